Background: an optimization exercise with open tools, aiming at a short achievable clock period and few clock cycles. Do not read the settings as production practice.
At most, simulation tests tie the RTL to the original design; equivalence was not proved.
The runs stand in the order in which they began. Some may have run side by side, so a run need not build on the results above it, and the first need not be the original design.
The series may have gaps, and a smaller design here may also do less where the tests do not look.
The RTL of runs 2 and 3 was laid out without a check of its function.
No activity file was given, so power comes from the tool's default toggle rates.

## flow/config.mk

```make
export PLATFORM = sky130hd
export DESIGN_NAME = RISC_V
export DESIGN_NICKNAME = RISC_V
export VERILOG_FILES = /design/flow/design.v
export SDC_FILE = /design/flow/constraint.sdc
export NUM_CORES = 4
export LEC_CHECK = 0
export CAP_MARGIN = 20
export CORE_MARGIN = 2
export CORE_UTILIZATION = 40
export SETUP_SLACK_MARGIN = 2.5
export SLEW_MARGIN = 20
```

## flow/design.v

```verilog
module ALU (SrcA, SrcB, ALUControl, ALUResult, zero, gte, lt);
    input [31:0] SrcA, SrcB;
    input [2:0] ALUControl;
    output reg [31:0] ALUResult;
    output  zero, gte, lt;
    always @(SrcA, SrcB, ALUControl) begin
        case (ALUControl)
            3'd0: ALUResult = SrcA+SrcB;
            3'd1: ALUResult = SrcA-SrcB;
            3'd2: ALUResult = SrcA & SrcB;
            3'd3: ALUResult = SrcA | SrcB;
            3'd4: ALUResult = SrcA ^ SrcB;
            3'd5: ALUResult = ($signed(SrcA) < $signed(SrcB)) ? 32'd1 : 32'd0;  
            3'd6: ALUResult= (SrcA < SrcB) ? 32'd1 : 32'd0;  
            default: ALUResult=32'd0;
        endcase
    end
    assign zero = (ALUResult == 0)? 1'b1 :1'b0; 
    assign gte = ($signed(SrcA) >= $signed(SrcB))? 1'b1 :1'b0;
    assign lt = ($signed(SrcA) < $signed(SrcB))? 1'b1 :1'b0;
endmodule
module PC_mux(PCSrc, PC4, PCImm, ALUres, PCNext);
    input [1:0] PCSrc;
    input [31:0] PC4, PCImm, ALUres;
    output reg [31:0] PCNext;
    always @(PCSrc, PC4, PCImm, ALUres) begin
        case (PCSrc)
            2'b00: PCNext = PC4;
            2'b01: PCNext = PCImm;
            2'b10: PCNext = ALUres;
            default: PCNext = 32'd0;
        endcase
    end
endmodule
module PC_register(clk,rst,PCNext,PC);
    input clk,rst;    
    input [31:0] PCNext;
    output reg [31:0] PC;
    always @(posedge clk or posedge rst) begin
        if(rst)
            PC<=32'd0;
        else
            PC <= PCNext;
    end  
endmodule
module Register_file(clk,rst, RegWrite, A1, A2, A3, WD3, RD1, RD2);
    input clk, rst;
    input RegWrite;
    input [4:0] A1;
    input [4:0] A2;
    input [4:0] A3;
    input [31:0] WD3;
    output [31:0] RD1;
    output [31:0] RD2;
    reg [31:0] registers [31:0];
    always @(posedge clk) begin
      if (RegWrite)
	    begin
	        registers[A3] <= WD3;
      end
    end
    assign RD1 = (A1 == 5'd0) ? 32'd0 : registers[A1];
    assign RD2 = (A2 == 5'd0) ? 32'd0 : registers[A2];
endmodule
module Result_mux (ResultSrc, ALUres, ReadData, PC4, ImmExt, Result);
    input [1:0]ResultSrc;
    input [31:0] ALUres, ReadData, PC4, ImmExt;
    output reg [31:0] Result;
    always @(ResultSrc, ALUres, ReadData, PC4, ImmExt) begin
        case (ResultSrc)
            2'b00: Result= ALUres;
            2'b01: Result= ReadData;
            2'b10: Result= PC4;
            2'b11: Result= ImmExt;
            default: Result=32'd0;
        endcase
    end
endmodule
module SrcB_mux(ALUSrc2, RD2, ImmExt, SrcB);
    input ALUSrc2;
    input [31:0] RD2, ImmExt;
    output reg [31:0] SrcB;
    always @(ALUSrc2, RD2, ImmExt) begin
        case (ALUSrc2)
            1'b0: SrcB= RD2;
            1'b1: SrcB= ImmExt;
            default: SrcB=32'd0;
        endcase
    end
endmodule
module adder_PC4(PC, PCPlus4);
    input [31:0] PC;
    output [31:0] PCPlus4;
    wire co;
    assign {co,PCPlus4} = PC + 32'd4;
endmodule
module adder_PCimm(PC, offset, PCTarget);
    input [31:0] PC;
    input [31:0] offset;
    output [31:0] PCTarget;
    wire co;
    assign {co,PCTarget} = PC + offset;
endmodule
module extension_unit (instruction, ImmSrc, ImmExt);
    input [31:0] instruction;
    input [2:0] ImmSrc;
    output [31:0] ImmExt;
    reg [31:0] ImmExt;
    always @(instruction, ImmSrc) begin
        case (ImmSrc)
            3'd0: ImmExt={{20{instruction[31]}},instruction[31:20]};  
            3'd1: ImmExt={{20{instruction[31]}},instruction[31:25],instruction[11:7]};  
            3'd2: ImmExt={{19{instruction[31]}},instruction[31],instruction[7],instruction[30:25],instruction[11:8],1'b0};  
       	    3'd3: ImmExt={{11{instruction[31]}},instruction[31],instruction[19:12],instruction[20],instruction[30:21],1'b0};  
	    3'd4: ImmExt={instruction[31:12],12'd0};  
            default: ImmExt =32'd0; 
        endcase
    end
endmodule
module controller (opcode, func3, func7, zero, bge, lt, 
                    PCSrc, ResultSrc, MemWrite, ALUControl, ALUSrc2, ImmSrc, RegWrite);
    input [6:0] opcode;
    input [2:0] func3;
    input [6:0] func7;
    input zero, bge, lt;
    output reg  MemWrite,RegWrite, ALUSrc2;
    output reg [1:0] PCSrc, ResultSrc;
    output reg [2:0] ALUControl, ImmSrc;
    wire [9:0] function_choose={func7,func3};
    always @(opcode, func3, func7, zero, bge, lt) begin
        {MemWrite, RegWrite} = 2'd0;
        {PCSrc, ResultSrc, ALUSrc2} = 5'd0;
        {ALUControl, ImmSrc} = 6'd0;
        case (opcode)
            	7'd51:begin
		RegWrite=1'b1;
		ALUSrc2=1'b0; 
		ResultSrc=2'b00;
		case (function_choose)
                	0:  ALUControl = 3'b000;    
                	256: ALUControl = 3'b001;   
			6: ALUControl = 3'b011;  
                	7: ALUControl = 3'b010;  
                	2: ALUControl = 3'b101;  
                	3: ALUControl= 3'b110;  
            	endcase 
		end
            	7'd19: begin
			ResultSrc=2'b00;		
			ImmSrc = 3'b000;
		    	RegWrite = 1'b1;
                    	ALUSrc2 = 1'b1;		
			case (func3)
                	3'b000: ALUControl = 3'b000;  
                	3'b100: ALUControl =3'b100;  
                	3'b110: ALUControl = 3'b011;  
                	3'b010: ALUControl = 3'b101;  
                	3'b011: ALUControl = 3'b110;  
            		endcase
		end
            	7'd3:begin
		case(func3)
			3'b010:begin
			ImmSrc = 3'b000;
                	ResultSrc=2'b01;
                	ALUSrc2=1'b1;
                	RegWrite=1'b1;
			end
			endcase
            	end           
            	7'd35:begin
		case(func3)
			3'b010:begin
                		MemWrite=1'b1;
                		ImmSrc=3'b001;
                		ALUSrc2=1'b1;
				ALUControl = 3'b000;
			end
			endcase
            	end           
		7'd99:begin
			ALUSrc2=1'b0;
			ImmSrc = 3'b010; 
			case (func3)
                	3'b000: begin ALUControl = 3'b001; PCSrc = (zero==1)? 2'b01 : 2'b00; end  
                	3'b001: begin ALUControl = 3'b001; PCSrc = (zero==1)? 2'b00 : 2'b01; end  
                	3'b100: PCSrc = (lt==1)?  2'b01: 2'b00;  
                	3'b101: PCSrc = (bge==1)? 2'b01: 2'b00;  
            		endcase
		end
            	7'd55:begin
                	ResultSrc=2'b11;
			ImmSrc= 3'b100;
                	RegWrite= 1'b1;
            	end   
            	7'd111:begin
               		PCSrc=2'b01;
                	ResultSrc=2'b10;
                	ImmSrc=3'b011;
                	RegWrite=1'b1;
            	end   
            	7'd103:begin
			ImmSrc= 3'b000;
			ALUControl = 3'b000;
                	PCSrc=2'b10;
                	ResultSrc=2'b10;
                	RegWrite=1'b1;
               		ALUSrc2=1'b1;
            	end  
        endcase
    end
endmodule
module Datapath(clk, rst, RegWrite, MemWrite, ResultSrc, PCSrc, ALUSrc2, ALUControl,ImmSrc, lt ,bge, zero, opcode, func3, func7,
                imem_addr, imem_rdata, dmem_addr, dmem_wdata, dmem_we, dmem_rdata);
    input clk, rst, RegWrite, MemWrite, ALUSrc2;
    input[1:0] ResultSrc, PCSrc;
    input[2:0] ALUControl, ImmSrc;
    output [6:0] opcode;
    output lt, bge, zero;
    output[2:0] func3;
    output[6:0] func7;
    output [31:0] imem_addr, dmem_addr, dmem_wdata;
    output dmem_we;
    input [31:0] imem_rdata, dmem_rdata;
    wire[31:0] ALUResult, PCPlus4, PCTarget, PCNext, PC, instr, Result, WD, RD1, RD2, ImmExt;
    wire[31:0] SrcB, ReadData;
    wire [4:0] A1, A2, A3;
    assign A1 = instr[19:15];
    assign A2 = instr[24:20];
    assign A3 = instr[11:7];
    assign WD = Result;
    assign opcode = instr[6:0];
    assign func3 = instr[14:12];
    assign func7 = instr[31:25];
    PC_mux PCMUX(PCSrc, PCPlus4, PCTarget, ALUResult, PCNext);
    PC_register PCreg(clk, rst, PCNext, PC);
    adder_PC4 PC4(PC, PCPlus4);
    adder_PCimm PCI(PC, ImmExt, PCTarget);
    SrcB_mux SrcB_data (ALUSrc2, RD2,ImmExt, SrcB);
    ALU ALU_UNIT(RD1, SrcB, ALUControl, ALUResult, zero, bge, lt);
    Result_mux RES_M(ResultSrc, ALUResult, ReadData, PCPlus4, ImmExt, Result);
    extension_unit EXTU(instr, ImmSrc, ImmExt);
    assign imem_addr = PC;
    assign instr = imem_rdata;
    Register_file Reg_F(clk,rst, RegWrite, A1, A2, A3, WD, RD1, RD2);
    assign dmem_addr = ALUResult;
    assign dmem_wdata = RD2;
    assign dmem_we = MemWrite;
    assign ReadData = dmem_rdata;
endmodule
module RISC_V(clk, rst, imem_addr, imem_rdata, dmem_addr, dmem_wdata, dmem_we, dmem_rdata);
    input clk, rst;
    output [31:0] imem_addr;
    input [31:0] imem_rdata;
    output [31:0] dmem_addr, dmem_wdata;
    output dmem_we;
    input [31:0] dmem_rdata;
    wire RegWrite, MemWrite;
    wire[1:0] ResultSrc, PCSrc;
    wire ALUSrc2;
    wire[2:0] ALUControl, ImmSrc;
    wire [6:0] opcode;
    wire lt, bge, zero;
    wire[2:0] func3;
    wire[6:0] func7;
    Datapath dp(clk, rst, RegWrite, MemWrite, ResultSrc, PCSrc, ALUSrc2, ALUControl,ImmSrc, lt ,bge, zero, opcode, func3, func7,
                imem_addr, imem_rdata, dmem_addr, dmem_wdata, dmem_we, dmem_rdata);
    controller cntr(opcode, func3, func7, zero, bge, lt, PCSrc, ResultSrc, MemWrite, ALUControl, ALUSrc2, ImmSrc, RegWrite);
endmodule
```

## flow/run.sh

```bash
#!/bin/bash
# synth_recipe.tcl (not shown) runs the flow's synth.tcl, then flattens the netlist and writes it again
# the make line also repeats each setting of config.mk as NAME=value (left out here)
make -C /OpenROAD-flow-scripts/flow DESIGN_CONFIG=/design/flow/config.mk WORK_HOME=/design/flow/orfs CLKGATE_MAP_FILE= SYNTH_SCRIPT=/design/flow/synth_recipe.tcl finish
```

## flow/constraint.sdc

```tcl
create_clock -name core_clock -period 8.8 [get_ports {clk}]
set_input_delay 1.7600 -clock core_clock [delete_from_list [all_inputs] [get_ports {clk}]]
set_output_delay 1.7600 -clock core_clock [all_outputs]
set_load 0.01 [all_outputs]
```

==> results of run 1 <==
==> synth_stat cells, drive strengths merged (7+ instances only) <==
library cell  instances
o221ai               10
o21bai               19
a21o                 52
edfxtp             1024
a21oi               150
a211o                16
nand4                17
o21ai               100
a211oi               32
clkbuf              187
o31ai                 9
or3                  18
inv                 137
a31oi                34
mux4                640
xor2                 28
and3                 19
nor3b                11
buf                  65
and2                  7
xnor2                34
o21a                 19
ha                  137
a2111oi               9
or2                  14
nand2b               56
a22oi                10
dfrtp                32
nor3                 30
nor2                213
a32oi                10
nor2b                14
nand2               235
o211ai               53
nor4                 19
nand3                81
a221oi                8
mux2i                46
==> worst min path at each step <==
stage	from	end	slack, ns	depth (start not counted)
2_1_floorplan	dp.PCreg.PC[2]$_DFF_PP0_	dp.PCreg.PC[2]$_DFF_PP0_	0.60	1
3_3_place_gp	dp.PCreg.PC[2]$_DFF_PP0_	dp.PCreg.PC[2]$_DFF_PP0_	0.71	1
3_5_place_dp	dp.PCreg.PC[8]$_DFF_PP0_	dp.PCreg.PC[8]$_DFF_PP0_	0.72	2
4_1_cts	dp.PCreg.PC[21]$_DFF_PP0_	dp.PCreg.PC[21]$_DFF_PP0_	0.73	3
5_1_grt	dp.PCreg.PC[2]$_DFF_PP0_	dp.PCreg.PC[2]$_DFF_PP0_	0.73	1
6_report	dp.PCreg.PC[2]$_DFF_PP0_	dp.PCreg.PC[2]$_DFF_PP0_	0.73	1
==> layout by cell type (no fill, tap or decap), drive strengths merged, types with 10 or more instances in the layout <==
master and instances:
xnor2 34, or3 18, nor2 213, and3 19, a32oi 10, clkbuf 133
ha 137, clkinv 57, o211ai 53, buf 839, nand3 81, or2 14
dfrtp 32, nand4 17, a211oi 32, o21a 19, o21ai 100, nor3 30
nand2b 56, o221ai 10, a21o 52, inv 139, mux4 640, o21bai 19
bufinv 13, nor4 19, a31oi 34, clkdlybuf4s50 114, a22oi 10, a21oi 150
nand2 235, mux2i 46, nor2b 14, xor2 28, nor3b 11, a211o 16
edfxtp 1024
==> kinds of logic after synthesis <==
logic type	count (synthesis)	synth area share, %
DFF	1056	54.60
and+or+nand+nor	759	6.201
muxes	691	25.84
AOI/OAI and AO/OA	587	6.788
buffers and inverters	389	2.563
adders and majority gates	140	3.070
xor gates and xnor gates	62	0.9397
==> per-layer routing <==
metal	share of wire, %	track usage [%]	vias up
met2	48	47.11	2438
met4	4.6	10.75	2
li1	-	-	16810
met3	10	4.683	488
met5	0.0037	0	-
met1	37	37.79	21470
==> metrics by stage <==
stage | area [sq um] | power, uW | setup TNS (ns) | util [%]
after detailed placement | 66850 | 10950 | -3.493 | 46.59
after global routing | 74480 | 16820 | 0 | 51.91
after CTS | 72190 | 15760 | 0 | 50.31
final | 74480 | 16310 | 0 | 51.91
after global placement | 66810 | 10920 | -3.083 | 46.56
after floorplan | 58530 | 8744 | 0 | -
==> final cells by class <==
type                            count  share of cell area (%)
Clock inverter                     78                   1.112
Timing Repair Buffer              975                   12.90
Multi-Input combinational cell   2239                   36.08
Tap cell                         1903                   3.197
Clock buffer                      120                   3.632
Antenna cell                        2                0.006719
Inverter                          137                  0.7139
Sequential cell                  1056                   42.36
==> sequential cells by signal, indices dropped and copies added, names as in the netlist <==
register / flops
dp.PCreg.PC: 32
dp.Reg_F.registers: 1024
==> where the power goes <==
part           switching [uW]  internal [uW]  leakage, uW  total, uW
Sequential                153           6200      0.00958       6350
Combinational            3060           2260       0.0149       5320
Clock                    2030           2610      0.00171       4630
==> repair_timing <==
| action | 4_1_cts | 5_1_grt |
|---|---|---|
| endpoints found under the setup margin | 873 | 965 |
| pin swaps | 66 | 174 |
| resized for setup | 289 | 304 |
| cloned | 15 | 10 |
| setup buffers | 52 | 113 |
==> reports/results.txt, run 1 <==
R2R Path Start: dp.Reg_F.registers[31][0]$_DFFE_PP_
Yosys top cell by area: edfxtp_1
Sequential cell area: 31550 sq um
pwr dens: 218.9 nW/um^2
Worst path top cell family by delay: compound AO/OA/AOI/OAI gates
Lkg Pwr: 0.02623 uW
slowest CP cell: mux4_2
nets: 4721
slowest stage delay, CP: 0.51 ns
sequential area share after synthesis: 54.60%
Worst R2R Path Depth: 37
Fin Hold WS: 0.7337 ns
die width: 384.1 microns
initial antenna violation count: 4
final setup margin: 0.4199 ns
RSZ-0062 raised after global routing: true
HP Class: reg2reg
#FFs+latches synth: 1056
DRC: 0
worst slack, placed: -0.3039 ns
top cell type's share of synthesized area: 53.21%
via count: 41210
Worst-Margin Slew: 1.171 ns
Final setup viols: 0
critical path depth: 25
cells taking the most area after synthesis: edfxtp_1 (53%), mux4_2 (25%), ha_1 (3.0%), nand2_1 (1.5%), dfrtp_1 (1.4%)
GRT Total Usage: 28.46%
Peak supply drop: 182.5 uV
CTS clk-pin slew, worst paths: 0.07 ns
syn avg cell area: 15.69 sq um
CP Max Fanout: 6
Synth cell types: 79
placed instance count: 6120
Synth Warn #: 8
clock buffer depth: 3
Final min period: 8.380 ns
post-DP HPWL: 141.2 mm
P&R area growth vs syn: 28.89%
final worst path period share: 95.23%
die height: 384.1 microns
# rows: 139
htree depth: 3
first-pass GRT wire length: 298.1 mm
crit end category: output pin
ys async rst share: 3.030%
final non-filler cell total: 6510
Clock Sinks: 1056
Placer Congestion: 1.004
Slew Limit Fails: 0
startpoint types: primary input
GR Overflow Total: 0
final hold violation count: 0
Die ar.: 147500 sq um
drt pass-1 iters: 5
Setup crit end: dmem_addr[31]
synthesized area: 57790 sq um
TritonCTS clock tree: built
max_slew headroom: 21.72%
# IOs: 163
Initial Util: 40.28%
share of layout cells above drive strength 1: 43.04%
Synth Instances: 3684
antenna viol nets, final: 0
core area: 143500 sq um
port bufs: 162
critical path arrival: 6.62 ns
total CTS buffers: 106
clock latency (worst-skew pair): 0.76 ns
top_reg_cell synth: edfxtp_1
Post-CTS Hold Buffers: 0
initial DRC count: 5203
flop2flop setup slack: 1.83 ns
Critical Path RT: 7.04 ns
fmax: 119.3 MHz
root buffer cell: clkbuf_16
Post-synth EDFFs: 1024
drt wl/cell: 32.87 microns
area occupied by multi-input gates: 26880 sq um
vias in the first global route: 40400
kind of critical path: in2out
Post-Route WL: 214.0 mm
Fillers: 11710
WP buf/inv: 9
clk_skew: 0.07372 ns
via/cell ratio: 6.330
status: finished clean
worst r2r dst: dp.PCreg.PC[24]$_DFF_PP0_
largest net degree at the start of global routing: 56
maxcap violations: 0
Critical path origin: imem_rdata[20]
Testbench counts, summed over its fixed seeds: cycles 156,553.
==> inputs of run 2 (changes only) <==
==> flow/design.v (replaced) <==
module RISC_V(clk, rst, imem_addr, imem_rdata, dmem_addr, dmem_wdata, dmem_we, dmem_rdata);
    input clk, rst;
    output [31:0] imem_addr;
    input [31:0] imem_rdata;
    output [31:0] dmem_addr, dmem_wdata;
    output dmem_we;
    input [31:0] dmem_rdata;
    localparam NBTB = 2;
    reg [31:0] pc_f;
    reg        d_valid;
    reg [31:0] d_ir, d_pc;
    reg        d_pred;
    reg [31:0] d_pred_ir;
    reg        e_valid;
    reg [4:0]  e_rd;
    reg        e_we, e_load, e_store, e_branch, e_jalr, e_pred;
    reg [2:0]  e_f3;
    reg [5:0]  e_sel;             
    reg        e_sub, e_unsigned;
    reg [31:0] e_a, e_b, e_r2, e_imm, e_alt, e_link;
    reg        m_valid;
    reg [4:0]  m_rd;
    reg        m_we, m_load, m_store;
    reg [31:0] m_val, m_wdata;
    reg [31:0] rf [1:31];
    reg [NBTB-1:0]      btb_v;
    reg [32*NBTB-1:0]   btb_tag, btb_tgt, btb_ir;
    reg [NBTB-1:0]      btb_ptr;      
    reg [NBTB-1:0]      d_pred_hit;
    reg [NBTB-1:0] f_hitv;
    reg [31:0] f_hit_tgt, f_hit_ir;
    integer k;
    always @* begin
        f_hit_tgt = 32'd0;
        f_hit_ir = 32'd0;
        for (k = 0; k < NBTB; k = k + 1) begin
            f_hitv[k] = btb_v[k] && (btb_tag[32*k +: 32] == pc_f);
            f_hit_tgt = f_hit_tgt | ({32{f_hitv[k]}} & btb_tgt[32*k +: 32]);
            f_hit_ir = f_hit_ir | ({32{f_hitv[k]}} & btb_ir[32*k +: 32]);
        end
    end
    wire f_hit = |f_hitv;
    assign imem_addr = pc_f;
    wire [6:0] op  = d_ir[6:0];
    wire [4:0] rd  = d_ir[11:7];
    wire [2:0] f3  = d_ir[14:12];
    wire [4:0] rs1 = d_ir[19:15];
    wire [4:0] rs2 = d_ir[24:20];
    wire       f7b = d_ir[30];
    wire is_r     = (op == 7'b0110011);
    wire is_i     = (op == 7'b0010011);
    wire is_load  = (op == 7'b0000011);
    wire is_store = (op == 7'b0100011);
    wire is_br    = (op == 7'b1100011);
    wire is_lui   = (op == 7'b0110111);
    wire is_jal   = (op == 7'b1101111);
    wire is_jalr  = (op == 7'b1100111);
    wire [31:0] imm_i = {{20{d_ir[31]}}, d_ir[31:20]};
    wire [31:0] imm_s = {{20{d_ir[31]}}, d_ir[31:25], d_ir[11:7]};
    wire [31:0] imm_b = {{20{d_ir[31]}}, d_ir[7], d_ir[30:25], d_ir[11:8], 1'b0};
    wire [31:0] imm_j = {{12{d_ir[31]}}, d_ir[19:12], d_ir[20], d_ir[30:21], 1'b0};
    wire [31:0] imm_u = {d_ir[31:12], 12'd0};
    wire use1 = is_r | is_i | is_load | is_store | is_br | is_jalr;
    wire use2 = is_r | is_store | is_br;
    wire writes = (is_r | is_i | is_load | is_lui | is_jal | is_jalr) && (rd != 5'd0);
    reg [5:0] sel;
    reg       sub, uns;
    always @* begin
        sel = 6'b000001;
        sub = 1'b0;
        uns = 1'b0;
        if (is_r) begin
            case (f3)
                3'b000: begin sel = 6'b000001; sub = f7b; end
                3'b010: begin sel = 6'b010000; sub = 1'b1; end
                3'b011: begin sel = 6'b010000; sub = 1'b1; uns = 1'b1; end
                3'b110: sel = 6'b000100;
                3'b111: sel = 6'b000010;
                3'b100: sel = 6'b001000;
                default: sel = 6'b000001;
            endcase
        end else if (is_i) begin
            case (f3)
                3'b010: begin sel = 6'b010000; sub = 1'b1; end
                3'b011: begin sel = 6'b010000; sub = 1'b1; uns = 1'b1; end
                3'b110: sel = 6'b000100;
                3'b111: sel = 6'b000010;
                3'b100: sel = 6'b001000;
                default: sel = 6'b000001;
            endcase
        end else if (is_jal | is_jalr) begin
            sel = 6'b100000;
        end
    end
    wire [31:0] e_res;
    wire [31:0] m_res = m_load ? dmem_rdata : m_val;
    wire fe1 = e_valid & e_we & (e_rd == rs1);
    wire fe2 = e_valid & e_we & (e_rd == rs2);
    wire fm1 = m_valid & m_we & (m_rd == rs1);
    wire fm2 = m_valid & m_we & (m_rd == rs2);
    wire [31:0] rf1 = (rs1 == 5'd0) ? 32'd0 : rf[rs1];
    wire [31:0] rf2 = (rs2 == 5'd0) ? 32'd0 : rf[rs2];
    wire [31:0] v1 = fe1 ? e_res : fm1 ? m_res : rf1;
    wire [31:0] v2 = fe2 ? e_res : fm2 ? m_res : rf2;
    wire [31:0] d_immv = is_store ? imm_s : is_lui ? imm_u : imm_i;
    wire stall = d_valid & e_valid & e_load & e_we &
                 ((use1 & (e_rd == rs1)) | (use2 & (e_rd == rs2)));
    wire [31:0] d_bimm = is_jal ? imm_j : imm_b;
    wire [31:0] d_tgt = d_pc + d_bimm;
    wire [31:0] d_pc4 = d_pc + 32'd4;
    wire want_taken = is_jal | (is_br & d_ir[31]);
    wire pred_ok = d_pred & (d_pred_ir == d_ir);
    wire e_redirect;
    wire d_redirect = d_valid & ~stall & ~e_redirect &
                      (want_taken ? ~pred_ok : d_pred);
    wire [31:0] d_redir_pc = want_taken ? d_tgt : d_pc4;
    wire btb_ins = d_redirect & want_taken;
    wire [31:0] bx = e_sub ? ~e_b : e_b;
    wire [32:0] sum33 = {1'b0, e_a} + {1'b0, bx} + {32'd0, e_sub};
    wire [31:0] sum = sum33[31:0];
    wire ltu = ~sum33[32];
    wire lts = (e_a[31] ^ e_b[31]) ? e_a[31] : sum[31];
    wire slt = e_unsigned ? ltu : lts;
    assign e_res = ({32{e_sel[0]}} & sum) |
                   ({32{e_sel[1]}} & (e_a & e_b)) |
                   ({32{e_sel[2]}} & (e_a | e_b)) |
                   ({32{e_sel[3]}} & (e_a ^ e_b)) |
                   ({31'd0, e_sel[4] & slt}) |
                   ({32{e_sel[5]}} & e_link);
    wire beq_c = (e_a == e_r2);
    wire blt_c = ($signed(e_a) < $signed(e_r2));
    reg  taken;
    always @* begin
        case (e_f3)
            3'b000: taken = beq_c;
            3'b001: taken = ~beq_c;
            3'b100: taken = blt_c;
            3'b101: taken = ~blt_c;
            default: taken = 1'b0;
        endcase
    end
    wire [31:0] jalr_tgt = e_a + e_imm;
    wire e_br_miss = e_valid & e_branch & (taken ^ e_pred);
    wire e_jr = e_valid & e_jalr;
    assign e_redirect = e_br_miss | e_jr;
    wire [31:0] pc_next = e_jr ? jalr_tgt :
                          e_br_miss ? e_alt :
                          d_redirect ? d_redir_pc :
                          stall ? pc_f :
                          f_hit ? f_hit_tgt : pc_f + 32'd4;
    always @(posedge clk or posedge rst) begin
        if (rst) begin
            pc_f <= 32'd0;
            d_valid <= 1'b0;
            e_valid <= 1'b0;
            m_valid <= 1'b0;
            m_store <= 1'b0;
        end else begin
            pc_f <= pc_next;
            if (e_redirect | d_redirect)
                d_valid <= 1'b0;
            else if (!stall)
                d_valid <= 1'b1;
            e_valid <= d_valid & ~stall & ~e_redirect;
            m_valid <= e_valid;
            m_store <= e_valid & e_store;
        end
    end
    always @(posedge clk) begin
        if (!stall) begin
            d_ir <= imem_rdata;
            d_pc <= pc_f;
            d_pred <= f_hit;
            d_pred_ir <= f_hit_ir;
            d_pred_hit <= f_hitv;
        end
    end
    always @(posedge clk) begin
        e_rd <= rd;
        e_we <= writes;
        e_load <= is_load;
        e_store <= is_store;
        e_branch <= is_br;
        e_jalr <= is_jalr;
        e_pred <= want_taken;
        e_f3 <= f3;
        e_sel <= sel;
        e_sub <= sub;
        e_unsigned <= uns;
        e_a <= is_lui ? 32'd0 : v1;
        e_b <= (is_r | is_br) ? v2 : d_immv;
        e_r2 <= v2;
        e_imm <= imm_i;
        e_alt <= d_ir[31] ? d_pc4 : d_tgt;
        e_link <= d_pc4;
    end
    always @(posedge clk) begin
        m_rd <= e_rd;
        m_we <= e_we;
        m_load <= e_load;
        m_val <= e_res;
        m_wdata <= e_r2;
    end
    always @(posedge clk) begin
        if (m_valid && m_we)
            rf[m_rd] <= m_res;
    end
    wire [NBTB-1:0] btb_wsel = d_pred ? d_pred_hit : btb_ptr;
    always @(posedge clk or posedge rst) begin
        if (rst) begin
            btb_ptr <= {{(NBTB-1){1'b0}}, 1'b1};
            btb_v <= {NBTB{1'b0}};
        end else if (btb_ins) begin
            btb_v <= btb_v | btb_wsel;
            if (!d_pred) btb_ptr <= {btb_ptr[NBTB-2:0], btb_ptr[NBTB-1]};
        end
    end
    always @(posedge clk) begin
        for (k = 0; k < NBTB; k = k + 1) begin
            if (btb_ins && btb_wsel[k]) begin
                btb_tag[32*k +: 32] <= d_pc;
                btb_tgt[32*k +: 32] <= d_tgt;
                btb_ir[32*k +: 32] <= d_ir;
            end
        end
    end
    assign dmem_addr = m_val;
    assign dmem_wdata = m_wdata;
    assign dmem_we = m_store;
endmodule
==> reports/results.txt, run 2 <==
pwr dens: 238.8 nW/um^2
vias in the first global route: 47330
count leader, synth: edfxtp_1
startpoint types: flop
die height: 440.2 microns
clock buffer depth: 3
RSZ-0062 raised after global routing: false
nets: 5440
most common cell after layout, fill and taps aside: edfxtp_1
HP Class: reg2reg
via count: 47930
Largest Register: rf
TritonCTS clock tree: built
clock power share: 34.0%
CTS clk-pin slew, worst paths: 0.06 ns
Gate power share: 18.2%
drt wl/cell: 31.34 microns
final hold violation count: 0
Post-CTS Hold Buffers: 0
clock latency (worst-skew pair): 0.84 ns
Largest register FFs: 992
maxcap violations: 0
Post-CTS Resized: 0
#FFs+latches synth: 1595
commonest non-fill, non-tap cells in the layout: edfxtp_1 (1281), mux4_2 (543), nor2_1 (289), dfxtp_1 (262), a21oi_1 (229)
crit-path cells: ha_1 > nand4_2 > a21oi_1 > a2111oi_1 > a211oi_1 > a2111o_1 > o41ai_2 > mux2i_2 > buf_4 > nor3_2 > nand4_1 > nor2_4 > buf_12
Final setup viols: 0
Synth top cells by count: edfxtp_1 (1281), mux4_2 (543), nor2_1 (324)
drt pass-1 iters: 6
initial antenna violation count: 3
slowest CP cell: nor2_4
critical path arrival: 6.52 ns
Yosys top cell by area: edfxtp_1
max_slew headroom: 25.04%
crit end category: flop
largest net degree at the start of global routing: 127
antenna viol nets, final: 0
Clock Sinks: 1595
final worst path period share: 68.95%
Sum Neg Setup Slack: 0 ns
Worst path top cell family by delay: compound AO/OA/AOI/OAI gates
# IOs: 163
port bufs: 162
Critical Path RT: 9.25 ns
# rows: 160
Post-Route WL: 245.4 mm
syn avg cell area: 15.01 sq um
GRT Total Usage: 25.13%
post-DP HPWL: 148.0 mm
Synth Warn #: 1
Peak supply drop: 221.4 uV
top cell type's share of synthesized area: 50.54%
Final min period: 6.068 ns
largest registers: rf: 992 flops, btb_ir: 64 flops, btb_tag: 64 flops
cells taking the most area after synthesis: edfxtp_1 (51%), mux4_2 (16%), dfxtp_1 (7.2%), ha_1 (3.1%), xor2_1 (2.2%)
Layout Utilization: 45.53%
fraction of power consumed by sequential logic: 47.8%
Initial Util: 40.15%
Placer Congestion: 0.9384
Die ar.: 193800 sq um
status: finished clean
slowest stage delay, CP: 0.89 ns
initial DRC count: 5921
ys async rst share: 2.508%
Worst-Margin Slew: 1.122 ns
GR Overflow Total: 0
clk_skew: 0.03237 ns
Post-synth EDFFs: 1281
Synth Instances: 5071
die width: 440.2 microns
R2R Path Start: e_a[31]$_SDFF_PN0_
setup bufs post-CTS: 0
htree depth: 4
total CTS buffers: 165
WP buf/inv: 2
kind of critical path: reg2reg
synthesized area: 76110 sq um
core area: 189600 sq um
Synth cell types: 89
root buffer cell: clkbuf_16
Lkg Pwr: 0.02991 uW
worst hold start: e_r2[13]$_DFF_P_
post-route cell area: 86310 sq um
share of layout cells above drive strength 1: 19.57%
Area after DPL: 80940 sq um
fmax: 164.8 MHz
internal power: 14520 uW
sequential area share after synthesis: 59.06%
DRC: 0
top_reg_cell synth: edfxtp_1
first-pass GRT wire length: 347.4 mm
Critical path origin: e_a[31]$_SDFF_PN0_
via/cell ratio: 6.120
sw power: 6090 uW
CP Max Fanout: 64
overall power: 20610 uW
Slew Limit Fails: 0
sw frac: 29.55%
P&R area growth vs syn: 13.40%
==> run 2: cell count changes in the layout (fill, tap and decap cells not counted), moves of 75 or more <==
| cell | previous run | this run |
|---|---|---|
| a211oi_1 | 17 | 159 |
| a21oi_1 | 109 | 229 |
| buf_4 | 644 | 109 |
| buf_6 | 80 | 0 |
| dfxtp_1 | 0 | 262 |
| edfxtp_1 | 1024 | 1281 |
| inv_1 | 121 | 196 |
| mux2i_1 | 34 | 154 |
| mux4_2 | 640 | 543 |
| nor2_1 | 153 | 289 |
| xor2_1 | 28 | 189 |
==> run 2: power by group through the flow <==
stage | sequential, uW | clock, uW | combinational [uW]
floorplan | 9600 | 0 | 2360
detailed placement | 9980 | 0 | 3710
global placement | 9980 | 0 | 3670
global route | 9880 | 7390 | 4070
finish | 9850 | 7000 | 3760
CTS | 9830 | 7110 | 3740
==> run 2: layout make-up <==
type                            count  area (sq um)
Fill cell                       16350        103300
Sequential cell                  1595         44990
Multi-Input combinational cell   2941         29440
Clock buffer                      202          4413
Tap cell                         2511          3142
Timing Repair Buffer              280          2620
Clock inverter                    103         954.7
Inverter                          198         748.2
Antenna cell                        1         2.502
==> run 2: worst paths after layout <==
| path | endpoint | slack (ns) | cells after the start |
|---|---|---|---|
| min reg2reg | m_wdata[13]$_DFF_P_ | 0.34 | 0 |
| max reg2reg | btb_tag[46]$_DFFE_PP_ | 2.73 | 13 |
| max in group asynchronous | pc_f[19]$_DFFE_PP0P_ | 6.85 | 3 |
| min in group asynchronous | btb_ptr[1]$_DFFE_PP0P_ | 1.45 | 3 |
| min | m_wdata[13]$_DFF_P_ | 0.34 | 0 |
| max | btb_tag[46]$_DFFE_PP_ | 2.73 | 13 |
==> run 2: cell families after synthesis <==
group | count (synthesis) | synth area share (%)
flops | 1595 | 59.06
compound gates | 907 | 7.987
simple gates | 811 | 4.935
mux | 754 | 18.93
buf+inv | 535 | 2.704
xor+xnor | 276 | 3.176
fa+ha+maj | 193 | 3.202
==> run 2: per-layer routing <==
layer  wire length (microns)  share of wire, %  global-route usage (%)  vias to the layer above
met3                   18910               7.7                   4.111                      504
met2                  116300                47                   40.33                     2301
met5                       0                 0                       0                        -
li1                        -                 -                       -                    20220
met1                   95550                39                   32.69                    24910
met4                   14660               6.0                   13.64                        0
==> run 2: through the flow <==
step	std cells	setup slack [ns]	hold slack (ns)
floorplan	5071	1.523	0.3306
global route	7830	2.526	0.3509
CTS	7830	2.705	0.3461
detailed placement	7525	2.701	0.3355
global placement	7525	2.803	0.3340
finish	7831	2.732	0.3429
==> run 2: worst reg2reg max path, stage by stage, from the launching register on <==
cell and delay [ns]:
dfxtp_1 0.46, ha_1 0.38, nand4_2 0.16, a21oi_1 0.06
a2111oi_1 0.83, a211oi_1 0.20, a2111o_1 0.44, o41ai_2 0.46
mux2i_2 0.12, buf_4 0.24, nor3_2 0.57, nand4_1 0.36
nor2_4 0.89, buf_12 0.40
==> inputs of run 3 (changes only) <==
==> flow/design.v (replaced) <==
module RISC_V(clk, rst, imem_addr, imem_rdata, dmem_addr, dmem_wdata, dmem_we, dmem_rdata);
    input clk, rst;
    output [31:0] imem_addr;
    input [31:0] imem_rdata;
    output [31:0] dmem_addr, dmem_wdata;
    output dmem_we;
    input [31:0] dmem_rdata;
    reg [31:0] pc_f;
    reg        e_valid;
    reg [4:0]  e_rd;
    reg        e_we, e_load, e_store, e_branch, e_jalr, e_pred;
    reg [2:0]  e_f3;
    reg [5:0]  e_sel;             
    reg        e_sub, e_unsigned;
    reg [31:0] e_a, e_b, e_r2, e_imm, e_alt, e_link;
    reg        m_valid;
    reg [4:0]  m_rd;
    reg        m_we, m_load, m_store;
    reg [31:0] m_val, m_wdata;
    reg [31:0] rf [1:31];
    wire [31:0] ir = imem_rdata;
    assign imem_addr = pc_f;
    wire [6:0] op  = ir[6:0];
    wire [4:0] rd  = ir[11:7];
    wire [2:0] f3  = ir[14:12];
    wire [4:0] rs1 = ir[19:15];
    wire [4:0] rs2 = ir[24:20];
    wire       f7b = ir[30];
    wire is_r     = (op == 7'b0110011);
    wire is_i     = (op == 7'b0010011);
    wire is_load  = (op == 7'b0000011);
    wire is_store = (op == 7'b0100011);
    wire is_br    = (op == 7'b1100011);
    wire is_lui   = (op == 7'b0110111);
    wire is_jal   = (op == 7'b1101111);
    wire is_jalr  = (op == 7'b1100111);
    wire [31:0] imm_i = {{20{ir[31]}}, ir[31:20]};
    wire [31:0] imm_s = {{20{ir[31]}}, ir[31:25], ir[11:7]};
    wire [31:0] imm_b = {{20{ir[31]}}, ir[7], ir[30:25], ir[11:8], 1'b0};
    wire [31:0] imm_j = {{12{ir[31]}}, ir[19:12], ir[20], ir[30:21], 1'b0};
    wire [31:0] imm_u = {ir[31:12], 12'd0};
    wire use1 = is_r | is_i | is_load | is_store | is_br | is_jalr;
    wire use2 = is_r | is_store | is_br;
    wire writes = (is_r | is_i | is_load | is_lui | is_jal | is_jalr) && (rd != 5'd0);
    reg [5:0] sel;
    reg       sub, uns;
    always @* begin
        sel = 6'b000001;
        sub = 1'b0;
        uns = 1'b0;
        if (is_r | is_i) begin
            case (f3)
                3'b000: begin sel = 6'b000001; sub = is_r & f7b; end
                3'b010: begin sel = 6'b010000; sub = 1'b1; end
                3'b011: begin sel = 6'b010000; sub = 1'b1; uns = 1'b1; end
                3'b110: sel = 6'b000100;
                3'b111: sel = 6'b000010;
                3'b100: sel = 6'b001000;
                default: sel = 6'b000001;
            endcase
        end else if (is_jal | is_jalr) begin
            sel = 6'b100000;
        end
    end
    wire [31:0] e_res;
    wire [31:0] m_res = m_load ? dmem_rdata : m_val;
    wire fe1 = e_valid & e_we & (e_rd == rs1);
    wire fe2 = e_valid & e_we & (e_rd == rs2);
    wire fm1 = m_valid & m_we & (m_rd == rs1);
    wire fm2 = m_valid & m_we & (m_rd == rs2);
    wire [31:0] rf1 = (rs1 == 5'd0) ? 32'd0 : rf[rs1];
    wire [31:0] rf2 = (rs2 == 5'd0) ? 32'd0 : rf[rs2];
    wire [31:0] v1 = fe1 ? e_res : fm1 ? m_res : rf1;
    wire [31:0] v2 = fe2 ? e_res : fm2 ? m_res : rf2;
    wire [31:0] f_immv = is_store ? imm_s : is_lui ? imm_u : imm_i;
    wire stall = e_valid & e_load & e_we &
                 ((use1 & (e_rd == rs1)) | (use2 & (e_rd == rs2)));
    wire pred_taken = is_jal | (is_br & ir[31]);
    wire [12:0] b_lo = {1'b0, pc_f[11:0]} + {1'b0, ir[7], ir[30:25], ir[11:8], 1'b0};
    wire [20:0] b_hi_p1 = pc_f[31:12] + 20'd1;
    wire [20:0] b_hi_m1 = pc_f[31:12] - 20'd1;
    wire [19:0] b_hi = (b_lo[12] == ir[31]) ? pc_f[31:12] :
                       b_lo[12] ? b_hi_p1[19:0] : b_hi_m1[19:0];
    wire [31:0] tgt_b = {b_hi, b_lo[11:0]};
    wire [20:0] j_lo = {1'b0, pc_f[19:0]} + {1'b0, ir[19:12], ir[20], ir[30:21], 1'b0};
    wire [11:0] j_hi_p1 = pc_f[31:20] + 12'd1;
    wire [11:0] j_hi_m1 = pc_f[31:20] - 12'd1;
    wire [11:0] j_hi = (j_lo[20] == ir[31]) ? pc_f[31:20] :
                       j_lo[20] ? j_hi_p1 : j_hi_m1;
    wire [31:0] tgt_j = {j_hi, j_lo[19:0]};
    wire [31:0] f_pc4 = pc_f + 32'd4;
    wire [31:0] bx = e_sub ? ~e_b : e_b;
    wire [32:0] sum33 = {1'b0, e_a} + {1'b0, bx} + {32'd0, e_sub};
    wire [31:0] sum = sum33[31:0];
    wire ltu = ~sum33[32];
    wire lts = (e_a[31] ^ e_b[31]) ? e_a[31] : sum[31];
    wire slt = e_unsigned ? ltu : lts;
    assign e_res = ({32{e_sel[0]}} & sum) |
                   ({32{e_sel[1]}} & (e_a & e_b)) |
                   ({32{e_sel[2]}} & (e_a | e_b)) |
                   ({32{e_sel[3]}} & (e_a ^ e_b)) |
                   ({31'd0, e_sel[4] & slt}) |
                   ({32{e_sel[5]}} & e_link);
    wire beq_c = (e_a == e_r2);
    wire blt_c = ($signed(e_a) < $signed(e_r2));
    reg  taken;
    always @* begin
        case (e_f3)
            3'b000: taken = beq_c;
            3'b001: taken = ~beq_c;
            3'b100: taken = blt_c;
            3'b101: taken = ~blt_c;
            default: taken = 1'b0;
        endcase
    end
    wire [31:0] jalr_tgt = e_a + e_imm;
    wire e_br_miss = e_valid & e_branch & (taken ^ e_pred);
    wire e_jr = e_valid & e_jalr;
    reg        m_jr;
    reg [31:0] m_tgt;
    wire [31:0] pc_next = m_jr ? m_tgt :
                          e_br_miss ? e_alt :
                          stall ? pc_f :
                          is_jal ? tgt_j :
                          (is_br & ir[31]) ? tgt_b : f_pc4;
    always @(posedge clk or posedge rst) begin
        if (rst) begin
            pc_f <= 32'd0;
            e_valid <= 1'b0;
            m_valid <= 1'b0;
            m_store <= 1'b0;
            m_jr <= 1'b0;
        end else begin
            pc_f <= pc_next;
            e_valid <= ~stall & ~e_br_miss & ~e_jr & ~m_jr;
            m_jr <= e_jr;
            m_valid <= e_valid;
            m_store <= e_valid & e_store;
        end
    end
    always @(posedge clk) begin
        e_rd <= rd;
        e_we <= writes;
        e_load <= is_load;
        e_store <= is_store;
        e_branch <= is_br;
        e_jalr <= is_jalr;
        e_pred <= pred_taken;
        e_f3 <= f3;
        e_sel <= sel;
        e_sub <= sub;
        e_unsigned <= uns;
        e_a <= is_lui ? 32'd0 : v1;
        e_b <= (is_r | is_br) ? v2 : f_immv;
        e_r2 <= v2;
        e_imm <= imm_i;
        e_alt <= ir[31] ? f_pc4 : tgt_b;
        e_link <= f_pc4;
    end
    always @(posedge clk) begin
        m_rd <= e_rd;
        m_we <= e_we;
        m_load <= e_load;
        m_val <= e_res;
        m_wdata <= e_r2;
        m_tgt <= jalr_tgt;
    end
    always @(posedge clk) begin
        if (m_valid && m_we)
            rf[m_rd] <= m_res;
    end
    assign dmem_addr = m_val;
    assign dmem_wdata = m_wdata;
    assign dmem_we = m_store;
endmodule
==> flow/flow/run.sh (new file) <==
#!/bin/bash
set -euo pipefail
bash standard.sh SETUP_SLACK_MARGIN=6 ADDER_MAP_FILE= ABC_CLOCK_PERIOD_IN_PS=2500 finish > standard_make.log 2>&1
==> flow/standard.sh (new file) <==
#!/bin/bash
# synth_recipe.tcl (not shown) runs the flow's synth.tcl, then flattens the netlist and writes it again
# the make line also repeats each setting of config.mk as NAME=value (left out here)
make -C /OpenROAD-flow-scripts/flow DESIGN_CONFIG=/design/flow/config.mk WORK_HOME=/design/flow/orfs CLKGATE_MAP_FILE= SYNTH_SCRIPT=/design/flow/synth_recipe.tcl "${@:-finish}"
--- a/flow/config.mk
+++ b/flow/config.mk
@@ -9,4 +9,3 @@
 export CORE_MARGIN = 2
 export CORE_UTILIZATION = 40
-export SETUP_SLACK_MARGIN = 2.5
 export SLEW_MARGIN = 20
removed: flow/run.sh
==> reports/results.txt, run 3 <==
drt pass-1 iters: 8
clock buffer depth: 3
# rows: 149
Slew Limit Fails: 0
Peak supply drop: 219.4 uV
Synth Instances: 4953
port bufs: 162
Sequential cell area: 36950 sq um
Largest register FFs: 992
# IOs: 163
via/cell ratio: 6.655
Synth cell types: 103
vias in the first global route: 49750
status: finished clean
Placer Congestion: 0.9301
max_slew headroom: 21.11%
kind of critical path: in2reg
antenna viol nets, final: 0
WP buf/inv: 3
CTS clk-pin slew, worst paths: 0.06 ns
GRT Total Usage: 32.46%
area occupied by multi-input gates: 32790 sq um
Post-synth EDFFs: 992
final hold violation count: 0
Area after DPL: 71160 sq um
sequential area share after synthesis: 54.86%
commonest non-fill, non-tap cells in the layout: edfxtp_1 (992), mux4_2 (490), buf_4 (410), nor2_1 (272), a21oi_1 (240)
DRC: 0
clock latency (worst-skew pair): 0.83 ns
P&R area growth vs syn: 35.45%
synthesized area: 66740 sq um
most common cell after layout, fill and taps aside: edfxtp_1
die height: 412.5 microns
critical path arrival: 4.47 ns
count leader, synth: edfxtp_1
TritonCTS clock tree: built
ys async rst share: 2.719%
fmax: 265.7 MHz
top_reg_cell synth: edfxtp_1
post-DP HPWL: 145.7 mm
root buffer cell: clkbuf_16
Die ar.: 170100 sq um
maxcap violations: 0
Initial Util: 40.36%
startpoint types: primary input
Worst path top cell family by delay: compound AO/OA/AOI/OAI gates
Final setup viols: 0
Final min period: 3.763 ns
share of layout cells above drive strength 1: 44.37%
initial DRC count: 8602
drt wl/cell: 35.92 microns
Post-Route WL: 286.2 mm
Synth Warn #: 1
pwr dens: 226.2 nW/um^2
crit end category: flop
die width: 412.5 microns
slowest CP cell: or4_4
syn avg cell area: 13.47 sq um
htree depth: 4
initial antenna violation count: 9
post-route cell area: 90400 sq um
cells taking the most area after synthesis: edfxtp_1 (45%), mux4_2 (17%), dfxtp_1 (8.9%), mux2i_1 (3.2%), xnor2_1 (2.6%)
total CTS buffers: 142
final worst path period share: 42.76%
Clock Sinks: 1324
Fillers: 12840
via count: 53030
clk_skew: 0.04313 ns
Critical Path RT: 9.51 ns
CP Max Fanout: 4
Synth top cells by count: edfxtp_1 (992), mux4_2 (490), nor2_1 (342)
slowest stage delay, CP: 0.49 ns
Worst-Margin Slew: 1.173 ns
nets: 5726
Yosys top cell by area: edfxtp_1
HP Class: reg2reg
GR Overflow Total: 0
largest net degree at the start of global routing: 48
Sum Neg Setup Slack: 0 ns
top cell type's share of synthesized area: 44.63%
#FFs+latches synth: 1324
first-pass GRT wire length: 386.7 mm
Lkg Pwr: 0.03143 uW
Largest Register: rf
RSZ-0062 raised after global routing: true
core area: 165400 sq um
crit-path cells: clkdlybuf4s15_1 > inv_2 > a221oi_4 > nor2_2 > buf_6 > or4_4 > o41ai_4 > o2111ai_2 > xor2_1 > o21ai_1 > a211o_1 > a22o_1
run 3: changes by cell type after synthesis, moves of 53 or more:
cell,change
a211oi_1,-106
a21oi_1,+82
buf_2,+58
edfxtp_1,-289
ha_1,-190
inv_1,-84
maj3_1,+57
mux2i_1,+58
mux4_2,-53
nand2_1,+75
o22ai_1,+53
xnor2_1,+113
xor2_1,-94
run 3: per-layer routing:
metal  vias to the layer above  wire length, microns  track usage (%)
met3                      1059                 36090            7.854
met1                     26750                 99390            41.47
met4                         8                 25460            23.04
met2                      4405                125200            48.50
li1                      20810                     -                -
met5                         -                    54                0
run 3: power breakdown:
| group | leakage (uW) | internal, uW | switching, uW |
|---|---|---|---|
| sequential | 0.0118 | 7680 | 496 |
| combinational | 0.0174 | 2700 | 3560 |
| clock | 0.00227 | 3320 | 2690 |
| total | 0.0314 | 13700 | 6750 |
run 3: worst paths after layout:
kind                            cells past startpoint              endpoint  slack (ns)              from
worst max-delay path                               12  pc_f[31]$_DFFE_PP0P_        5.04     imem_rdata[7]
worst min-delay path                                0        m_load$_DFF_P_        0.35    e_load$_DFF_P_
worst max register to register                     16        e_b[0]$_DFF_P_        5.18  e_sub$_SDFF_PN0_
worst min register to register                      0        m_load$_DFF_P_        0.35    e_load$_DFF_P_
max in group asynchronous                           3   pc_f[3]$_DFFE_PP0P_        6.98               rst
min in group asynchronous                           2  pc_f[30]$_DFFE_PP0P_        1.25               rst
run 3: cell families (layout without fill, tap and decap cells):
| group | Yosys count | in the layout | share of synthesized area, % |
|---|---|---|---|
| multiplexers | 750 | 750 | 20.52 |
| flip-flops | 1324 | 1324 | 54.86 |
| buffers and inverters | 543 | 1363 | 3.305 |
| AND/OR/NAND/NOR | 975 | 976 | 6.751 |
| AO/OA/AOI/OAI | 1005 | 1005 | 9.763 |
| other | 0 | 6 | 0 |
| adder cells (fa/ha/maj) | 61 | 61 | 0.9261 |
| XOR/XNOR | 295 | 295 | 3.871 |
run 3: final cells by class:
| type | count | share of cell area, % |
|---|---|---|
| Sequential cell | 1324 | 40.88 |
| Multi-Input combinational cell | 3087 | 36.27 |
| Timing Repair Buffer | 965 | 13.79 |
| Clock buffer | 203 | 4.525 |
| Tap cell | 2189 | 3.030 |
| Inverter | 121 | 0.6907 |
| Clock inverter | 55 | 0.6408 |
| Timing Repair inverter | 19 | 0.1606 |
| Antenna cell | 6 | 0.01661 |
run 3: per-stage QoR:
stage / instances / hold slack (ns) / total power [uW] / setup WS, ns / utilization (%)
after global routing: 7964 / 0.3736 / 20970 / 4.967 / 54.66
after CTS: 7789 / 0.3498 / 19710 / 5.151 / 52.62
after floorplan: 4953 / 0.3314 / 10680 / 4.513 / -
after detailed placement: 6993 / 0.3416 / 12300 / 2.683 / 43.03
after global placement: 6992 / 0.3388 / 12270 / 2.669 / 43.02
final: 7969 / 0.3539 / 20450 / 5.037 / 54.67
run 3: repair_timing:
item | CTS | global route
endpoints found under the setup margin | 837 | 667
hold buffers | 0 | 0
gates resized for setup | 1713 | 396
cloned | 112 | 14
setup buffers | 426 | 158
pin swaps | 247 | 246
run 3: worst reg2reg max path, cell delays in order (launching register included):
cell and delay (ns):
dfxtp_4 0.38, buf_12 0.15, buf_4 0.14, nor3_4 0.20, a221oi_4 0.05, buf_4 0.15
o211ai_1 0.27, a31o_2 0.27, a31oi_4 0.12, o41a_1 0.37, buf_12 0.16, o2111ai_4 0.22
a311oi_2 0.14, nor4_2 0.39, buf_4 0.27, a21oi_4 0.08, o21a_1 0.17
==> inputs of run 4 (changes only) <==
--- a/flow/design.v
+++ b/flow/design.v
@@ -1,2 +1,74 @@
+module ALU (a, b, sub, uns, sel, link, res);
+    input  [31:0] a, b, link;
+    input         sub, uns;
+    input  [5:0]  sel;            
+    output [31:0] res;
+    wire [31:0] bx = sub ? ~b : b;
+    wire [32:0] sum33 = {1'b0, a} + {1'b0, bx} + {32'd0, sub};
+    wire [31:0] sum = sum33[31:0];
+    wire ltu = ~sum33[32];
+    wire lts = (a[31] ^ b[31]) ? a[31] : sum[31];
+    wire slt = uns ? ltu : lts;
+    assign res = ({32{sel[0]}} & sum) |
+                 ({32{sel[1]}} & (a & b)) |
+                 ({32{sel[2]}} & (a | b)) |
+                 ({32{sel[3]}} & (a ^ b)) |
+                 ({31'd0, sel[4] & slt}) |
+                 ({32{sel[5]}} & link);
+endmodule
+module PC_mux (a, b, f3, pred, miss);
+    input  [31:0] a, b;
+    input  [2:0]  f3;
+    input         pred;
+    output        miss;
+    wire beq_c = (a == b);
+    wire blt_c = ($signed(a) < $signed(b));
+    reg  taken;
+    always @* begin
+        case (f3)
+            3'b000: taken = beq_c;
+            3'b001: taken = ~beq_c;
+            3'b100: taken = blt_c;
+            3'b101: taken = ~blt_c;
+            default: taken = 1'b0;
+        endcase
+    end
+    assign miss = taken ^ pred;
+endmodule
+module Register_file (rs, regs, rd);
+    input  [4:0]       rs;
+    input  [32*31-1:0] regs;      
+    output reg [31:0]  rd;
+    integer k;
+    always @* begin
+        rd = 32'd0;
+        for (k = 1; k < 32; k = k + 1)
+            rd = rd | ({32{rs == k}} & regs[32*(k-1) +: 32]);
+    end
+endmodule
+module adder_PC4 (a, b, s);
+    input  [31:0] a, b;
+    output [31:0] s;
+    assign s = a + b;
+endmodule
+module adder_PCimm (pc, ir, tgt_b, tgt_j);
+    input  [31:0] pc, ir;
+    output [31:0] tgt_b, tgt_j;
+    wire [12:0] b_lo = {1'b0, pc[11:0]} + {1'b0, ir[7], ir[30:25], ir[11:8], 1'b0};
+    wire [19:0] hi_p1 = pc[31:12] + 20'd1;
+    wire [19:0] hi_m1 = pc[31:12] - 20'd1;
+    wire [19:0] b_hi = (b_lo[12] == ir[31]) ? pc[31:12] :
+                       b_lo[12] ? hi_p1 : hi_m1;
+    assign tgt_b = {b_hi, b_lo[11:0]};
+    wire [12:0] j_lo = {1'b0, pc[11:0]} + {1'b0, ir[20], ir[30:21], 1'b0};
+    wire [8:0]  j_m0 = {1'b0, pc[19:12]} + {1'b0, ir[19:12]};
+    wire [8:0]  j_m1 = {1'b0, pc[19:12]} + {1'b0, ir[19:12]} + 9'd1;
+    wire [8:0]  j_mid = j_lo[12] ? j_m1 : j_m0;
+    wire [11:0] jhi_p1 = pc[31:20] + 12'd1;
+    wire [11:0] jhi_m1 = pc[31:20] - 12'd1;
+    wire [11:0] j_hi = (j_mid[8] == ir[31]) ? pc[31:20] :
+                       j_mid[8] ? jhi_p1 : jhi_m1;
+    assign tgt_j = {j_hi, j_mid[7:0], j_lo[11:0]};
+endmodule
 module RISC_V(clk, rst, imem_addr, imem_rdata, dmem_addr, dmem_wdata, dmem_we, dmem_rdata);
     input clk, rst;
@@ -65,63 +137,48 @@
     wire [31:0] e_res;
     wire [31:0] m_res = m_load ? dmem_rdata : m_val;
-    wire fe1 = e_valid & e_we & (e_rd == rs1);
+    wire fe1 = e_valid & e_we & (e_rd == rs1) & ~is_lui;
     wire fe2 = e_valid & e_we & (e_rd == rs2);
-    wire fm1 = m_valid & m_we & (m_rd == rs1);
+    wire fm1 = m_valid & m_we & (m_rd == rs1) & ~is_lui;
     wire fm2 = m_valid & m_we & (m_rd == rs2);
-    wire [31:0] rf1 = (rs1 == 5'd0) ? 32'd0 : rf[rs1];
-    wire [31:0] rf2 = (rs2 == 5'd0) ? 32'd0 : rf[rs2];
-    wire [31:0] v1 = fe1 ? e_res : fm1 ? m_res : rf1;
-    wire [31:0] v2 = fe2 ? e_res : fm2 ? m_res : rf2;
+    wire [32*31-1:0] rf_flat;
+    genvar gi;
+    generate for (gi = 1; gi < 32; gi = gi + 1) begin : rff
+        assign rf_flat[32*(gi-1) +: 32] = rf[gi];
+    end endgenerate
+    wire [31:0] rf1, rf2;
+    Register_file RF1 (.rs(rs1), .regs(rf_flat), .rd(rf1));
+    Register_file RF2 (.rs(rs2), .regs(rf_flat), .rd(rf2));
+    wire s1e = fe1;
+    wire s1m = ~fe1 & fm1;
+    wire s1r = ~fe1 & ~fm1 & ~is_lui;
+    wire s2e = fe2;
+    wire s2m = ~fe2 & fm2;
+    wire s2r = ~fe2 & ~fm2;
+    wire [31:0] v1 = ({32{s1e}} & e_res) | ({32{s1m}} & m_res) | ({32{s1r}} & rf1);
+    wire [31:0] v2 = ({32{s2e}} & e_res) | ({32{s2m}} & m_res) | ({32{s2r}} & rf2);
     wire [31:0] f_immv = is_store ? imm_s : is_lui ? imm_u : imm_i;
     wire stall = e_valid & e_load & e_we &
                  ((use1 & (e_rd == rs1)) | (use2 & (e_rd == rs2)));
     wire pred_taken = is_jal | (is_br & ir[31]);
-    wire [12:0] b_lo = {1'b0, pc_f[11:0]} + {1'b0, ir[7], ir[30:25], ir[11:8], 1'b0};
-    wire [20:0] b_hi_p1 = pc_f[31:12] + 20'd1;
-    wire [20:0] b_hi_m1 = pc_f[31:12] - 20'd1;
-    wire [19:0] b_hi = (b_lo[12] == ir[31]) ? pc_f[31:12] :
-                       b_lo[12] ? b_hi_p1[19:0] : b_hi_m1[19:0];
-    wire [31:0] tgt_b = {b_hi, b_lo[11:0]};
-    wire [20:0] j_lo = {1'b0, pc_f[19:0]} + {1'b0, ir[19:12], ir[20], ir[30:21], 1'b0};
-    wire [11:0] j_hi_p1 = pc_f[31:20] + 12'd1;
-    wire [11:0] j_hi_m1 = pc_f[31:20] - 12'd1;
-    wire [11:0] j_hi = (j_lo[20] == ir[31]) ? pc_f[31:20] :
-                       j_lo[20] ? j_hi_p1 : j_hi_m1;
-    wire [31:0] tgt_j = {j_hi, j_lo[19:0]};
+    wire [31:0] tgt_b, tgt_j;
+    adder_PCimm TGT (.pc(pc_f), .ir(ir), .tgt_b(tgt_b), .tgt_j(tgt_j));
     wire [31:0] f_pc4 = pc_f + 32'd4;
-    wire [31:0] bx = e_sub ? ~e_b : e_b;
-    wire [32:0] sum33 = {1'b0, e_a} + {1'b0, bx} + {32'd0, e_sub};
-    wire [31:0] sum = sum33[31:0];
-    wire ltu = ~sum33[32];
-    wire lts = (e_a[31] ^ e_b[31]) ? e_a[31] : sum[31];
-    wire slt = e_unsigned ? ltu : lts;
-    assign e_res = ({32{e_sel[0]}} & sum) |
-                   ({32{e_sel[1]}} & (e_a & e_b)) |
-                   ({32{e_sel[2]}} & (e_a | e_b)) |
-                   ({32{e_sel[3]}} & (e_a ^ e_b)) |
-                   ({31'd0, e_sel[4] & slt}) |
-                   ({32{e_sel[5]}} & e_link);
-    wire beq_c = (e_a == e_r2);
-    wire blt_c = ($signed(e_a) < $signed(e_r2));
-    reg  taken;
-    always @* begin
-        case (e_f3)
-            3'b000: taken = beq_c;
-            3'b001: taken = ~beq_c;
-            3'b100: taken = blt_c;
-            3'b101: taken = ~blt_c;
-            default: taken = 1'b0;
-        endcase
-    end
-    wire [31:0] jalr_tgt = e_a + e_imm;
-    wire e_br_miss = e_valid & e_branch & (taken ^ e_pred);
+    ALU ALU_E (.a(e_a), .b(e_b), .sub(e_sub), .uns(e_unsigned), .sel(e_sel),
+               .link(e_link), .res(e_res));
+    wire br_miss;
+    PC_mux BR (.a(e_a), .b(e_r2), .f3(e_f3), .pred(e_pred), .miss(br_miss));
+    wire [31:0] jalr_tgt;
+    adder_PC4 JT (.a(e_a), .b(e_imm), .s(jalr_tgt));
+    wire e_br_miss = e_valid & e_branch & br_miss;
     wire e_jr = e_valid & e_jalr;
     reg        m_jr;
     reg [31:0] m_tgt;
-    wire [31:0] pc_next = m_jr ? m_tgt :
-                          e_br_miss ? e_alt :
-                          stall ? pc_f :
-                          is_jal ? tgt_j :
-                          (is_br & ir[31]) ? tgt_b : f_pc4;
+    wire sel_other = m_jr | e_br_miss | stall;
+    wire sel_j  = ~sel_other & is_jal;
+    wire sel_b  = ~sel_other & is_br & ir[31];
+    wire sel_4  = ~sel_other & ~is_jal & ~(is_br & ir[31]);
+    wire [31:0] pc_other = m_jr ? m_tgt : e_br_miss ? e_alt : pc_f;
+    wire [31:0] pc_next = ({32{sel_j}} & tgt_j) | ({32{sel_b}} & tgt_b) |
+                          ({32{sel_4}} & f_pc4) | ({32{sel_other}} & pc_other);
     always @(posedge clk or posedge rst) begin
         if (rst) begin
@@ -151,5 +208,5 @@
         e_sub <= sub;
         e_unsigned <= uns;
-        e_a <= is_lui ? 32'd0 : v1;
+        e_a <= v1;
         e_b <= (is_r | is_br) ? v2 : f_immv;
         e_r2 <= v2;
--- a/flow/config.mk
+++ b/flow/config.mk
@@ -10,2 +10,3 @@
 export CORE_UTILIZATION = 40
 export SLEW_MARGIN = 20
+export SYNTH_HIERARCHICAL = 1
==> reports/results.txt, run 4 <==
Final min period: 3.955 ns
Peak supply drop: 203.0 uV
P&R area growth vs syn: 35.34%
top cell type's share of synthesized area: 43.98%
startpoint types: primary input
syn avg cell area: 11.46 sq um
most used cell, CP: buf_12
htree depth: 4
Fillers: 13690
flop2flop setup slack: 5.00 ns
Slew Limit Fails: 0
WP buf/inv: 5
total CTS buffers: 149
Largest register FFs: 992
drt pass-1 iters: 17
clock buffer depth: 3
largest net degree at the start of global routing: 48
maxcap violations: 0
count leader, synth: edfxtp_1
kind of critical path: in2reg
commonest non-fill, non-tap cells in the layout: edfxtp_1 (992), buf_4 (485), mux2i_1 (363), a22oi_1 (320), nand2_1 (299)
# IOs: 163
die width: 415.5 microns
RSZ-0062 raised after global routing: true
Worst R2R Path Depth: 15
final worst path period share: 44.94%
core area: 168700 sq um
via/cell ratio: 7.069
hold depth: 0
Post-synth EDFFs: 992
nets: 6711
Die ar.: 172600 sq um
port bufs: 162
Sum Neg Setup Slack: 0 ns
worst hold start: e_load$_DFF_P_
Placer Congestion: 0.9779
vias in the first global route: 58570
# rows: 151
status: finished clean
clk_skew: 0.04912 ns
Lkg Pwr: 0.03263 uW
sw frac: 33.33%
Hold Path Sink: m_load$_DFF_P_
initial DRC count: 11850
fmax: 252.9 MHz
sequential area share after synthesis: 54.09%
Final setup viols: 0
most common cell after layout, fill and taps aside: edfxtp_1
Synth cell types: 132
max_slew headroom: 32.00%
Synth Warn #: 9
pwr dens: 220.1 nW/um^2
root buffer cell: clkbuf_16
first-pass GRT wire length: 451.6 mm
slowest CP cell: nand4_1
via count: 63700
R2R Path Start: e_r2[25]$_DFF_P_
synthesized area: 67730 sq um
crit-path cells: clkbuf_16 > buf_16 > buf_12 > nand2_8 > buf_12 > nor3_4 > buf_4 > a22o_1 > nor4b_4 > nand4_1 > a21oi_2 > o21ai_1
drt wl/cell: 37.53 microns
area occupied by multi-input gates: 34290 sq um
post-route cell area: 91670 sq um
HP Class: reg2reg
post-DP HPWL: 185.8 mm
Post-Route WL: 338.2 mm
Area after DPL: 72620 sq um
Sequential cell area: 36900 sq um
Yosys top cell by area: edfxtp_1
top_reg_cell synth: edfxtp_1
#FFs+latches synth: 1325
fraction of power consumed by sequential logic: 39.7%
share of layout cells above drive strength 1: 33.99%
final hold violation count: 0
Worst-Margin Slew: 1.020 ns
ys async rst share: 2.717%
CTS clk-pin slew, worst paths: 0.07 ns
crit end category: flop
Critical Path RT: 9.50 ns
antenna viol nets, final: 0
Gate power share: 29.1%
initial antenna violation count: 35
Clock Sinks: 1325
CP Max Fanout: 11
sw power: 6724 uW
DRC: 0
GRT Total Usage: 36.93%
internal power: 13450 uW
Synth Instances: 5912
slowest stage delay, CP: 0.71 ns
critical path arrival: 4.65 ns
clock latency (worst-skew pair): 0.84 ns
cells taking the most area after synthesis: edfxtp_1 (44%), dfxtp_1 (8.8%), mux2i_1 (5.6%), a22oi_1 (4.6%), xnor2_1 (2.8%)
worst r2r dst: pc_f[28]$_DFF_PP0_
die height: 415.5 microns
clock power share: 31.1%
GR Overflow Total: 0
Initial Util: 40.15%
TritonCTS clock tree: built
Worst path top cell family by delay: simple AND/OR/NAND/NOR gates
Synth top cells by count: edfxtp_1 (992), a22oi_1 (411), mux2i_1 (381)
Largest Register: rf
## run 4: power by group through the flow
| stage | Sequential (uW) | Combinational, uW | Clock (uW) |
|---|---|---|---|
| floorplan | 7980 | 2350 | 0 |
| global route | 8030 | 5990 | 6530 |
| finish | 8020 | 5880 | 6280 |
| global placement | 8200 | 3850 | 0 |
| detailed placement | 8210 | 3890 | 0 |
| CTS | 8000 | 5160 | 6270 |
## run 4: modules after synthesis (local to each module, per instance)
module	flops+latches	cell area, sq um
RISC_V	1325	42320
Register_file	0	7412
ALU	0	5216
adder_PCimm	0	2580
adder_PC4	0	1755
PC_mux	0	1037
## run 4: final cells by class
cell class	count	area share, %
clock inverter	85	0.9049
multi-input combinational	4039	37.41
antenna	24	0.06551
timing repair buffer	1010	13.35
tap	2218	3.027
inverter	107	0.5214
timing repair inverter	13	0.1037
sequential	1325	40.25
clock buffer	190	4.370
## run 4: cell families (layout without fill, tap and decap cells)
group / Yosys count / after routing / share of synthesized area [%]
DFF: 1325 / 1325 / 54.09
adders and majority gates: 66 / 66 / 0.9957
other: 0 / 24 / 0
AOI/OAI and AO/OA: 1681 / 1684 / 18.28
muxes: 470 / 470 / 7.144
and+or+nand+nor: 1495 / 1509 / 11.64
xor gates and xnor gates: 310 / 310 / 4.047
buffers and inverters: 565 / 1405 / 3.809
## run 4: worst max-delay path by stage
stage	startpoint	end	slack, ns	cells after the start
2_1_floorplan	imem_rdata[27]	pc_f[14]$_DFF_PP0_	4.50	13
3_3_place_gp	imem_rdata[21]	e_r2[15]$_DFF_P_	3.02	12
3_5_place_dp	imem_rdata[17]	e_a[15]$_DFF_P_	3.10	10
4_1_cts	e_a[18]$_DFF_P_	pc_f[28]$_DFF_PP0_	5.02	16
5_1_grt	e_a[22]$_DFF_P_	pc_f[8]$_DFF_PP0_	4.90	18
6_report	imem_rdata[20]	e_b[19]$_DFF_P_	4.85	12
## run 4: worst register-to-register path: cells and delay by family (launching register included)
family	cells	cell delay (ns)
buf+inv	3	0.39
simple gates	3	0.77
mux	2	0.59
fa+ha+maj	1	0.40
flops	1	0.47
compound gates	6	1.00
## run 4: layer usage
metal,up-vias,share of wire (%),track usage (%)
li1,24860,-,-
met1,31130,33,43.20
met3,1851,15,15.93
met5,-,0.048,0
met2,5860,41,52.94
met4,10,10,29.03
## run 4: stage by stage
step	total power [uW]	hold WS, ns	instances	util [%]	setup slack, ns
after floorplan	10330	0.3308	5912	-	4.502
after global placement	12050	0.3731	8010	43.03	3.015
after detailed placement	12100	0.3733	8012	43.04	3.100
after CTS	19420	0.3781	8822	52.32	5.018
after global routing	20550	0.3907	8992	54.31	4.905
final	20180	0.3841	9011	54.33	4.845
## run 4: timing repair
item | in CTS | in global routing
resized for setup | 1712 | 360
buffers inserted | 448 | 152
hold buffers | 0 | 0
cloned | 87 | 12
endpoints found under the setup margin | 741 | 615
pin swaps | 347 | 251
hold endpoints to repair | 0 | 0
Testbench counts for the RTL of run 4, summed over its fixed seeds: cycles 166,949.
==> inputs of run 5 (changes only) <==
--- a/flow/design.v
+++ b/flow/design.v
@@ -17,33 +17,47 @@
                  ({32{sel[5]}} & link);
 endmodule
-module PC_mux (a, b, f3, pred, miss);
+module PC_mux (a, b, c_eq1, c_eq0, c_lt1, c_lt0, c_al, miss);
     input  [31:0] a, b;
-    input  [2:0]  f3;
-    input         pred;
+    input         c_eq1, c_eq0, c_lt1, c_lt0, c_al;
     output        miss;
-    wire beq_c = (a == b);
-    wire blt_c = ($signed(a) < $signed(b));
-    reg  taken;
+    wire eq = (a == b);
+    wire lt = ($signed(a) < $signed(b));
+    assign miss = (c_eq1 & eq) | (c_eq0 & ~eq) | (c_lt1 & lt) | (c_lt0 & ~lt) | c_al;
+endmodule
+module PC_register (e_jr, e_miss, stall, pred_b, pred_j,
+                    jalr_tgt, e_alt, pc, tgt_b, tgt_j, pc4, pc_next);
+    input         e_jr, e_miss, stall, pred_b, pred_j;
+    input  [7:0] jalr_tgt, e_alt, pc, tgt_b, tgt_j, pc4;
+    output [7:0] pc_next;
+    wire sel_f  = ~e_jr & ~e_miss & ~stall;
+    wire sel_st = ~e_jr & ~e_miss & stall;
+    wire sel_b  = sel_f & pred_b;
+    wire sel_j  = sel_f & pred_j;
+    wire sel_4  = sel_f & ~pred_b & ~pred_j;
+    assign pc_next = ({8{e_jr}} & jalr_tgt) | ({8{e_miss}} & e_alt) |
+                     ({8{sel_st}} & pc) | ({8{sel_b}} & tgt_b) |
+                     ({8{sel_j}} & tgt_j) | ({8{sel_4}} & pc4);
+endmodule
+module Register_file (rs, regs, rd);
+    input  [4:0] rs; input [32*31-1:0] regs; output reg [31:0] rd;
+    wire [32*32-1:0] all = {regs, 32'd0};
+    reg [31:0] g [0:3];
+    integer k, j;
     always @* begin
-        case (f3)
-            3'b000: taken = beq_c;
-            3'b001: taken = ~beq_c;
-            3'b100: taken = blt_c;
-            3'b101: taken = ~blt_c;
-            default: taken = 1'b0;
-        endcase
-    end
-    assign miss = taken ^ pred;
-endmodule
-module Register_file (rs, regs, rd);
-    input  [4:0]       rs;
-    input  [32*31-1:0] regs;      
-    output reg [31:0]  rd;
-    integer k;
-    always @* begin
-        rd = 32'd0;
-        for (k = 1; k < 32; k = k + 1)
-            rd = rd | ({32{rs == k}} & regs[32*(k-1) +: 32]);
-    end
+        for (k = 0; k < 4; k = k + 1) begin
+            g[k] = 32'd0;
+            for (j = 0; j < 8; j = j + 1)
+                g[k] = g[k] | ({32{rs[2:0] == j}} & all[32*(8*k+j) +: 32]);
+        end
+        rd = ({32{rs[4:3] == 2'd0}} & g[0]) | ({32{rs[4:3] == 2'd1}} & g[1]) |
+             ({32{rs[4:3] == 2'd2}} & g[2]) | ({32{rs[4:3] == 2'd3}} & g[3]);
+    end
+endmodule
+module SrcB_mux (se, sm, sr, si, e_res, m_res, rf, imm, v);
+    input         se, sm, sr, si;
+    input  [7:0] e_res, m_res, rf, imm;
+    output [7:0] v;
+    assign v = ({8{se}} & e_res) | ({8{sm}} & m_res) |
+               ({8{sr}} & rf) | ({8{si}} & imm);
 endmodule
 module adder_PC4 (a, b, s);
@@ -52,22 +66,17 @@
     assign s = a + b;
 endmodule
-module adder_PCimm (pc, ir, tgt_b, tgt_j);
+module adder_PCimm (pc, hi_m1, ir, tgt);
     input  [31:0] pc, ir;
-    output [31:0] tgt_b, tgt_j;
-    wire [12:0] b_lo = {1'b0, pc[11:0]} + {1'b0, ir[7], ir[30:25], ir[11:8], 1'b0};
-    wire [19:0] hi_p1 = pc[31:12] + 20'd1;
-    wire [19:0] hi_m1 = pc[31:12] - 20'd1;
-    wire [19:0] b_hi = (b_lo[12] == ir[31]) ? pc[31:12] :
-                       b_lo[12] ? hi_p1 : hi_m1;
-    assign tgt_b = {b_hi, b_lo[11:0]};
-    wire [12:0] j_lo = {1'b0, pc[11:0]} + {1'b0, ir[20], ir[30:21], 1'b0};
-    wire [8:0]  j_m0 = {1'b0, pc[19:12]} + {1'b0, ir[19:12]};
-    wire [8:0]  j_m1 = {1'b0, pc[19:12]} + {1'b0, ir[19:12]} + 9'd1;
-    wire [8:0]  j_mid = j_lo[12] ? j_m1 : j_m0;
-    wire [11:0] jhi_p1 = pc[31:20] + 12'd1;
-    wire [11:0] jhi_m1 = pc[31:20] - 12'd1;
-    wire [11:0] j_hi = (j_mid[8] == ir[31]) ? pc[31:20] :
-                       j_mid[8] ? jhi_p1 : jhi_m1;
-    assign tgt_j = {j_hi, j_mid[7:0], j_lo[11:0]};
+    input  [23:0] hi_m1;
+    output [31:0] tgt;
+    wire [8:0] lo = {1'b0, pc[7:0]} + {1'b0, ir[27:25], ir[11:8], 1'b0};
+    assign tgt = {lo[8] ? pc[31:8] : hi_m1, lo[7:0]};
+endmodule
+module adder_PCj (pc, hi_p1, hi_m1, ir, tgt);
+    input  [31:0] pc, ir;
+    input  [23:0] hi_p1, hi_m1;
+    output [31:0] tgt;
+    wire [8:0] lo = {1'b0, pc[7:0]} + {1'b0, ir[27:21], 1'b0};
+    assign tgt = {(lo[8] == ir[31]) ? pc[31:8] : lo[8] ? hi_p1 : hi_m1, lo[7:0]};
 endmodule
 module RISC_V(clk, rst, imem_addr, imem_rdata, dmem_addr, dmem_wdata, dmem_we, dmem_rdata);
@@ -81,9 +90,9 @@
     reg        e_valid;
     reg [4:0]  e_rd;
-    reg        e_we, e_load, e_store, e_branch, e_jalr, e_pred;
-    reg [2:0]  e_f3;
+    reg        e_we, e_load, e_store, e_pred;
+    reg        c_eq1, c_eq0, c_lt1, c_lt0, c_al, e_jr;
     reg [5:0]  e_sel;             
     reg        e_sub, e_unsigned;
-    reg [31:0] e_a, e_b, e_r2, e_imm, e_alt, e_link;
+    reg [31:0] e_a, e_b, e_r2, e_imm, e_bimm, e_pc, e_link;
     reg        m_valid;
     reg [4:0]  m_rd;
@@ -149,4 +158,5 @@
     Register_file RF1 (.rs(rs1), .regs(rf_flat), .rd(rf1));
     Register_file RF2 (.rs(rs2), .regs(rf_flat), .rd(rf2));
+    wire bimm = ~(is_r | is_br);
     wire s1e = fe1;
     wire s1m = ~fe1 & fm1;
@@ -155,30 +165,57 @@
     wire s2m = ~fe2 & fm2;
     wire s2r = ~fe2 & ~fm2;
-    wire [31:0] v1 = ({32{s1e}} & e_res) | ({32{s1m}} & m_res) | ({32{s1r}} & rf1);
-    wire [31:0] v2 = ({32{s2e}} & e_res) | ({32{s2m}} & m_res) | ({32{s2r}} & rf2);
     wire [31:0] f_immv = is_store ? imm_s : is_lui ? imm_u : imm_i;
+    wire [31:0] v1, v2, vb;
+    genvar si;
+    generate for (si = 0; si < 4; si = si + 1) begin : ops
+        SrcB_mux OPA (.se(s1e), .sm(s1m), .sr(s1r), .si(1'b0), .e_res(e_res[8*si +: 8]),
+                      .m_res(m_res[8*si +: 8]), .rf(rf1[8*si +: 8]), .imm(8'd0), .v(v1[8*si +: 8]));
+        SrcB_mux OPB (.se(s2e & ~bimm), .sm(s2m & ~bimm), .sr(s2r & ~bimm), .si(bimm),
+                      .e_res(e_res[8*si +: 8]), .m_res(m_res[8*si +: 8]), .rf(rf2[8*si +: 8]),
+                      .imm(f_immv[8*si +: 8]), .v(vb[8*si +: 8]));
+        SrcB_mux OPR (.se(s2e), .sm(s2m), .sr(s2r), .si(1'b0), .e_res(e_res[8*si +: 8]),
+                      .m_res(m_res[8*si +: 8]), .rf(rf2[8*si +: 8]), .imm(8'd0), .v(v2[8*si +: 8]));
+    end endgenerate
     wire stall = e_valid & e_load & e_we &
                  ((use1 & (e_rd == rs1)) | (use2 & (e_rd == rs2)));
-    wire pred_taken = is_jal | (is_br & ir[31]);
+    wire short_b = (ir[7] == ir[31]) & (ir[30:28] == {3{ir[31]}});
+    wire short_j = (ir[19:12] == {8{ir[31]}}) & (ir[20] == ir[31]) &
+                   (ir[30:28] == {3{ir[31]}});
+    wire pred_b = is_br & ir[31] & short_b;
+    wire pred_j = is_jal;
+    wire pred_taken = pred_b | pred_j;
+    wire [23:0] hi_p1 = pc_f[31:8] + 24'd1;
+    wire [23:0] hi_m1 = pc_f[31:8] - 24'd1;
     wire [31:0] tgt_b, tgt_j;
-    adder_PCimm TGT (.pc(pc_f), .ir(ir), .tgt_b(tgt_b), .tgt_j(tgt_j));
+    adder_PCimm TGB (.pc(pc_f), .hi_m1(hi_m1), .ir(ir), .tgt(tgt_b));
+    adder_PCj   TGJ (.pc(pc_f), .hi_p1(hi_p1), .hi_m1(hi_m1), .ir(ir), .tgt(tgt_j));
     wire [31:0] f_pc4 = pc_f + 32'd4;
+    wire bq  = is_br & (f3 == 3'b000);
+    wire bn  = is_br & (f3 == 3'b001);
+    wire bl  = is_br & (f3 == 3'b100);
+    wire bg  = is_br & (f3 == 3'b101);
+    wire bx  = is_br & ~bq & ~bn & ~bl & ~bg;
+    wire f_eq1 = (bq & ~pred_taken) | (bn & pred_taken);
+    wire f_eq0 = (bq & pred_taken) | (bn & ~pred_taken);
+    wire f_lt1 = (bl & ~pred_taken) | (bg & pred_taken);
+    wire f_lt0 = (bl & pred_taken) | (bg & ~pred_taken);
+    wire f_al  = (is_jal & ~short_j) | (bx & pred_taken);
     ALU ALU_E (.a(e_a), .b(e_b), .sub(e_sub), .uns(e_unsigned), .sel(e_sel),
                .link(e_link), .res(e_res));
-    wire br_miss;
-    PC_mux BR (.a(e_a), .b(e_r2), .f3(e_f3), .pred(e_pred), .miss(br_miss));
-    wire [31:0] jalr_tgt;
+    wire e_miss;
+    PC_mux BR (.a(e_a), .b(e_r2), .c_eq1(c_eq1), .c_eq0(c_eq0), .c_lt1(c_lt1),
+               .c_lt0(c_lt0), .c_al(c_al), .miss(e_miss));
+    wire [31:0] jalr_tgt, e_tgt;
     adder_PC4 JT (.a(e_a), .b(e_imm), .s(jalr_tgt));
-    wire e_br_miss = e_valid & e_branch & br_miss;
-    wire e_jr = e_valid & e_jalr;
-    reg        m_jr;
-    reg [31:0] m_tgt;
-    wire sel_other = m_jr | e_br_miss | stall;
-    wire sel_j  = ~sel_other & is_jal;
-    wire sel_b  = ~sel_other & is_br & ir[31];
-    wire sel_4  = ~sel_other & ~is_jal & ~(is_br & ir[31]);
-    wire [31:0] pc_other = m_jr ? m_tgt : e_br_miss ? e_alt : pc_f;
-    wire [31:0] pc_next = ({32{sel_j}} & tgt_j) | ({32{sel_b}} & tgt_b) |
-                          ({32{sel_4}} & f_pc4) | ({32{sel_other}} & pc_other);
+    adder_PC4 BT (.a(e_pc), .b(e_bimm), .s(e_tgt));
+    wire [31:0] e_alt = e_pred ? e_link : e_tgt;
+    wire [31:0] pc_next;
+    generate for (si = 0; si < 4; si = si + 1) begin : pcn
+        PC_register PCN (.e_jr(e_jr), .e_miss(e_miss), .stall(stall), .pred_b(pred_b),
+                         .pred_j(pred_j), .jalr_tgt(jalr_tgt[8*si +: 8]), .e_alt(e_alt[8*si +: 8]),
+                         .pc(pc_f[8*si +: 8]), .tgt_b(tgt_b[8*si +: 8]), .tgt_j(tgt_j[8*si +: 8]),
+                         .pc4(f_pc4[8*si +: 8]), .pc_next(pc_next[8*si +: 8]));
+    end endgenerate
+    wire f_go = ~stall & ~e_miss & ~e_jr;
     always @(posedge clk or posedge rst) begin
         if (rst) begin
@@ -187,9 +224,19 @@
             m_valid <= 1'b0;
             m_store <= 1'b0;
-            m_jr <= 1'b0;
+            c_eq1 <= 1'b0;
+            c_eq0 <= 1'b0;
+            c_lt1 <= 1'b0;
+            c_lt0 <= 1'b0;
+            c_al <= 1'b0;
+            e_jr <= 1'b0;
         end else begin
             pc_f <= pc_next;
-            e_valid <= ~stall & ~e_br_miss & ~e_jr & ~m_jr;
-            m_jr <= e_jr;
+            e_valid <= f_go;
+            c_eq1 <= f_go & f_eq1;
+            c_eq0 <= f_go & f_eq0;
+            c_lt1 <= f_go & f_lt1;
+            c_lt0 <= f_go & f_lt0;
+            c_al <= f_go & f_al;
+            e_jr <= f_go & is_jalr;
             m_valid <= e_valid;
             m_store <= e_valid & e_store;
@@ -201,16 +248,14 @@
         e_load <= is_load;
         e_store <= is_store;
-        e_branch <= is_br;
-        e_jalr <= is_jalr;
-        e_pred <= pred_taken;
-        e_f3 <= f3;
+        e_pred <= pred_b | (is_jal & short_j);
         e_sel <= sel;
         e_sub <= sub;
         e_unsigned <= uns;
         e_a <= v1;
-        e_b <= (is_r | is_br) ? v2 : f_immv;
+        e_b <= vb;
         e_r2 <= v2;
         e_imm <= imm_i;
-        e_alt <= ir[31] ? f_pc4 : tgt_b;
+        e_bimm <= is_jal ? imm_j : imm_b;
+        e_pc <= pc_f;
         e_link <= f_pc4;
     end
@@ -221,5 +266,4 @@
         m_val <= e_res;
         m_wdata <= e_r2;
-        m_tgt <= jalr_tgt;
     end
     always @(posedge clk) begin
--- a/flow/config.mk
+++ b/flow/config.mk
@@ -8,5 +8,5 @@
 export CAP_MARGIN = 20
 export CORE_MARGIN = 2
-export CORE_UTILIZATION = 40
+export CORE_UTILIZATION = 30
 export SLEW_MARGIN = 20
 export SYNTH_HIERARCHICAL = 1
==> reports/results.txt, run 5 <==
status: finished clean
GRT Total Usage: 27.64%
Die ar.: 249800 sq um
initial DRC count: 13160
initial antenna violation count: 27
most common cell after layout, fill and taps aside: edfxtp_1
clock latency (worst-skew pair): 0.86 ns
top cell type's share of synthesized area: 40.39%
Post-synth EDFFs: 992
DRC: 0
Yosys top cell by area: edfxtp_1
Worst-Margin Slew: 1.098 ns
post-DP HPWL: 189.5 mm
startpoint types: flop
commonest non-fill, non-tap cells in the layout: edfxtp_1 (992), a21oi_1 (538), nand2_1 (493), a22oi_1 (413), buf_4 (366)
root buffer cell: clkbuf_16
share of layout cells above drive strength 1: 26.86%
Largest register FFs: 992
critical path arrival: 4.42 ns
Synth cell types: 114
# rows: 182
cells taking the most area after synthesis: edfxtp_1 (40%), dfxtp_1 (7.4%), a22oi_1 (5.0%), a21oi_1 (3.8%), xnor2_1 (3.2%)
final hold violation count: 0
GR Overflow Total: 0
top_reg_cell synth: edfxtp_1
via count: 71010
ys async rst share: 3.144%
Layout Utilization: 38.67%
# IOs: 163
maxcap violations: 0
kind of critical path: reg2reg
Final setup viols: 0
Post-CTS Hold Buffers: 0
Placer Congestion: 0.9300
syn avg cell area: 10.55 sq um
CP Max Fanout: 8
final worst path period share: 42.32%
synthesized area: 73750 sq um
nets: 7514
overall power: 21860 uW
P&R area growth vs syn: 28.59%
clk_skew: 0.04758 ns
port bufs: 162
die width: 499.8 microns
TritonCTS clock tree: built
die height: 499.8 microns
count leader, synth: edfxtp_1
Clock Sinks: 1304
Peak supply drop: 225.6 uV
pwr dens: 230.5 nW/um^2
antenna viol nets, final: 0
Lkg Pwr: 0.03330 uW
drt pass-1 iters: 12
Final min period: 3.724 ns
htree depth: 4
crit end category: flop
CTS clk-pin slew, worst paths: 0.07 ns
sequential area share after synthesis: 49.14%
Synth top cells by count: edfxtp_1 (992), a21oi_1 (566), nand2_1 (504)
via/cell ratio: 6.571
Slew Limit Fails: 0
RSZ-0062 raised after global routing: true
fmax: 268.5 MHz
total CTS buffers: 141
Synth Instances: 6993
worst slack, placed: 3.109 ns
vias in the first global route: 66150
final setup margin: 5.076 ns
HP Class: reg2reg
Critical Path RT: 9.50 ns
core area: 245300 sq um
Initial Util: 30.07%
Largest Register: rf
drt wl/cell: 33.66 microns
Post-Route WL: 363.8 mm
Synth Warn #: 9
#FFs+latches synth: 1304
largest net degree at the start of global routing: 79
Sum Neg Setup Slack: 0 ns
max_slew headroom: 26.81%
clock buffer depth: 3
first-pass GRT wire length: 499.5 mm
[run 5: cell count changes after synthesis, moves of 73 or more]
cell,delta
nand2b_1,+76
a22oi_1,+83
a222oi_1,+89
a21o_1,+137
a221oi_1,+95
o21ai_0,+93
a21oi_1,+321
buf_2,+73
mux2_2,+122
nand2_1,+181
nor3_1,+97
mux2i_1,-305
[run 5: modules after synthesis (local to each module, per instance)]
module / area [sq um] / copies in the design
Register_file: 8848 / 2
adder_PCj: 2125 / 1
PC_register: 366.6 / 4
PC_mux: 820.8 / 1
adder_PCimm: 574.3 / 1
SrcB_mux: 225.2 / 12
ALU: 5216 / 1
RISC_V: 39640 / 1
adder_PC4: 1755 / 2
[run 5: logic make-up (layout without fill, tap and decap cells)]
| kind of cell | count (synthesis) | count (layout) | synth area share, % |
|---|---|---|---|
| buffers and inverters | 819 | 1293 | 5.442 |
| flip-flops | 1304 | 1304 | 49.14 |
| adder cells (fa/ha/maj) | 74 | 74 | 1.028 |
| XOR/XNOR | 359 | 359 | 4.309 |
| AO/OA/AOI/OAI | 2484 | 2492 | 24.20 |
| AND/OR/NAND/NOR | 1665 | 1682 | 11.63 |
| multiplexers | 287 | 287 | 4.253 |
| other | 1 | 96 | 0.005085 |
[run 5: per-stage QoR]
step / hold WS (ns) / instance area [sq um] / std cells
after CTS: 0.3809 / 93100 / 10690
after floorplan: 0.3433 / 75400 / 7067
final: 0.3785 / 94840 / 10810
after detailed placement: 0.3739 / 78630 / 9943
after global routing: 0.3940 / 94800 / 10790
after global placement: 0.3768 / 78570 / 9941
[run 5: critical path, stage by stage (launching register included)]
cell	delay [ns]
dfxtp_4	0.41
buf_6	0.15
or2_4	0.25
a21oi_4	0.20
nor4_4	0.08
o221a_1	0.31
a2111o_1	0.43
and2_4	0.18
a211o_1	0.30
o21ai_2	0.18
xnor2_1	0.09
a221o_2	0.43
a22oi_2	0.42
nand2_1	0.13
[run 5: final timing paths]
| path | startpoint | end | slack (ns) | cells after the start |
|---|---|---|---|---|
| worst max-delay path | e_sub$_SDFF_PN0_ | e_a[31]$_DFF_P_ | 5.08 | 13 |
| worst min-delay path | e_r2[20]$_DFF_P_ | m_wdata[20]$_DFF_P_ | 0.38 | 0 |
| worst max register to register | e_sub$_SDFF_PN0_ | e_a[31]$_DFF_P_ | 5.08 | 13 |
| worst min register to register | e_r2[20]$_DFF_P_ | m_wdata[20]$_DFF_P_ | 0.38 | 0 |
| max in group asynchronous | rst | pc_f[26]$_DFF_PP0_ | 6.81 | 3 |
| min in group asynchronous | rst | pc_f[2]$_DFF_PP0_ | 1.43 | 3 |
[run 5: cell type report]
cell class / instances / area, sq um
Clock buffer: 175 / 3737
Antenna cell: 21 / 52.55
Multi-Input combinational cell: 4969 / 37310
Fill cell: 23100 / 150400
Timing Repair Buffer: 874 / 11620
Tap cell: 3220 / 4029
Clock inverter: 86 / 939.7
Inverter: 158 / 630.6
Sequential cell: 1304 / 36520
[run 5: repair_timing]
action	in CTS	in global routing
setup buffers	374	87
pin swaps	308	136
gates resized for setup	1392	162
setup endpoints to repair	702	397
gates cloned	113	7
[run 5: report_power, final]
| group | internal [uW] | total [uW] | switching (uW) |
|---|---|---|---|
| clock network | 3440 | 6150 | 2710 |
| logic | 2960 | 7550 | 4600 |
| registers | 7570 | 8160 | 589 |
| total | 14000 | 21900 | 7900 |
[run 5: layer usage]
metal  vias up  wire (microns)  GRT usage, %
met5         -             209             0
met4        20           35630         21.86
met3      1956           56120         11.48
met2      6504          150700         40.10
met1     34340          121100         32.05
li1      28190               -             -
Testbench counts for the RTL of run 5, summed over its fixed seeds: cycles 165,922.
==> inputs of run 6 (changes only) <==
--- a/flow/design.v
+++ b/flow/design.v
@@ -90,5 +90,5 @@
     reg        e_valid;
     reg [4:0]  e_rd;
-    reg        e_we, e_load, e_store, e_pred;
+    reg        e_we, e_load, e_store, e_pred, e_stfwd;
     reg        c_eq1, c_eq0, c_lt1, c_lt0, c_al, e_jr;
     reg [5:0]  e_sel;             
@@ -177,6 +177,7 @@
                       .m_res(m_res[8*si +: 8]), .rf(rf2[8*si +: 8]), .imm(8'd0), .v(v2[8*si +: 8]));
     end endgenerate
-    wire stall = e_valid & e_load & e_we &
-                 ((use1 & (e_rd == rs1)) | (use2 & (e_rd == rs2)));
+    wire ld_e = e_valid & e_load & e_we;
+    wire stall = ld_e & ((use1 & (e_rd == rs1)) | (use2 & ~is_store & (e_rd == rs2)));
+    wire st_fwd = ld_e & is_store & (e_rd == rs2);
     wire short_b = (ir[7] == ir[31]) & (ir[30:28] == {3{ir[31]}});
     wire short_j = (ir[19:12] == {8{ir[31]}}) & (ir[20] == ir[31]) &
@@ -249,4 +250,5 @@
         e_store <= is_store;
         e_pred <= pred_b | (is_jal & short_j);
+        e_stfwd <= st_fwd;
         e_sel <= sel;
         e_sub <= sub;
@@ -265,5 +267,5 @@
         m_load <= e_load;
         m_val <= e_res;
-        m_wdata <= e_r2;
+        m_wdata <= e_stfwd ? dmem_rdata : e_r2;
     end
     always @(posedge clk) begin
--- a/flow/config.mk
+++ b/flow/config.mk
@@ -8,5 +8,4 @@
 export CAP_MARGIN = 20
 export CORE_MARGIN = 2
-export CORE_UTILIZATION = 30
+export CORE_UTILIZATION = 40
 export SLEW_MARGIN = 20
-export SYNTH_HIERARCHICAL = 1
==> reports/results.txt, run 6 <==
status: finished clean
clock latency (worst-skew pair): 0.83 ns
root buffer cell: clkbuf_16
top_reg_cell synth: edfxtp_1
P&R area growth vs syn: 36.26%
Synth top cells by count: edfxtp_1 (992), a22oi_1 (478), clkbuf_1 (405)
final setup margin: 4.899 ns
fmax: 256.3 MHz
Peak supply drop: 165.1 uV
Synth Warn #: 3
Synth Instances: 5715
Worst-Margin Slew: 1.185 ns
WP buf/inv: 1
count leader, synth: edfxtp_1
worst slack, placed: 2.605 ns
first-pass GRT wire length: 441.0 mm
# rows: 147
syn avg cell area: 11.30 sq um
htree depth: 4
Post-synth EDFFs: 992
initial antenna violation count: 11
max_slew headroom: 21.02%
via count: 61320
final worst path period share: 44.33%
ys async rst share: 3.142%
GR Overflow Total: 0
pwr dens: 230.0 nW/um^2
worst hold start: e_load$_DFF_P_
DR top layer: met5
Final min period: 3.901 ns
R2R Path Start: e_r2[18]$_DFF_P_
core area: 160400 sq um
Post-Route WL: 323.7 mm
clock buffer depth: 3
most common cell after layout, fill and taps aside: edfxtp_1
DRC: 0
final hold violation count: 0
crit end category: flop
critical path arrival: 4.60 ns
cells taking the most area after synthesis: edfxtp_1 (46%), dfxtp_1 (8.4%), a22oi_1 (5.6%), a22o_1 (3.2%), a221oi_1 (3.0%)
kind of critical path: in2reg
post-DP HPWL: 162.0 mm
startpoint types: primary input
TritonCTS clock tree: built
nets: 6398
port bufs: 162
drt wl/cell: 37.53 microns
clk_skew: 0.04977 ns
Met2 Wirelength: 130.6 mm
Initial Util: 40.27%
met1 WL: 108.1 mm
final non-filler cell total: 8626
slowest CP cell: maj3_2
Placer Congestion: 0.9497
Fillers: 12930
CP Max Fanout: 5
slowest stage delay, CP: 0.37 ns
vias in the first global route: 57560
Slew Limit Fails: 0
Lkg Pwr: 0.03006 uW
Worst path top cell family by delay: compound AO/OA/AOI/OAI gates
die height: 405.8 microns
synthesized area: 64580 sq um
most used cell, CP: maj3_2
Largest Register: rf
Sum Neg Setup Slack: 0 ns
die width: 405.8 microns
Critical Path RT: 9.50 ns
crit-path cells: buf_12 > a31oi_4 > o31ai_4 > maj3_2 > maj3_2 > maj3_2 > a21o_1 > o21a_4 > nor4b_4 > o21ai_1 > a22o_1 > a221oi_2 > o211ai_1
top cell type's share of synthesized area: 46.12%
share of layout cells above drive strength 1: 34.61%
# IOs: 163
CTS clk-pin slew, worst paths: 0.06 ns
largest net degree at the start of global routing: 63
#FFs+latches synth: 1305
Critical path origin: imem_rdata[9]
antenna viol nets, final: 0
sequential area share after synthesis: 56.14%
RSZ-0062 raised after global routing: true
Clock Sinks: 1305
drt pass-1 iters: 14
commonest non-fill, non-tap cells in the layout: edfxtp_1 (992), buf_4 (434), a22oi_1 (357), nand2_1 (323), a22o_1 (234)
GRT Total Usage: 37.86%
HP Class: reg2reg
Synth cell types: 95
WL met3: 52.30 mm
maxcap violations: 0
via/cell ratio: 7.109
Die ar.: 164700 sq um
initial DRC count: 10830
Largest register FFs: 992
Final setup viols: 0
Yosys top cell by area: edfxtp_1
total CTS buffers: 145
placed instance count: 7653
==> run 6: cell types whose count changed after synthesis, sizes merged, moves of 88 or more <==
| cell | change |
|---|---|
| nand2b | -99 |
| buf | -211 |
| o22ai | -157 |
| nand4 | +98 |
| mux2 | -115 |
| nand2 | -154 |
| a22oi | -88 |
| a21o | -132 |
| a221oi | +104 |
| a22o | +214 |
| nor3 | -93 |
| a21oi | -290 |
| a222oi | -100 |
==> run 6: metal layers <==
layer | vias up | GRT usage (%)
met3 | 1788 | 15.21
met4 | 12 | 30.70
met1 | 29560 | 45.99
li1 | 23910 | -
met2 | 6051 | 52.70
met5 | - | 0.3866
==> run 6: cells by family after synthesis <==
kind of cell | count (synthesis) | share of synthesized area [%]
multiplexers | 185 | 3.247
flip-flops | 1305 | 56.14
AND/OR/NAND/NOR | 1258 | 9.576
AO/OA/AOI/OAI | 1982 | 22.37
adder cells (fa/ha/maj) | 59 | 0.9241
XOR/XNOR | 289 | 3.919
buffers and inverters | 637 | 3.820
==> run 6: final cells by class <==
cell class              count  area, sq um  share of cell area (%)
well taps                2160         2703                   3.071
clock inverters            77        938.4                   1.066
multi-input cells        3789        31120                   35.36
clock buffers             193         4053                   4.605
diodes                     11        27.53                 0.03128
repair buffers            970        12080                   13.73
repair inverters            8        52.55                 0.05972
flip-flops and latches   1305        36530                   41.51
inverters                 113        493.0                  0.5602
==> run 6: worst reg2reg max path, delay by kind of cell (launching register included) <==
kind                      cells  cell delay, ns
AOI/OAI and AO/OA             9            2.67
xor gates and xnor gates      1            0.18
DFF                           1            0.68
and+or+nand+nor               1            0.21
==> run 6: final timing paths <==
path | endpoint | cells after the start | slack, ns
worst min register to register | m_load$_DFF_P_ | 0 | 0.34
worst min-delay path | m_load$_DFF_P_ | 0 | 0.34
worst max register to register | pc_f[20]$_DFF_PP0_ | 11 | 4.97
min in group asynchronous | pc_f[24]$_DFF_PP0_ | 2 | 1.43
worst max-delay path | pc_f[31]$_DFF_PP0_ | 13 | 4.90
max in group asynchronous | pc_f[2]$_DFF_PP0_ | 2 | 6.76
==> run 6: metrics by stage <==
stage               utilization [%]  area (sq um)  power, uW  hold slack (ns)
floorplan                         -         66690      10440           0.3304
global placement              43.23         69330      12030           0.3337
detailed placement            43.24         69350      12080           0.3345
CTS                           52.80         84680      19490           0.3425
global route                  54.86         87980      20670           0.3552
finish                        54.87         88000      20240           0.3421
==> run 6: where the power goes <==
part / internal (uW) / switching, uW
clock network: 3710 / 2700
registers: 7520 / 554
logic: 2340 / 3420
total: 13600 / 6680
==> run 6: repair_timing <==
item,4_1_cts,5_1_grt
hold buffers,0,0
resized for setup,1517,428
setup endpoints to repair,932,497
pin swaps,397,334
buffers inserted,443,147
gates cloned,95,7
Testbench counts for the RTL of run 6, summed over its fixed seeds: cycles 165,573.
==> inputs of run 7 (changes only) <==
--- a/flow/config.mk
+++ b/flow/config.mk
@@ -8,4 +8,5 @@
 export CAP_MARGIN = 20
 export CORE_MARGIN = 2
-export CORE_UTILIZATION = 40
+export CORE_UTILIZATION = 30
 export SLEW_MARGIN = 20
+export SYNTH_HIERARCHICAL = 1
==> reports/results.txt, run 7 <==
met1 Usage GRT: 32.72%
Lkg Pwr: 0.03305 uW
Initial Util: 30.17%
#FFs+latches synth: 1305
Layout Utilization: 38.50%
drt wl/cell: 34.72 microns
share of layout cells above drive strength 1: 27.02%
Largest Register: rf
sw frac: 36.22%
Slew Limit Fails: 0
via/cell ratio: 6.632
Largest register FFs: 992
DRC: 0
Placer Congestion: 0.9646
via count: 71620
initial DRC count: 13580
ys async rst share: 3.142%
CTS clk-pin slew, worst paths: 0.06 ns
Post-Route WL: 374.9 mm
flop2flop setup slack: 5.09 ns
HP Class: reg2reg
drt pass-1 iters: 15
die width: 501.3 microns
clock latency (worst-skew pair): 0.86 ns
clk_skew: 0.06206 ns
Synth Warn #: 9
Final min period: 3.771 ns
Hold Path Sink: m_we$_DFF_P_
# IOs: 163
GRT Total Usage: 27.91%
nets: 7517
sw power: 7992 uW
crit end category: flop
# rows: 182
P&R area growth vs syn: 27.62%
Worst R2R Path Depth: 14
commonest non-fill, non-tap cells in the layout: edfxtp_1 (992), a21oi_1 (538), nand2_1 (491), a22oi_1 (406), buf_4 (329)
internal power: 14070 uW
worst hold start: e_we$_DFF_P_
clock buffer depth: 3
kind of critical path: in2reg
syn avg cell area: 10.56 sq um
Synth cell types: 116
grt met2 use: 41.60%
startpoint types: primary input
TritonCTS clock tree: built
maxcap violations: 0
Clock Sinks: 1305
final hold violation count: 0
fraction of power consumed by sequential logic: 37.2%
Synth top cells by count: edfxtp_1 (992), a21oi_1 (571), nand2_1 (504)
Post-synth EDFFs: 992
synthesized area: 74190 sq um
die height: 501.3 microns
status: finished clean
CP Max Fanout: 9
GR Overflow Total: 0
hold depth: 0
initial antenna violation count: 20
post-DP HPWL: 194.4 mm
max_slew headroom: 24.15%
total CTS buffers: 140
core area: 245900 sq um
clock power share: 28.2%
Synth Instances: 7027
sequential area share after synthesis: 48.88%
Die ar.: 251300 sq um
cells taking the most area after synthesis: edfxtp_1 (40%), dfxtp_1 (7.3%), a22oi_1 (5.0%), a21oi_1 (3.9%), mux2_2 (3.6%)
RSZ-0062 raised after global routing: true
largest net degree at the start of global routing: 91
Gate power share: 34.6%
Fillers: 23320
root buffer cell: clkbuf_16
final worst path period share: 42.85%
critical path arrival: 4.44 ns
top_reg_cell synth: edfxtp_1
top cell type's share of synthesized area: 40.15%
Worst-Margin Slew: 1.138 ns
met3 usage: 9.800%
Yosys top cell by area: edfxtp_1
vias in the first global route: 65380
antenna viol nets, final: 0
Final setup viols: 0
Critical Path RT: 9.47 ns
worst r2r dst: pc_f[19]$_DFF_PP0_
R2R Path Start: e_a[26]$_DFF_P_
most common cell after layout, fill and taps aside: edfxtp_1
port bufs: 162
fmax: 265.2 MHz
first-pass GRT wire length: 504.3 mm
GRT Max-Usage Layer: met2
count leader, synth: edfxtp_1
htree depth: 4
Sum Neg Setup Slack: 0 ns
Peak supply drop: 240.5 uV
pwr dens: 233.0 nW/um^2
-- run 7: power by group through the flow --
stage,registers [uW],logic [uW],clock network [uW]
final,8200,7640,6230
after global routing,8210,7920,6460
after CTS,8180,7080,6220
after detailed placement,8550,5700,0
after global placement,8540,5660,0
after floorplan,8050,3940,0
-- run 7: per-module statistics from Yosys (local to each module, per instance) --
module,cell area [sq um],flip-flops and latches,copies in the design
ALU,5216,0,1
PC_mux,820.8,0,1
PC_register,366.6,0,4
RISC_V,40080,1305,1
Register_file,8848,0,2
SrcB_mux,225.2,0,12
adder_PC4,1755,0,2
adder_PCimm,574.3,0,1
adder_PCj,2125,0,1
-- run 7: per-layer routing --
layer  part of all wire (%)  wire length, microns
met5                  0.048                   179
met3                     15                 56240
met4                     11                 39420
met2                     41                155300
met1                     33                123800
-- run 7: cell type report --
cell class	count	area [sq um]	area share (%)
clock buffers	185	3899	4.118
flip-flops and latches	1305	36560	38.62
diodes	12	30.03	0.03172
repair inverters	1	8.758	0.009251
repair buffers	842	10900	11.51
well taps	3220	4029	4.255
clock inverters	72	827.0	0.8735
multi-input cells	4998	37760	39.88
inverters	163	669.4	0.7070
-- run 7: stage by stage --
stage                     std cells  area [sq um]  hold WS (ns)  power, uW  setup WS, ns
after CTS                     10670         92420        0.3550      21480         5.138
final                         10800         94680        0.3581      22060         5.029
after detailed placement       9982         79020        0.3426      14250         3.178
after global placement         9981         79000        0.3388      14200         3.158
after global routing          10790         94650        0.3701      22590         5.067
after floorplan                7101         75560        0.3306      11990         5.277
-- run 7: worst max-delay path, stage by stage --
cell and delay, ns:
clkdlybuf4s50_1 0.67, and4_1 0.45, nand4_1 0.25, clkinvlp_4 0.40
nor4b_4 0.26, buf_4 0.21, a222oi_1 0.29, nand4_1 0.14
-- run 7: what timing repair did --
action	CTS	global route
hold buffers	0	0
setup endpoints to repair	439	616
gates resized for setup	1325	251
endpoints found under the hold margin	0	0
buffers inserted	334	102
cloned	96	15
pin swaps	251	211
-- run 7: worst max-delay path by stage --
stage                     slack [ns]  cells after the start                 end              from
after global routing            5.07                     16     e_a[12]$_DFF_P_  e_sub$_SDFF_PN0_
after floorplan                 5.28                      9   pc_f[5]$_DFF_PP0_    imem_rdata[20]
after CTS                       5.14                     12  pc_f[11]$_DFF_PP0_   e_a[26]$_DFF_P_
after detailed placement        3.18                      9   pc_f[8]$_DFF_PP0_     imem_rdata[2]
final                           5.03                      8  pc_f[19]$_DFF_PP0_    imem_rdata[29]
after global placement          3.16                      8  pc_f[17]$_DFF_PP0_    imem_rdata[26]
-- run 7: cells by family (layout without fill, tap and decap cells) --
kind of cell    count (synthesis)  in the layout  synth area share (%)
fa+ha+maj                      74             74                 1.022
compound gates               2490           2500                 24.11
buf+inv                       822           1263                 5.432
simple gates                 1660           1674                 11.60
xor+xnor                      360            360                 4.296
flops                        1305           1305                 48.88
mux                           315            315                 4.660
other cells                     1             87              0.005055

==> afterwards: timing with drivers on the ports <==
How much do the figures lean on ideal ports? The routed layouts below were timed once more, with nothing changed but the port constraints.
Step 1, drivers: a clkbuf_16 drives clk and a buf_2 each remaining input, both assumed.
Step 2 also shifts input and output timing later by t, the mid clock arrival at the registers, as if the neighbouring blocks saw the same clock.
Slacks: no drivers / after step 1 / after step 2; pairs: no drivers / after step 1.
run | shift t [ns] | slack for setup (ns) | worst setup path after step 2 | worst slew at a driven data input, ns | cell pins on the clock port's net
run 1 | 0.800 | 0.420 / 0.148 / -0.396 | input to register | 0.29 | 1
run 2 | 0.917 | 2.732 / 2.732 / 2.732 | register to register | 0.06 | 1
run 3 | 0.898 | 5.037 / 4.914 / 4.016 | input to register | 0.50 | 1
run 4 | 0.911 | 4.845 / 4.670 / 3.759 | input to register | 0.40 | 1
run 5 | 0.925 | 5.076 / 4.948 / 4.023 | input to register | 0.46 | 1
run 6 | 0.894 | 4.899 / 4.736 / 3.842 | input to register | 0.38 | 1
run 7 | 0.913 | 5.029 / 4.951 / 4.038 | input to register | 0.41 | 1
Met with ideal ports but missed after step 2: setup timing in run 1. The setup slack of run 4, which loses most, moves by -0.175 ns with the drivers and by -1.086 ns with both steps.
